What follows belongs to an exercise in optimizing a design on an open flow for small area and few clock cycles; a production flow would make more cautious choices. At most, simulation tests tie the RTL to the original design; equivalence was not proved. Runs are listed by start time; runs that overlapped did not see each other's results, and the first one shown may already differ from the original design. The series may have gaps, and a smaller design here may also do less where the tests do not look. The RTL of runs 1 and 2 was laid out without a check of its function. Power is estimated from default activity; no workload was simulated.

===== flow/design.v =====
module cpu (
    input clk, 
    input reset,
    output reg [31:0] iaddr,
    input [31:0] idata,
    output reg [31:0] daddr,
    input [31:0] drdata,
    output reg [31:0] dwdata,
    output reg [3:0] dwe
);
    wire [3:0] dwe1;
    wire [5:0] op;
    wire [31:0] rv1, rv2, rvout, r_rv2, wdata,daddr1,dwdata1;
    wire [4:0] rs1, rs2, rd;
    wire we;
    alu32 u1(
        .op(op),
        .rv1(rv1),            
        .rv2(rv2),
        .rvout(rvout),
        .drdata(drdata),      
        .dwdata(dwdata1),     
        .dwe(dwe1),
        .daddr(daddr1),
        .iaddr(iaddr),
        .instr(idata)
    );
    regfile u2(
        .rs1(rs1),
        .rs2(rs2),
        .rd(rd),
        .we(we),
        .wdata(rvout),
        .rv1(rv1),
        .rv2(r_rv2),
        .clk(clk),
        .op(op),
        .instr(idata),
        .daddr(daddr1)
    );
    dummydecoder u3(
        .instr(idata),
        .op(op),
        .rs1(rs1),
        .rs2(rs2),
        .rd(rd),
        .r_rv2(r_rv2),
        .rv2(rv2),
        .we(we)
    );
    always @* begin
        if (reset) begin
            daddr = 0;
            dwdata = 0;
            dwe = 0;
            end
        else begin
        daddr = daddr1;
        dwdata = dwdata1;
        dwe = dwe1;
        end
    end
    always @(posedge clk) begin
        if (reset) begin
            iaddr <= 0;
        end else begin 
            case(op)  
                29 : iaddr <= iaddr + {{12{idata[31]}},idata[19:12],idata[20],idata[30:21],1'b0};  
                30 : iaddr <= (rv1 + {{20{idata[31]}},idata[31:20]}) & 32'hfffffffe;  
                31 : begin if(rv1 == rv2) iaddr <= iaddr + {{20{idata[31]}},idata[7],idata[30:25],idata[11:8],1'b0};  
                     else iaddr <= iaddr + 4; end
                32 : begin if(rv1 != rv2) iaddr <= iaddr + {{20{idata[31]}},idata[7],idata[30:25],idata[11:8],1'b0};  
                     else iaddr <= iaddr + 4; end
                33 : begin if($signed(rv1) < $signed(rv2)) iaddr <= iaddr + {{20{idata[31]}},idata[7],idata[30:25],idata[11:8],1'b0};  
                     else iaddr <= iaddr + 4; end
                34 : begin if($signed(rv1) >= $signed(rv2)) iaddr <= iaddr + {{20{idata[31]}},idata[7],idata[30:25],idata[11:8],1'b0};  
                     else iaddr <= iaddr + 4;  end
                35 : begin if(rv1 < rv2) iaddr <= iaddr + {{20{idata[31]}},idata[7],idata[30:25],idata[11:8],1'b0};  
                     else iaddr <= iaddr + 4; end
                36 : begin if(rv1 >= rv2) iaddr <= iaddr + {{20{idata[31]}},idata[7],idata[30:25],idata[11:8],1'b0}; 
                     else iaddr <= iaddr + 4; end
                default : iaddr <= iaddr + 4;  
            endcase
        end
    end
endmodule
module alu32(
    input [5:0] op,       
    input [31:0] rv1,     
    input [31:0] rv2,     
    output reg [31:0] rvout,   
    input [31:0] drdata,
    output reg [31:0] dwdata,
    output reg [3:0] dwe,
    input [31:0] daddr,
    input [31:0] iaddr,
    input [31:0] instr
);
    always @* begin
        case(op)
            0 : begin dwdata = 0;rvout = rv1 + rv2; dwe = 0; end   
            1 : begin dwdata = 0;rvout = $signed(rv1) < $signed(rv2); dwe = 0; end  
            2 : begin dwdata = 0;rvout = rv1 < rv2; dwe = 0; end  
            3 : begin dwdata = 0;rvout = rv1 ^ rv2; dwe = 0; end  
            4 : begin dwdata = 0;rvout = rv1 | rv2; dwe = 0; end  
            5 : begin dwdata = 0;rvout = rv1 & rv2; dwe = 0; end  
            6 : begin dwdata = 0;rvout = rv1 << rv2[4:0]; dwe = 0; end  
            7 : begin dwdata = 0;rvout = rv1 >> rv2[4:0]; dwe = 0; end  
            8 : begin dwdata = 0;rvout = $signed(rv1) >>> rv2[4:0]; dwe = 0; end  
            9 : begin dwdata = 0;rvout = rv1 + rv2; dwe = 0; end  
            10: begin dwdata = 0;rvout = rv1 - rv2; dwe = 0; end  
            11: begin dwdata = 0;rvout = rv1 << rv2[4:0]; dwe = 0; end  
            12: begin dwdata = 0;rvout = $signed(rv1) < $signed(rv2); dwe = 0; end  
            13: begin dwdata = 0;rvout = rv1 < rv2; dwe = 0; end  
            14: begin dwdata = 0;rvout = rv1 ^ rv2; dwe = 0; end  
            15: begin dwdata = 0;rvout = rv1 >> rv2[4:0]; dwe = 0; end  
            16: begin dwdata = 0;rvout = $signed(rv1) >>> rv2[4:0]; dwe = 0; end  
            17: begin dwdata = 0;rvout = rv1 | rv2; dwe = 0; end  
            18: begin dwdata = 0;rvout = rv1 & rv2; dwe = 0; end  
            19: begin dwdata = 0;dwe = 0;  
                case (daddr[1:0])
                    2'b00 : rvout = {{24{drdata[7]}},drdata[7:0]};
                    2'b01 : rvout = {{24{drdata[15]}},drdata[15:8]};
                    2'b10 : rvout = {{24{drdata[23]}},drdata[23:16]};
                    2'b11 : rvout = {{24{drdata[31]}},drdata[31:24]};
                    default : rvout = {{24{drdata[7]}}, drdata[7:0]};
                endcase
                end
            20: begin dwdata = 0;dwe = 0;  
                case (daddr[1:0])
                    2'b00 : rvout = {{16{drdata[15]}},drdata[15:0]};
                    2'b10 : rvout = {{16{drdata[31]}},drdata[31:16]};
                    default : rvout = {{16{drdata[15]}}, drdata[15:0]};
                endcase
                end
            21: begin dwdata = 0;rvout = drdata; dwe = 0; end  
            22: begin dwdata = 0;dwe = 0;  
                case (daddr[1:0])
                    2'b00 : rvout = {{24{1'b0}},drdata[7:0]};
                    2'b01 : rvout = {{24{1'b0}},drdata[15:8]};
                    2'b10 : rvout = {{24{1'b0}},drdata[23:16]};
                    2'b11 : rvout = {{24{1'b0}},drdata[31:24]};
                    default : rvout = {{24{1'b0}}, drdata[7:0]};
                endcase
                end
            23: begin dwdata = 0;dwe = 0;  
                case(daddr[1:0])
                    2'b00 : rvout = {{16{1'b0}},drdata[15:0]};
                    2'b10 : rvout = {{16{1'b0}},drdata[31:16]};
                    default : rvout = {{16{1'b0}}, drdata[15:0]};
                endcase
                end
            24: begin dwdata = {4{rv2[7:0]}};rvout =0;  
                case(daddr[1:0])
                    2'b00 : dwe = 4'b0001;
                    2'b01 : dwe = 4'b0010;
                    2'b10 : dwe = 4'b0100;
                    2'b11 : dwe = 4'b1000;
                    default : dwe = 4'b0001;
                endcase
                end
            25: begin dwdata = {2{rv2[15:0]}};rvout =0;  
                case(daddr[1:0])
                    2'b00 : dwe = 4'b0011;
                    2'b10 : dwe = 4'b1100;
                    default : dwe = 4'b0011;
                endcase
                end
            26: begin dwdata = rv2; dwe = 4'b1111;rvout =0; end  
            27: begin dwdata = 0;rvout = {instr[31:12],{12{1'b0}}}; dwe = 0; end  
            28: begin dwdata = 0;rvout = iaddr + {instr[31:12],{12{1'b0}}}; dwe = 0; end  
            29: begin dwdata = 0;rvout = iaddr +4; dwe = 0; end  
            30: begin dwdata = 0;rvout = iaddr +4; dwe = 0; end  
            31: begin dwdata = 0;dwe = 0;rvout =0; end   
            32: begin dwdata = 0;dwe = 0;rvout =0; end
            33: begin dwdata = 0;dwe = 0;rvout =0; end
            34: begin dwdata = 0;dwe = 0;rvout =0; end
            35: begin dwdata = 0;dwe = 0;rvout =0; end
            36: begin dwdata = 0;dwe = 0;rvout =0; end
            default : begin dwdata = 0;rvout =0;dwe=0; end
        endcase
    end
endmodule
module regfile(
    input [4:0] rs1,      
    input [4:0] rs2,      
    input [4:0] rd,       
    input we,             
    input [31:0] wdata,   
    output reg [31:0] rv1,    
    output reg [31:0] rv2,    
    input clk,             
    input [5:0] op,
    input [31:0] instr,
    output reg [31:0] daddr
);
        integer i;
    reg [31:0] memory [0:31];
    always @*
        begin
        rv1 = memory[rs1];
        rv2 = memory[rs2];
        case(op)
            19,20,21,22,
            23: daddr = rv1 + {{20{instr[31]}},instr[31:20]};  
            24,25,
            26: daddr = rv1 + {{20{instr[31]}},instr[31:25],instr[11:7]};
            default : daddr = 0;
        endcase 
    end
    always @(posedge clk) begin
        if(we == 1 & rd!=0) begin  
            memory[rd] <= wdata;
        end
        else begin
            memory[0] <= 0;
        end
    end
endmodule
module dummydecoder(
    input [31:0] instr,       
    output reg [5:0] op,      
    output reg [4:0] rs1,     
    output reg [4:0] rs2,     
    output reg [4:0] rd,      
    input  [31:0] r_rv2,      
    output reg [31:0] rv2,    
    output reg we             
);
    always @* begin
        case({instr[14:12], instr[6:0]})
            10'b0000010011 : begin op = 0; rv2 = {{20{instr[31]}},instr[31:20]}; we = 1;end			 
            10'b0100010011 : begin op = 1; rv2 = {{20{instr[31]}},instr[31:20]}; we = 1;end			 
            10'b0110010011 : begin op = 2; rv2 = {{20{instr[31]}},instr[31:20]}; we = 1;end			 
            10'b1000010011 : begin op = 3; rv2 = {{20{instr[31]}},instr[31:20]}; we = 1;end			 
            10'b1100010011 : begin op = 4; rv2 = {{20{instr[31]}},instr[31:20]}; we = 1;end			 
            10'b1110010011 : begin op = 5; rv2 = {{20{instr[31]}},instr[31:20]}; we = 1;end			 
            10'b0010010011 : begin op = 6; rv2 = {{20{instr[31]}},instr[31:20]}; we = 1;end			 
            10'b1010010011 : begin op = instr[30] ? 8 : 7;  rv2 = instr[24:20]; we = 1;end	 
            10'b0000110011 : begin op = instr[30] ? 10 : 9; rv2 = r_rv2; we = 1;end	 
		    10'b0010110011 : begin op = 11; rv2 = r_rv2; we = 1;end			    
		    10'b0100110011 : begin op = 12; rv2 = r_rv2; we = 1;end			    
		    10'b0110110011 : begin op = 13; rv2 = r_rv2; we = 1;end			    
		    10'b1000110011 : begin op = 14; rv2 = r_rv2; we = 1;end			    
            10'b1010110011 : begin op = instr[30] ? 16 : 15; rv2 = r_rv2; we = 1;end	 
		    10'b1100110011 : begin op = 17; rv2 = r_rv2; we = 1;end			    
		    10'b1110110011 : begin op = 18; rv2 = r_rv2; we = 1;end			    
            10'b0000000011 : begin op = 19; rv2 = r_rv2; we = 1;end             
            10'b0010000011 : begin op = 20; rv2 = r_rv2; we = 1;end             
            10'b0100000011 : begin op = 21; rv2 = r_rv2; we = 1;end             
            10'b1000000011 : begin op = 22; rv2 = r_rv2; we = 1;end             
            10'b1010000011 : begin op = 23; rv2 = r_rv2; we = 1;end             
            10'b0000100011 : begin op = 24; rv2 = r_rv2; we = 0;end             
            10'b0010100011 : begin op = 25; rv2 = r_rv2; we = 0;end             
            10'b0100100011 : begin op = 26; rv2 = r_rv2; we = 0;end             
            10'b0001100011 : begin op = 31; rv2 = r_rv2; we = 0;end             
            10'b0011100011 : begin op = 32; rv2 = r_rv2; we = 0;end             
            10'b1001100011 : begin op = 33; rv2 = r_rv2; we = 0;end             
            10'b1011100011 : begin op = 34; rv2 = r_rv2; we = 0;end             
            10'b1101100011 : begin op = 35; rv2 = r_rv2; we = 0;end             
            10'b1111100011 : begin op = 36; rv2 = r_rv2; we = 0;end             
            10'b0001100111 : begin op = 30; rv2 = r_rv2; we = 1;end             
            default : begin case(instr[6:0])      
                7'b1101111 : begin op = 29; rv2 = r_rv2; we = 1;end             
                7'b0110111 : begin op = 27; rv2 = r_rv2; we = 1;end             
                7'b0010111 : begin op = 28; rv2 = r_rv2; we = 1;end             
                default: begin op = 0; rv2 = r_rv2;we = 0; end
            endcase
            end        
    endcase
     rs1 = instr [19:15];
     rs2 = instr [24:20];
     rd  = instr [11:7];
    end    
endmodule

===== flow/run.sh =====
#!/bin/bash
# synth_recipe.tcl (not shown) runs the flow's synth.tcl, then flattens the netlist and writes it again
# the make line also repeats each setting of config.mk as NAME=value (left out here)
make -C /OpenROAD-flow-scripts/flow DESIGN_CONFIG=/design/flow/config.mk WORK_HOME=/design/flow/orfs CLKGATE_MAP_FILE= SYNTH_SCRIPT=/design/flow/synth_recipe.tcl finish

===== flow/config.mk =====
export PLATFORM = sky130hd
export DESIGN_NAME = cpu
export DESIGN_NICKNAME = cpu
export VERILOG_FILES = /design/flow/design.v
export SDC_FILE = /design/flow/constraint.sdc
export NUM_CORES = 4
export LEC_CHECK = 0
export CAP_MARGIN = 20
export CORE_MARGIN = 2
export CORE_UTILIZATION = 40
export SLEW_MARGIN = 20

===== flow/constraint.sdc =====
create_clock -name core_clock -period 15.0 [get_ports {clk}]
set_input_delay 3.0000 -clock core_clock [delete_from_list [all_inputs] [get_ports {clk}]]
set_output_delay 3.0000 -clock core_clock [all_outputs]
set_load 0.01 [all_outputs]

==> results of run 1 <==
-- layout make-up --
class,instances,share of cell area [%]
multi-input combinational,4071,45.3
sequential,1055,41.5
timing repair buffer,343,4.11
clock buffer,128,3.76
tap,2204,3.65
clock inverter,76,1.08
inverter,112,0.560
antenna,3,0.00994
-- through the flow --
| stage | power [mW] | setup slack (ns) | hold WS, ns | utilization [%] |
|---|---|---|---|---|
| floorplan | 4.45 | 4.27 | 0.520 | - |
| global route | 8.20 | 1.97 | 0.629 | 45.1 |
| CTS | 7.93 | 2.30 | 0.630 | 45.1 |
| detailed placement | 5.17 | 2.30 | 0.624 | 42.9 |
| finish | 8.00 | 2.15 | 0.622 | 45.1 |
| global placement | 5.17 | 2.16 | 0.600 | 42.9 |
-- kinds of logic (layout without fill, tap and decap cells) --
family | after synthesis | in the layout | synth area share [%]
DFF | 1055 | 1055 | 46.5
xor gates and xnor gates | 143 | 143 | 1.86
other | 1 | 4 | 0.00556
muxes | 936 | 936 | 19.9
adders and majority gates | 195 | 195 | 3.69
AOI/OAI and AO/OA | 1553 | 1553 | 15.3
and+or+nand+nor | 1243 | 1243 | 8.99
buffers and inverters | 548 | 659 | 3.76
-- where the power goes --
group | leakage [nW] | switching, mW | internal (mW)
clock | 1.78 | 1.21 | 1.59
combinational | 15.3 | 1.32 | 0.637
sequential | 10.2 | 0.0203 | 3.22
-- layer usage --
layer	vias up	share of wire (%)
li1	22700	-
met1	28100	38
met2	4203	43
met3	903	12
met4	4	6.9
met5	-	0.0087
-- path summary, 6_finish.rpt --
path | cells past startpoint | from | slack (ns) | to
setup / recovery | 18 | idata[17] | 2.15 | daddr[25]
setup reg to reg | 17 | u2.memory[31][0] | 7.19 | u2.memory[5][30]
hold / removal | 2 | iaddr[1] | 0.62 | iaddr[1]
hold reg to reg | 2 | iaddr[1] | 0.62 | iaddr[1]
-- flip-flops by register name, indices dropped and copies added (netlist names) --
name	count
u2.memory	1024
iaddr	31
-- placed cells by master (no fill, tap or decap), types with 39 or more instances in the layout --
| cell type | count |
|---|---|
| a21o_1 | 91 |
| a31oi_1 | 65 |
| o22ai_1 | 157 |
| clkbuf_16 | 111 |
| nor2_1 | 269 |
| clkdlybuf4s50_1 | 157 |
| edfxtp_1 | 1024 |
| xor2_1 | 43 |
| nand3_1 | 150 |
| mux4_2 | 324 |
| a211oi_1 | 51 |
| o21bai_1 | 39 |
| a21oi_1 | 386 |
| inv_1 | 108 |
| nor3_1 | 62 |
| and3_1 | 60 |
| nand2_1 | 353 |
| nor4_1 | 53 |
| ha_1 | 188 |
| xnor2_1 | 100 |
| buf_4 | 168 |
| a22oi_1 | 141 |
| a221oi_1 | 51 |
| o21ai_0 | 220 |
| mux2i_1 | 598 |
-- worst max-delay path, delay by kind of cell --
| family | cells | cell delay [ns] |
|---|---|---|
| AND/OR/NAND/NOR | 5 | 2.09 |
| adder cells (fa/ha/maj) | 1 | 0.71 |
| buffers and inverters | 4 | 2.14 |
| AO/OA/AOI/OAI | 8 | 1.87 |
==> flow_summary.yaml, run 1 <==
drt:
  first_iter_violations: 8922
  vias: 55900
  firstDrtPassIters: 8
  wl_per_cell_um: 37.6
  postRouteAntennaNets: 0
  routed_wirelength_um: 301000
  viasPerCell: 6.99
  drc_errors: 0
critical_path:
  critPathLaunchType: "input pin"
  cp_max_fo: 21
  crit_type: "input pin to primary output"
  slowest_stage: "or4b_2"
  cp_common_cell: "a21oi_1"
  crit_path_end_kind: "primary output"
  slowest_delay_ns: 0.98
  required_ns: 12.00
  worstPathCellList: "clkdlybuf4s50_1 > buf_4 > or4b_2 > buf_4 > o22ai_1 > nor4_1 > nand3_1 > ha_1 > a21oi_1 > o21ai_0 > a21boi_0 > o21ai_0 > a21oi_1 > nand2_1 > a21oi_1 > nor2_1 > a31o_2 > clkdlybuf4s50_1"
  arrival_ns: 9.85
run_status:
  status: "finished clean"
synthesis:
  synth-main-ff-cell: "edfxtp_1"
  yosysTopAreaCellShare_pct: 45.6
  synth_cells: 5674
  yosys.cell_types.count: 111
  synth_area_mm2: 0.0675
  ys_async_sr_fraction_pct: 0
  synth_seq_cells: 1055
  synth_largest_area_cell: "edfxtp_1"
  synth.avg_cell_area_um2: 11.9
  synth_edf_count: 1024
  synth_common_cells: "1024 x edfxtp_1, 599 x mux2i_1, 393 x a21oi_1"
  synthTopCellsByArea: "edfxtp_1 46%, mux4_2 11%, mux2i_1 8.9%, ha_1 3.5%, a21oi_1 2.9%"
  ys_seq_area_share_pct: 46.5
  yosysWarnings: 4
  yosysMostFrequentCell: "edfxtp_1"
clock_network:
  clk_latency_ns: 0.76
  clkSlewWorstSetupHoldPaths_ns: 0.05
  cts_inserted_buffers: 110
  cts_root_buf: "clkbuf_16"
  cts_resized: 0
  cts.sinks: 1055
  ctsHoldBuffers: 0
  clockBufferDepth: 3
  cts_tree: "yes"
  htreeDepth: 3
  post_cts_buffers: 0
layout:
  syn_to_final_growth_pct: 11.9
  multi_input_area_mm2: 0.0342
  final_cell_count_no_fill: 7992
  final.fill_count: 15100
  drive_gt1_share_pct: 14.4
  seq_area_mm2: 0.0314
  fin_nets: 5954
  final_cell_area_mm2: 0.0755
placement:
  place_area_mm2: 0.0719
  dp.cells: 7784
  hpwl_um: 200000
  gp_congestion: 1.08
  portBuffers: 164
sta:
  max_freq_ghz: 0.0778
  finalHoldViolCount: 0
  setup_viol: 0
  tightest_slew_ns: 1.22
  rsz0062_at_grt: "false"
  fin_crit_sh_pct: 85.7
  fin_skew_ns: 0.0541
  slew_viol_final: 0
  post-route-min-period_ns: 12.85
  max-slew-margin-rel_pct: 17.7
  tns_ns: 0
global_route:
  met2_usage_pct: 50.6
  grt_pass1_vias: 52800
  top_usage_layer: "met2"
  antenna_found_initial: 9
  track_usage_pct: 33.8
  grt_start_max_net_pins: 121
  met3_usage_pct: 8.55
  grt_use_met1_pct: 44.4
  grt_remaining_overflow: 0
  grt_pass1_wl_um: 415000
power_and_ir_drop:
  irDropWorstVdd_mv: 0.0877
  power_density_mw_per_mm2: 106
  power_leakage_nw: 27.3
floorplan:
  initial_core_util_pct: 40.3
  fp.dieH_um: 415
  rows: 150
  core_mm2: 0.167
  dieArea_mm2: 0.172
  pin_count: 166
  dieWidth_um: 415
min_path:
  min_path_type: "flip-flop to flip-flop"
flow_run:
  max_cap_violations: 0
==> run 2, diff against run 1 <==
==> flow/design.v (replaced) <==
module cpu (
    input         clk,
    input         reset,
    output [31:0] iaddr,
    input  [31:0] idata,
    output [31:0] daddr,
    input  [31:0] drdata,
    output [31:0] dwdata,
    output [3:0]  dwe
);
    reg  [31:2] pc;
    wire [31:0] ins = idata;
    wire [4:0]  opc = ins[6:2];
    wire [2:0]  f3  = ins[14:12];
    wire o_jmp   =  opc[4] &  opc[0];               
    wire o_jal   =  opc[4] &  opc[1];
    wire o_br    =  opc[4] & ~opc[0];
    wire o_ls    = ~opc[4] & ~opc[2];               
    wire o_st    =  o_ls   &  opc[3];
    wire o_u     = ~opc[4] &  opc[2] &  opc[0];     
    wire o_auipc =  o_u    & ~opc[3];
    wire o_alu   = ~opc[4] &  opc[2] & ~opc[0];     
    wire o_op    =  o_alu  &  opc[3];
    wire        s31 = ins[31];
    wire [31:0] imm_i = {{21{s31}}, ins[30:20]};
    wire [31:0] imm_s = {{21{s31}}, ins[30:25], ins[11:7]};
    wire [31:0] imm_u = {ins[31:12], 12'd0};
    wire [31:0] imm_j = {{12{s31}}, ins[19:12], ins[20], ins[30:21], 1'b0};
    wire [31:0] imm = o_u ? imm_u : o_jal ? imm_j : o_st ? imm_s : imm_i;
    wire [31:0] rv1, rv2, wdata;
    wire        we = ~o_st & ~o_br;
    wire [31:1] ws, s1, s2;
    rf_dec dw (.a(ins[11:7]),  .en(we),              .y(ws));
    rf_dec d1 (.a(ins[19:15]), .en(~(o_u | o_jal)), .y(s1));
    rf_dec d2 (.a(ins[24:20]), .en(1'b1),            .y(s2));
    wire        pc_sel = o_auipc | o_jal;    
    wire [31:0] q [1:31];
    genvar i;
    generate
        for (i = 1; i < 32; i = i + 1) begin : r
            reg  [31:0] x;
            wire [31:0] d;
            rf_wr w (.s(ws[i]), .ns(~ws[i]), .w(wdata), .q(x), .d(d));
            always @(posedge clk) x <= d;
            assign q[i] = x;
        end
    endgenerate
    wire [31:0] g1 [0:10];
    wire [31:0] g2 [0:10];
    generate
        for (i = 0; i < 10; i = i + 1) begin : rd
            rf_rd3 a (.sa(s1[3*i+1]), .sb(s1[3*i+2]), .sc(s1[3*i+3]),
                      .qa(q[3*i+1]), .qb(q[3*i+2]), .qc(q[3*i+3]), .y(g1[i]));
            rf_rd3 b (.sa(s2[3*i+1]), .sb(s2[3*i+2]), .sc(s2[3*i+3]),
                      .qa(q[3*i+1]), .qb(q[3*i+2]), .qc(q[3*i+3]), .y(g2[i]));
        end
    endgenerate
    rf_rd2 a10 (.sa(s1[31]), .sb(pc_sel), .qa(q[31]), .qb({pc, 2'b00}), .y(g1[10]));
    rf_rd1 b10 (.sa(s2[31]), .qa(q[31]), .y(g2[10]));
    rf_or11 o1 (.g0(g1[0]), .g1(g1[1]), .g2(g1[2]), .g3(g1[3]), .g4(g1[4]), .g5(g1[5]),
                .g6(g1[6]), .g7(g1[7]), .g8(g1[8]), .g9(g1[9]), .g10(g1[10]), .y(rv1));
    rf_or11 o2 (.g0(g2[0]), .g1(g2[1]), .g2(g2[2]), .g3(g2[3]), .g4(g2[4]), .g5(g2[5]),
                .g6(g2[6]), .g7(g2[7]), .g8(g2[8]), .g9(g2[9]), .g10(g2[10]), .y(rv2));
    wire [31:0] opb = (o_op | o_br) ? rv2 : imm;
    wire        sub = o_br | (o_alu & ~f3[2] & f3[1]) | (o_op & ins[30] & f3 == 3'd0);
    wire [31:0] sum, ares;
    wire        eq, lt_s, lt_u;
    alu32 alu (
        .a(rv1), .b(opb), .sub(sub), .sra(ins[30]), .f3(f3),
        .sum(sum), .res(ares), .eq(eq), .lt_s(lt_s), .lt_u(lt_u)
    );
    wire [15:0] h    = sum[1] ? drdata[31:16] : drdata[15:0];
    wire [7:0]  lo8  = sum[0] ? h[15:8] : h[7:0];
    wire        ext  = ~f3[2] & (f3[0] ? h[15] : lo8[7]);
    wire [31:0] ldat = {f3[1] ? drdata[31:16] : {16{ext}},
                        (f3[1] | f3[0]) ? h[15:8] : {8{ext}},
                        lo8};
    wire [31:2] link = pc + 30'd1;
    wire [31:2] btgt = pc + {{20{s31}}, ins[7], ins[30:25], ins[11:9]};
    wire        cond = f3[2] ? (f3[1] ? lt_u : lt_s) : eq;
    wire        taken = o_br & (cond ^ f3[0]);
    always @(posedge clk) begin
        if (reset)
            pc <= 30'd0;
        else if (o_jmp)
            pc <= sum[31:2];
        else if (taken)
            pc <= btgt;
        else
            pc <= link;
    end
    assign wdata = o_ls  ? ldat :
                   o_jmp ? {link, 2'b00} :
                   o_u ? sum : ares;
    assign iaddr  = {pc, 2'b00};
    assign daddr  = sum;
    assign dwdata = {f3[1] ? rv2[31:24] : f3[0] ? rv2[15:8] : rv2[7:0],
                     f3[1] ? rv2[23:16] : rv2[7:0],
                     (f3[1] | f3[0]) ? rv2[15:8] : rv2[7:0],
                     rv2[7:0]};
    wire st = o_st & ~reset;
    assign dwe = {st & (f3[1] | (sum[1] & (f3[0] | sum[0]))),
                  st & (f3[1] | (sum[1] & (f3[0] | ~sum[0]))),
                  st & (f3[1] | (~sum[1] & (f3[0] | sum[0]))),
                  st & (f3[1] | (~sum[1] & (f3[0] | ~sum[0])))};
endmodule
module alu32(
    input      [31:0] a,
    input      [31:0] b,
    input             sub,      
    input             sra,      
    input      [2:0]  f3,
    output     [31:0] sum,
    output     [31:0] res,      
    output            eq,
    output            lt_s,
    output            lt_u
);
    wire [32:0] s33 = {1'b0, a} + {1'b0, b ^ {32{sub}}} + {32'd0, sub};
    assign sum  = s33[31:0];
    assign lt_u = ~s33[32];
    assign lt_s = (a[31] ^ b[31]) ? a[31] : s33[31];
    wire [31:0] x = a ^ b;
    assign eq = ~|x;
    wire left = ~f3[2];
    wire [31:0] ar;
    genvar i;
    generate for (i = 0; i < 32; i = i + 1) begin : rv
        assign ar[i] = a[31 - i];
    end endgenerate
    wire [31:0] sin  = left ? ar : a;
    wire        fill = sra & a[31] & ~left;
    wire [31:0] sh = $signed({fill, sin}) >>> b[4:0];
    wire [31:0] shr;
    generate for (i = 0; i < 32; i = i + 1) begin : rv2
        assign shr[i] = sh[31 - i];
    end endgenerate
    wire [31:0] shv = left ? shr : sh;
    reg [31:0] r;
    always @* begin
        case (f3)
            3'd0: r = sum;
            3'd1: r = shv;
            3'd2: r = {31'd0, lt_s};
            3'd3: r = {31'd0, lt_u};
            3'd4: r = x;
            3'd5: r = shv;
            3'd6: r = a | b;
            default: r = a & b;
        endcase
    end
    assign res = r;
endmodule
module rf_wr(
    input         s,
    input         ns,
    input  [31:0] w,
    input  [31:0] q,
    output [31:0] d
);
    assign d = ({32{s}} & w) | ({32{ns}} & q);
endmodule
module rf_rd3(
    input         sa, sb, sc,
    input  [31:0] qa, qb, qc,
    output [31:0] y
);
    assign y = ~(({32{sa}} & qa) | ({32{sb}} & qb) | ({32{sc}} & qc));
endmodule
module rf_rd2(
    input         sa, sb,
    input  [31:0] qa, qb,
    output [31:0] y
);
    assign y = ~(({32{sa}} & qa) | ({32{sb}} & qb));
endmodule
module rf_rd1(
    input         sa,
    input  [31:0] qa,
    output [31:0] y
);
    assign y = ~({32{sa}} & qa);
endmodule
module rf_or11(
    input  [31:0] g0, g1, g2, g3, g4, g5, g6, g7, g8, g9, g10,
    output [31:0] y
);
    assign y = ~(g0 & g1 & g2 & g3 & g4 & g5 & g6 & g7 & g8 & g9 & g10);
endmodule
module rf_dec(
    input  [4:0]  a,
    input         en,
    output [31:1] y
);
    genvar i;
    generate for (i = 1; i < 32; i = i + 1) begin : d
        assign y[i] = en & (a == i);
    end endgenerate
endmodule
--- a/flow/config.mk
+++ b/flow/config.mk
@@ -11 +11,2 @@
 export SLEW_MARGIN = 20
+export SYNTH_HIERARCHICAL = 1
==> flow_summary.yaml, run 2 <==
layout:
  finish.utilization_pct: 45.2
  largest_registers: "r.x: 992 flops, pc: 30 flops"
  fin_nets: 5533
  final_common_cell: "dfxtp_1"
  syn_to_final_growth_pct: 11.8
  final.fill_count: 12900
  largest_reg_flops: 992
  drive_gt1_share_pct: 14.0
  layout_common_cells: "1022 x dfxtp_1, 933 x a22o_1, 640 x a222oi_1"
  final_cell_count_no_fill: 7211
  largest-register: "r.x"
synthesis:
  ys_async_sr_fraction_pct: 0
  synth_area_mm2: 0.0541
  synth.avg_cell_area_um2: 10.2
  yosysTopAreaCellShare_pct: 37.8
  synth_simple_gate_area_share_pct: 9.37
  synth_common_cells: "1022 x dfxtp_1, 933 x a22o_1, 640 x a222oi_1"
  synthAdderAreaFrac_pct: 2.97
  synth_seq_cells: 1022
  yosys.cell_types.count: 98
  ys_seq_area_share_pct: 37.8
  synth.mux.area_fraction_pct: 3.34
  synth_cells: 5308
  synth_largest_area_cell: "dfxtp_1"
  yosysMostFrequentCell: "dfxtp_1"
  synth_top_family_by_area: "compound AO/OA/AOI/OAI gates"
  synth_edf_count: 0
  synthXorXnorAreaFrac_pct: 1.86
  yosysWarnings: 8
  synth_compound_area_share_pct: 35.6
  synthTopCellsByArea: "dfxtp_1 38%, a22o_1 15%, a222oi_1 12%, buf_6 6.6%, ha_1 2.9%"
  synth-main-ff-cell: "dfxtp_1"
power_and_ir_drop:
  power_density_mw_per_mm2: 156
  power.net_switching_mw: 3.34
  p_int_mw: 6.06
  power_frac_comb_pct: 27.6
  irDropWorstVdd_mv: 0.129
  power_leakage_nw: 23.7
  seqPwrFrac_pct: 42.1
  p_sw_share_pct: 35.6
  clkPwrFrac_pct: 30.3
floorplan:
  fp.dieH_um: 372
  dieArea_mm2: 0.138
  initial_core_util_pct: 40.4
  rows: 134
  dieWidth_um: 372
  pin_count: 166
  core_mm2: 0.134
clock_network:
  cts_resized: 0
  cts_tree: "yes"
  htreeDepth: 3
  cts_inserted_buffers: 105
  clkSlewWorstSetupHoldPaths_ns: 0.06
  clockBufferDepth: 3
  cts.sinks: 1022
  post_cts_buffers: 0
  clk_latency_ns: 0.75
  cts_root_buf: "clkbuf_16"
  ctsHoldBuffers: 0
sta:
  fin_skew_ns: 0.0739
  post-route-min-period_ns: 14.28
  max-slew-margin-rel_pct: 7.50
  tns_ns: 0
  max_freq_ghz: 0.0700
  setup_viol: 0
  slew_viol_final: 0
  rsz0062_at_grt: "false"
  finalHoldViolCount: 0
  tightest_slew_ns: 1.37
  fin_crit_sh_pct: 95.2
  hold_slack_ns: 0.498
global_route:
  grt_remaining_overflow: 0
  track_usage_pct: 38.0
  grt_start_max_net_pins: 64
  antenna_found_initial: 39
  met3_usage_pct: 13.9
  grt_pass1_vias: 48100
  met2_usage_pct: 51.4
  top_usage_layer: "met1"
  grt_use_met1_pct: 51.9
  grt_pass1_wl_um: 377000
critical_path:
  cp_max_fo: 17
  critPathLaunchType: "input pin"
  worst_r2r_endpoint: "r[3].x[24]"
  rrSetupSlack_ns: 7.61
  crit_path_end_kind: "primary output"
  required_ns: 12.00
  r2r-start: "r[25].x[8]"
  crit_type: "input pin to primary output"
  r2r_cells: 21
  arrival_ns: 11.28
placement:
  hpwl_um: 187000
  portBuffers: 161
  gp_congestion: 1.04
  dp.cells: 6996
min_path:
  whs_path_depth: 1
  hold_end: "r[27].x[13]"
  min_path_type: "flip-flop to flip-flop"
  hp-start: "r[27].x[13]"
drt:
  wl_per_cell_um: 38.2
  viasPerCell: 7.54
  first_iter_violations: 13200
  drc_errors: 0
  vias: 54300
  firstDrtPassIters: 14
  routed_wirelength_um: 276000
  postRouteAntennaNets: 0
flow_run:
  max_cap_violations: 0
run_status:
  status: "finished clean"
[run 2: cell count changes after synthesis, moves of 82 or more]
| cell | change |
|---|---|
| a222oi_1 | +617 |
| o22ai_1 | -150 |
| edfxtp_1 | -1024 |
| buf_6 | +291 |
| o21ai_0 | -106 |
| clkbuf_1 | -108 |
| mux4_2 | -286 |
| a21oi_1 | -211 |
| a22oi_1 | -82 |
| a22o_1 | +910 |
| nand4_1 | +119 |
| mux2i_1 | -544 |
| dfxtp_1 | +991 |
[run 2: power by group through the flow]
| stage | logic [mW] | clock network (mW) | registers, mW |
|---|---|---|---|
| floorplan | 1.41 | 0 | 3.81 |
| global placement | 2.43 | 0 | 3.94 |
| detailed placement | 2.46 | 0 | 3.95 |
| CTS | 2.46 | 2.84 | 3.91 |
| global route | 2.66 | 2.95 | 4.01 |
| finish | 2.59 | 2.85 | 3.95 |
[run 2: critical path, stage by stage]
cell and delay (ns):
clkdlybuf4s50_1 0.46, buf_4 0.21, nand2_1 0.20, or2_2 0.44, nand2_1 0.48, inv_1 0.36
nand4b_1 0.49, nor2_4 0.26, buf_4 0.35, a222oi_1 0.40, nand4_1 0.44, or3_1 0.68
ha_1 0.46, nand4_1 0.18, nor2_1 0.40, nand3_1 0.13, nor3_1 0.32, buf_4 0.19
a21oi_1 0.14, o31ai_1 0.29, nand2_1 0.10, xnor2_1 0.58, clkdlybuf4s50_1 0.67
[run 2: metal layers]
layer	routed length, um	part of all wire [%]	up-vias
met5	207	0.075	-
met4	17300	6.3	30
met3	43100	16	822
met2	108000	39	4774
met1	107000	39	26700
li1	-	-	22000
[run 2: how the worst max path moves through the flow]
stage                      to  startpoint  cells after the start  slack (ns)
floorplan           daddr[24]   idata[24]                     20        4.45
global placement    daddr[29]    idata[4]                     23        1.11
detailed placement  daddr[29]    idata[4]                     23        1.11
CTS                 daddr[29]    idata[4]                     23        1.08
global route        daddr[29]    idata[4]                     23        0.77
finish              daddr[29]    idata[4]                     23        0.72
[run 2: modules after synthesis, one instance, submodules excluded]
module | cells | times used
rf_dec | 46 | 3
rf_rd3 | 41 | 20
rf_rd2 | 38 | 1
alu32 | 979 | 1
rf_rd1 | 35 | 1
rf_wr | 38 | 31
rf_or11 | 128 | 2
cpu | 1864 | 1
[run 2: logic make-up (layout without fill, tap and decap cells)]
kind of cell,Yosys count,in the layout
AO/OA/AOI/OAI,2247,2247
XOR/XNOR,114,114
adder cells (fa/ha/maj),127,127
buffers and inverters,631,737
flip-flops,1022,1022
multiplexers,127,127
other,2,31
AND/OR/NAND/NOR,1038,1038
[run 2: per-stage QoR]
stage          total power, mW  worst slack (ns)  area [um2]
2_1_floorplan             5.23              4.45       54100
3_3_place_gp              6.37              1.11       56500
3_5_place_dp              6.41              1.11       56500
4_1_cts                   9.22              1.08       60300
5_1_grt                   9.63             0.768       60400
6_report                  9.40             0.718       60400
[run 2: cell type report]
class,instances,area [um2],area share (%)
well taps,1768,2210,3.66
clock inverters,42,649,1.07
diodes,19,47.5,0.0787
clock buffers,149,3060,5.07
inverters,117,439,0.727
repair buffers,429,3690,6.11
multi-input cells,3665,29900,49.4
flip-flops and latches,1022,20500,33.9
==> run 3, diff against run 2 <==
==> flow/design.v (replaced) <==
module cpu (
    input         clk,
    input         reset,
    output [31:0] iaddr,
    input  [31:0] idata,
    output [31:0] daddr,
    input  [31:0] drdata,
    output [31:0] dwdata,
    output [3:0]  dwe
);
    reg  [31:2] pc;
    wire [31:0] ins = idata;
    wire [4:0]  opc = ins[6:2];
    wire [2:0]  f3  = ins[14:12];
    wire o_jmp   =  opc[4] &  opc[0];               
    wire o_jal   =  opc[4] &  opc[1];
    wire o_br    =  opc[4] & ~opc[0];
    wire o_ls    = ~opc[4] & ~opc[2];               
    wire o_st    =  o_ls   &  opc[3];
    wire o_ld    =  o_ls   & ~opc[3];
    wire o_u     = ~opc[4] &  opc[2] &  opc[0];     
    wire o_auipc =  o_u    & ~opc[3];
    wire o_alu   = ~opc[4] &  opc[2] & ~opc[0];     
    wire o_op    =  o_alu  &  opc[3];
    wire [31:0] rv1, rv2, wdata;
    wire        we = ~o_st & ~o_br;
    wire [31:1] ws, s1, s2;
    rf_dec dw (.a(ins[11:7]),  .en(we),              .y(ws));
    rf_dec d1 (.a(ins[19:15]), .en(~(o_u | o_jal)), .y(s1));
    rf_dec d2 (.a(ins[24:20]), .en(1'b1),            .y(s2));
    wire        pc_sel = o_auipc | o_jal;    
    wire [31:0] q [1:31];
    genvar i, b;
    generate
        for (i = 1; i < 32; i = i + 1) begin : r
            reg  [31:0] x;
            wire [31:0] d;
            wire        nws = ~ws[i];
            for (b = 0; b < 32; b = b + 1) begin : w
                g_ao22 m (.s(ws[i]), .w(wdata[b]), .ns(nws), .q(x[b]), .d(d[b]));
            end
            always @(posedge clk) x <= d;
            assign q[i] = x;
        end
    endgenerate
    wire [31:0] pcw = {pc, 2'b00};
    generate
        for (b = 0; b < 32; b = b + 1) begin : rb
            wire [10:0] g1, g2;
            for (i = 0; i < 10; i = i + 1) begin : t
                g_aoi222 a (.a1(s1[3*i+1]), .a2(q[3*i+1][b]), .b1(s1[3*i+2]), .b2(q[3*i+2][b]),
                            .c1(s1[3*i+3]), .c2(q[3*i+3][b]), .y(g1[i]));
                g_aoi222 c (.a1(s2[3*i+1]), .a2(q[3*i+1][b]), .b1(s2[3*i+2]), .b2(q[3*i+2][b]),
                            .c1(s2[3*i+3]), .c2(q[3*i+3][b]), .y(g2[i]));
            end
            g_aoi22  a10 (.a1(s1[31]), .a2(q[31][b]), .b1(pc_sel), .b2(pcw[b]), .y(g1[10]));
            g_nand2  c10 (.a(s2[31]), .b(q[31][b]), .y(g2[10]));
            g_nand11 o1 (.g(g1), .y(rv1[b]));
            g_nand11 o2 (.g(g2), .y(rv2[b]));
        end
    endgenerate
    wire        s31 = ins[31];
    wire        sub = o_br | (o_alu & ~f3[2] & f3[1]) | (o_op & ins[30] & f3 == 3'd0);
    wire [31:0] opb;
    dp_opb ob (.ins(ins), .rv2(rv2), .sub(sub), .use_rv2(o_op | o_br), .o_u(o_u), .o_jal(o_jal), .o_st(o_st), .opb(opb));
    wire [31:0] p, g, sum;
    wire        cout, allp;
    alu_add add (.a(rv1), .b(opb), .cin(sub), .p(p), .g(g), .sum(sum), .cout(cout), .allp(allp));
    wire        lt_u = ~cout;
    wire        lt_s = p[31] ? sum[31] : rv1[31];
    wire        eq   = allp;           
    wire [31:0] shn;
    alu_shift shf (.a(rv1), .sh(opb[4:0]), .left(~f3[2]), .fill(ins[30] & rv1[31]), .yn(shn));
    wire [31:2] link, btgt;
    dp_pc pcu (.pc(pc), .ins(ins), .link(link), .btgt(btgt));
    wire        cond = f3[2] ? (f3[1] ? lt_u : lt_s) : eq;
    wire        taken = o_br & (cond ^ f3[0]);
    always @(posedge clk) begin
        if (reset)
            pc <= 30'd0;
        else if (o_jmp)
            pc <= sum[31:2];
        else if (taken)
            pc <= btgt;
        else
            pc <= link;
    end
    wire r_sum = o_u | (o_alu & f3 == 3'd0);
    wire r_sh  = o_alu & f3[1:0] == 2'b01;
    wire r_slt = o_alu & f3[2:1] == 2'b01;
    wire r_x   = o_alu & f3 == 3'd4;
    wire r_or  = o_alu & f3 == 3'd6;
    wire r_and = o_alu & f3 == 3'd7;
    wire lt    = f3[0] ? lt_u : lt_s;
    dp_wb wbm (.sum(sum), .shn(shn), .p(p), .g(g), .drdata(drdata), .link(link), .f3(f3),
               .r_sum(r_sum), .r_sh(r_sh), .r_xo(r_x | r_or), .r_ao(r_and | r_or), .r_ld(o_ld),
               .r_jmp(o_jmp), .slt(r_slt & lt), .wdata(wdata));
    assign iaddr  = {pc, 2'b00};
    assign daddr  = sum;
    assign dwdata = {f3[1] ? rv2[31:24] : f3[0] ? rv2[15:8] : rv2[7:0],
                     f3[1] ? rv2[23:16] : rv2[7:0],
                     (f3[1] | f3[0]) ? rv2[15:8] : rv2[7:0],
                     rv2[7:0]};
    wire st = o_st & ~reset;
    assign dwe = {st & (f3[1] | (sum[1] & (f3[0] | sum[0]))),
                  st & (f3[1] | (sum[1] & (f3[0] | ~sum[0]))),
                  st & (f3[1] | (~sum[1] & (f3[0] | sum[0]))),
                  st & (f3[1] | (~sum[1] & (f3[0] | ~sum[0])))};
endmodule
module alu_add(
    input  [31:0] a,
    input  [31:0] b,        
    input         cin,
    output [31:0] p,        
    output [31:0] g,        
    output [31:0] sum,
    output        cout,
    output        allp      
);
    assign p = a ^ b;
    assign g = a & b;
    wire [8:0]  C;
    wire [7:0]  P;
    wire [31:0] c;
    assign C[0] = cin;
    genvar j;
    generate for (j = 0; j < 8; j = j + 1) begin : blk
        wire [3:0] pp = p[4*j+3:4*j];
        wire [3:0] gg = g[4*j+3:4*j];
        wire G1 = gg[1] | pp[1] & gg[0];
        wire G2 = gg[2] | pp[2] & G1;
        wire G3 = gg[3] | pp[3] & G2;
        wire P1 = pp[1] & pp[0];
        wire P2 = pp[2] & P1;
        assign P[j] = pp[3] & P2;
        assign c[4*j]   = C[j];
        assign c[4*j+1] = gg[0] | pp[0] & C[j];
        assign c[4*j+2] = G1 | P1 & C[j];
        assign c[4*j+3] = G2 | P2 & C[j];
        assign C[j+1]   = G3 | P[j] & C[j];
    end endgenerate
    assign sum  = p ^ c;
    assign cout = C[8];
    assign allp = &P;
endmodule
module alu_shst #(parameter K = 1, parameter Z = 0) (
    input  [31:0] x,
    input         n, r, l,
    input         f,
    output [31:0] y
);
    genvar i;
    generate for (i = 0; i < 32; i = i + 1) begin : s
        wire xr = (i + K < 32) ? x[(i + K) % 32] : f;
        if (i >= K)
            g_aoi222 m (.a1(n), .a2(x[i]), .b1(r), .b2(xr), .c1(l), .c2(x[(i + 32 - K) % 32]), .y(y[i]));
        else if (Z)
            g_aoi221 m (.a1(n), .a2(x[i]), .b1(r), .b2(xr), .c(l), .y(y[i]));
        else
            g_aoi22 m (.a1(n), .a2(x[i]), .b1(r), .b2(xr), .y(y[i]));
    end endgenerate
endmodule
module alu_shift(
    input  [31:0] a,
    input  [4:0]  sh,
    input         left,
    input         fill,       
    output [31:0] yn          
);
    wire [31:0] s1, s2, s4, s8;
    wire right = ~left;
    alu_shst #(.K(1),  .Z(0)) t1  (.x(a),  .n(~sh[0]), .r(sh[0] & right), .l(sh[0] & left), .f(fill),  .y(s1));
    alu_shst #(.K(2),  .Z(1)) t2  (.x(s1), .n(~sh[1]), .r(sh[1] & right), .l(sh[1] & left), .f(~fill), .y(s2));
    alu_shst #(.K(4),  .Z(0)) t4  (.x(s2), .n(~sh[2]), .r(sh[2] & right), .l(sh[2] & left), .f(fill),  .y(s4));
    alu_shst #(.K(8),  .Z(1)) t8  (.x(s4), .n(~sh[3]), .r(sh[3] & right), .l(sh[3] & left), .f(~fill), .y(s8));
    alu_shst #(.K(16), .Z(0)) t16 (.x(s8), .n(~sh[4]), .r(sh[4] & right), .l(sh[4] & left), .f(fill),  .y(yn));
endmodule
module g_ao22(input s, input w, input ns, input q, output d);
    assign d = (s & w) | (ns & q);
endmodule
module g_aoi222(input a1, a2, b1, b2, c1, c2, output y);
    assign y = ~((a1 & a2) | (b1 & b2) | (c1 & c2));
endmodule
module g_aoi221(input a1, a2, b1, b2, c, output y);
    assign y = ~((a1 & a2) | (b1 & b2) | c);
endmodule
module g_aoi22(input a1, a2, b1, b2, output y);
    assign y = ~((a1 & a2) | (b1 & b2));
endmodule
module g_nand2(input a, b, output y);
    assign y = ~(a & b);
endmodule
module g_nand11(input [10:0] g, output y);
    assign y = ~&g;
endmodule
module rf_pre2(input [1:0] a, output [3:0] y);
    assign y = {a[1] & a[0], a[1] & ~a[0], ~a[1] & a[0], ~a[1] & ~a[0]};
endmodule
module rf_pre3(input [2:0] a, input en, output [7:0] y);
    genvar i;
    generate for (i = 0; i < 8; i = i + 1) begin : d
        assign y[i] = en & (a == i);
    end endgenerate
endmodule
module g_and2(input a, b, output y);
    assign y = a & b;
endmodule
module rf_dec(
    input  [4:0]  a,
    input         en,
    output [31:1] y
);
    wire [3:0] lo;
    wire [7:0] hi;
    rf_pre2 pl (.a(a[1:0]), .y(lo));
    rf_pre3 ph (.a(a[4:2]), .en(en), .y(hi));
    genvar i;
    generate for (i = 1; i < 32; i = i + 1) begin : d
        g_and2 m (.a(lo[i % 4]), .b(hi[i / 4]), .y(y[i]));
    end endgenerate
endmodule
module g_a2bb2oi(input a1n, a2n, b1, b2, output y);
    assign y = ~((~a1n & ~a2n) | (b1 & b2));
endmodule
module g_nand2b(input an, b, output y);
    assign y = ~(~an & b);
endmodule
module g_nand4(input a, b, c, d, output y);
    assign y = ~(a & b & c & d);
endmodule
module g_xnor2(input a, b, output y);
    assign y = ~(a ^ b);
endmodule
module dp_opb(
    input  [31:0] ins,
    input  [31:0] rv2,
    input         sub,
    input         use_rv2,
    input         o_u,
    input         o_jal,
    input         o_st,
    output [31:0] opb
);
    wire s31 = ins[31];
    wire r   = use_rv2;
    wire iu  = ~use_rv2 & (o_u | o_jal);               
    wire isx = ~use_rv2 & ~(o_u | o_jal);              
    wire ii  = isx & ~o_st;                            
    wire is  = isx &  o_st;                            
    wire ij  = ~use_rv2 & o_jal;                       
    wire iij = ii | ij;                                
    wire iisj = ~use_rv2 & ~o_u;                       
    wire [31:0] y;
    genvar i;
    generate for (i = 0; i < 32; i = i + 1) begin : b
        if (i == 0)                        
            g_aoi222 m (.a1(r), .a2(rv2[i]), .b1(ii), .b2(ins[20]), .c1(is), .c2(ins[7]), .y(y[i]));
        else if (i < 5)                    
            g_aoi222 m (.a1(r), .a2(rv2[i]), .b1(iij), .b2(ins[20+i]), .c1(is), .c2(ins[7+i]), .y(y[i]));
        else if (i < 11)                   
            g_aoi22  m (.a1(r), .a2(rv2[i]), .b1(iisj), .b2(ins[20+i]), .y(y[i]));
        else if (i == 11)                  
            g_aoi222 m (.a1(r), .a2(rv2[i]), .b1(isx), .b2(s31), .c1(ij), .c2(ins[20]), .y(y[i]));
        else if (i < 20)                   
            g_aoi222 m (.a1(r), .a2(rv2[i]), .b1(isx), .b2(s31), .c1(iu), .c2(ins[i]), .y(y[i]));
        else                               
            g_aoi222 m (.a1(r), .a2(rv2[i]), .b1(iisj), .b2(s31), .c1(~use_rv2 & o_u), .c2(ins[i]), .y(y[i]));
        g_xnor2 x (.a(y[i]), .b(sub), .y(opb[i]));
    end endgenerate
endmodule
module dp_pc(
    input  [31:2] pc,
    input  [31:0] ins,
    output [31:2] link,
    output [31:2] btgt
);
    assign link = pc + 30'd1;
    wire [12:2] off = {ins[31], ins[7], ins[30:25], ins[11:9]};
    wire [13:2] c;
    assign c[2] = 1'b0;
    genvar i;
    generate for (i = 2; i < 13; i = i + 1) begin : lo
        assign btgt[i] = pc[i] ^ off[i] ^ c[i];
        assign c[i+1]  = (pc[i] & off[i]) | (c[i] & (pc[i] ^ off[i]));
    end endgenerate
    wire inc = c[13] & ~ins[31];
    wire dec = ins[31] & ~c[13];
    wire [31:13] ones, zeros;     
    assign ones[13]  = 1'b1;
    assign zeros[13] = 1'b1;
    generate for (i = 13; i < 31; i = i + 1) begin : hi
        assign ones[i+1]  = ones[i] & pc[i];
        assign zeros[i+1] = zeros[i] & ~pc[i];
    end endgenerate
    assign btgt[31:13] = pc[31:13] ^ (({19{inc}} & ones) | ({19{dec}} & zeros));
endmodule
module dp_wb(
    input  [31:0] sum,
    input  [31:0] shn,
    input  [31:0] p,
    input  [31:0] g,
    input  [31:0] drdata,
    input  [31:2] link,
    input  [2:0]  f3,
    input         r_sum, r_sh, r_xo, r_ao, r_ld, r_jmp,
    input         slt,
    output [31:0] wdata
);
    wire [31:0] d  = drdata;
    wire [31:0] lk = {link, 2'b00};
    wire [7:0]  b8  = sum[1] ? (sum[0] ? d[31:24] : d[23:16]) : (sum[0] ? d[15:8] : d[7:0]);
    wire        h15 = sum[1] ? d[31] : d[15];
    wire        ext = ~f3[2] & (f3[0] ? h15 : b8[7]);
    wire        hw  = f3[1] | f3[0];                   
    wire        lw  = r_ld & f3[1];                    
    wire        en  = ~(r_ld & ~f3[1] & ext);          
    wire        lh0 = r_ld & hw & ~sum[1];             
    wire        lh1 = r_ld & hw & sum[1];              
    wire        e8n = ~(r_ld & ~hw & ext);             
    wire [3:0]  bs  = {4{r_ld}} & {sum[1] & sum[0], sum[1] & ~sum[0], ~sum[1] & sum[0], ~sum[1] & ~sum[0]};
    wire        hn  = ~r_sh;
    genvar i;
    generate for (i = 0; i < 32; i = i + 1) begin : b
        wire ya, yb, yc, ye;
        g_aoi222 ma (.a1(r_sum), .a2(sum[i]), .b1(r_xo), .b2(p[i]), .c1(r_ao), .c2(g[i]), .y(ya));
        if (i >= 16) begin
            g_a2bb2oi mb (.a1n(shn[i]), .a2n(hn), .b1(d[i]), .b2(lw), .y(yb));
            g_nand2   mc (.a(lk[i]), .b(r_jmp), .y(yc));
            g_nand4   my (.a(ya), .b(yb), .c(yc), .d(en), .y(wdata[i]));
        end else if (i >= 8) begin
            g_aoi222  mb (.a1(d[i]), .a2(lh0), .b1(d[i+16]), .b2(lh1), .c1(lk[i]), .c2(r_jmp), .y(yb));
            g_nand2b  me (.an(shn[i]), .b(r_sh), .y(ye));
            g_nand4   my (.a(ya), .b(yb), .c(ye), .d(e8n), .y(wdata[i]));
        end else begin
            g_aoi222  mb (.a1(d[i]), .a2(bs[0]), .b1(d[i+8]), .b2(bs[1]), .c1(d[i+16]), .c2(bs[2]), .y(yb));
            if (i >= 2)
                g_aoi22 mc (.a1(d[i+24]), .a2(bs[3]), .b1(lk[i]), .b2(r_jmp), .y(yc));
            else
                g_nand2 mc (.a(d[i+24]), .b(bs[3]), .y(yc));
            if (i == 0)
                assign ye = ~((~shn[i] & r_sh) | slt);
            else
                g_nand2b me (.an(shn[i]), .b(r_sh), .y(ye));
            g_nand4   my (.a(ya), .b(yb), .c(yc), .d(ye), .y(wdata[i]));
        end
    end endgenerate
endmodule
--- a/flow/config.mk
+++ b/flow/config.mk
@@ -9,3 +9,6 @@
 export CORE_MARGIN = 2
-export CORE_UTILIZATION = 40
+export CORE_UTILIZATION = 55
+export CTS_BUF_LIST = sky130_fd_sc_hd__clkbuf_8
+export CTS_CLUSTER_DIAMETER = 80
+export CTS_CLUSTER_SIZE = 16
 export SLEW_MARGIN = 20
==> flow_summary.yaml, run 3 <==
clock_network:
  cts_tree: "yes"
  post_cts_buffers: 0
  cts_root_buf: "clkbuf_8"
  cts.sinks: 1022
  clkSlewWorstSetupHoldPaths_ns: 0.08
  ctsHoldBuffers: 0
  cts_resized: 0
  htreeDepth: 3
  clockBufferDepth: 3
  clk_latency_ns: 0.81
  cts_inserted_buffers: 76
floorplan:
  pin_count: 166
  initial_core_util_pct: 55.3
  dieArea_mm2: 0.0876
  fp.dieH_um: 296
  dieWidth_um: 296
  core_mm2: 0.0847
  rows: 107
critical_path:
  cp_max_fo: 32
  slowest_stage: "clkdlybuf4s50_1"
  crit_path_end_kind: "primary output"
  slowest_delay_ns: 0.90
  worst-path-buf-inv: 3
  crit_type: "input pin to primary output"
  worstPathCellList: "clkdlybuf4s50_1 > and4_2 > and2_1 > buf_4 > a222oi_1 > nand4_1 > or3_1 > a222oi_1 > xnor2_1 > ha_1 > nand4_1 > nor2_1 > o211ai_2 > a41oi_2 > a2111oi_0 > nor3_1 > clkdlybuf4s50_1"
  arrival_ns: 10.77
  required_ns: 12.00
  critPathLaunchType: "input pin"
  crit_family: "simple AND/OR/NAND/NOR gates"
sta:
  max_freq_ghz: 0.0726
  setup_viol: 0
  max-slew-margin-rel_pct: 20.6
  post-route-min-period_ns: 13.77
  hold_slack_ns: 0.501
  tightest_slew_ns: 1.19
  finalHoldViolCount: 0
  fin_crit_sh_pct: 91.8
  slew_viol_final: 0
  fin_skew_ns: 0.0758
  tns_ns: 0
  rsz0062_at_grt: "false"
synthesis:
  yosysWarnings: 7
  yosysTopAreaCellShare_pct: 43.7
  synth_common_cells: "1022 x dfxtp_1, 992 x a22o_1, 843 x a222oi_1"
  synth.avg_cell_area_um2: 11.4
  ys_async_sr_fraction_pct: 0
  ys_seq_area_share_pct: 43.7
  synth_largest_area_cell: "dfxtp_1"
  synth_area_mm2: 0.0469
  yosysMostFrequentCell: "dfxtp_1"
  synthTopCellsByArea: "dfxtp_1 44%, a22o_1 19%, a222oi_1 18%, nand4_1 2.3%, a22oi_2 1.7%"
  synth-main-ff-cell: "dfxtp_1"
  synth_cells: 4128
  yosys.cell_types.count: 88
  synth_seq_cells: 1022
  synth_edf_count: 0
drt:
  routed_wirelength_um: 232000
  first_iter_violations: 14700
  wl_per_cell_um: 40.8
  viasPerCell: 8.68
  drc_errors: 0
  firstDrtPassIters: 19
  vias: 49400
  postRouteAntennaNets: 0
global_route:
  grt_remaining_overflow: 0
  grt_start_max_net_pins: 62
  antenna_found_initial: 24
  track_usage_pct: 50.2
  grt_pass1_vias: 43700
  grt_pass1_wl_um: 320000
layout:
  drive_gt1_share_pct: 10.6
  syn_to_final_growth_pct: 11.8
  final_common_cell: "dfxtp_1"
  largest_registers: "r.x: 992 flops, pc: 30 flops"
  largest-register: "r.x"
  layout_common_cells: "1022 x dfxtp_1, 992 x a22o_1, 843 x a222oi_1"
  finish.utilization_pct: 61.8
  fin_nets: 4644
  largest_reg_flops: 992
  final.fill_count: 7092
power_and_ir_drop:
  power_leakage_nw: 19.4
  irDropWorstVdd_mv: 0.114
  power_density_mw_per_mm2: 130
placement:
  gp_congestion: 1.06
  hpwl_um: 146000
  portBuffers: 161
run_status:
  status: "finished clean"
flow_run:
  max_cap_violations: 0
min_path:
  min_path_type: "flip-flop to flip-flop"
-- run 3: changes by cell type in the layout (fill, tap and decap cells not counted), moves of 88 or more --
cell	change
a222oi_1	+203
ha_1	-88
nor2_1	-103
clkbuf_16	-106
a21oi_1	-154
nand2_1	-207
-- run 3: worst paths after layout --
path | startpoint | to | slack (ns) | cells past startpoint
max | idata[22] | daddr[31] | 1.23 | 17
min | r[3].x[24] | r[3].x[24] | 0.50 | 1
max reg2reg | r[7].x[0] | r[25].x[16] | 6.93 | 15
min reg2reg | r[3].x[24] | r[3].x[24] | 0.50 | 1
-- run 3: kinds of logic (layout without fill, tap and decap cells) --
group | after synthesis | count (layout) | synth area share [%]
AO/OA/AOI/OAI | 2067 | 2067 | 41.3
flip-flops | 1022 | 1022 | 43.7
AND/OR/NAND/NOR | 719 | 719 | 8.96
buffers and inverters | 106 | 503 | 1.08
XOR/XNOR | 96 | 96 | 1.81
multiplexers | 61 | 61 | 1.38
adder cells (fa/ha/maj) | 55 | 55 | 1.76
other | 2 | 25 | 0.0160
-- run 3: routing by layer --
metal	share of wire, %	GRT usage, %
met5	0.14	1.72
met4	8.0	32.7
met3	18	19.1
met2	39	68.4
met1	35	65.7
-- run 3: cell type report --
cell class / instances / area [um2] / share of cell area, %
Timing Repair Buffer: 350 / 3050 / 5.82
Sequential cell: 1022 / 20500 / 39.0
Antenna cell: 13 / 32.5 / 0.0621
Multi-Input combinational cell: 3010 / 26000 / 49.6
Clock buffer: 76 / 1050 / 2.00
Tap cell: 1144 / 1430 / 2.73
Inverter: 63 / 236 / 0.451
Clock inverter: 14 / 149 / 0.284
-- run 3: stage by stage --
step | setup WS (ns) | power, mW | cell area [um2] | std cells
finish | 1.23 | 6.82 | 52400 | 5692
global placement | 1.77 | 5.27 | 51200 | 5588
CTS | 1.76 | 6.68 | 52400 | 5678
global route | 1.50 | 7.00 | 52400 | 5684
detailed placement | 1.77 | 5.30 | 51200 | 5588
floorplan | 4.28 | 4.62 | 46900 | 4138
-- run 3: modules after synthesis (local to each module, per instance), a selection --
module | area (um2) | cells
g_nand2 | 3.75 | 1
rf_pre3 | 96.3 | 8
cpu | 22000 | 1262
g_a2bb2oi | 15.0 | 1
dp_opb | 60.1 | 10
g_nand11 | 23.8 | 4
g_xnor2 | 8.76 | 1
g_ao22 | 8.76 | 1
-- run 3: worst reg2reg max path: cells and delay by family (launching register included) --
family / cells / cell delay [ns]
DFF: 1 / 0.34
AOI/OAI and AO/OA: 9 / 4.04
and+or+nand+nor: 3 / 2.07
buffers and inverters: 2 / 1.19
xor gates and xnor gates: 1 / 0.31
-- run 3: power breakdown --
group          internal, mW  switching [mW]  total (mW)  leakage, nW
combinational         0.732           0.998        1.73         10.4
clock                 0.477           0.957        1.43        0.611
sequential             3.22           0.438        3.65         8.37
Testbench counts for the RTL of run 3, summed over its fixed seeds: cycles 111,036.
==> run 4, diff against run 3 <==
--- a/flow/design.v
+++ b/flow/design.v
@@ -48,3 +48,4 @@
         for (b = 0; b < 32; b = b + 1) begin : rb
-            wire [10:0] g1, g2;
+            wire [11:0] g1;
+            wire [10:0] g2;
             for (i = 0; i < 10; i = i + 1) begin : t
@@ -55,5 +56,6 @@
             end
-            g_aoi22  a10 (.a1(s1[31]), .a2(q[31][b]), .b1(pc_sel), .b2(pcw[b]), .y(g1[10]));
+            g_nand2  a10 (.a(s1[31]), .b(q[31][b]), .y(g1[10]));
+            g_nand2  a11 (.a(pc_sel), .b(pcw[b]), .y(g1[11]));
             g_nand2  c10 (.a(s2[31]), .b(q[31][b]), .y(g2[10]));
-            g_nand11 o1 (.g(g1), .y(rv1[b]));
+            g_nand12 o1 (.g(g1), .y(rv1[b]));
             g_nand11 o2 (.g(g2), .y(rv2[b]));
@@ -77,12 +79,14 @@
     wire        taken = o_br & (cond ^ f3[0]);
-    always @(posedge clk) begin
-        if (reset)
-            pc <= 30'd0;
-        else if (o_jmp)
-            pc <= sum[31:2];
-        else if (taken)
-            pc <= btgt;
-        else
-            pc <= link;
-    end
+    wire        pj = ~reset & o_jmp;
+    wire        pt = ~reset & ~o_jmp & taken;
+    wire        pn = ~reset & ~o_jmp & ~taken;
+    wire [31:2] pc_d;
+    genvar k;
+    generate for (k = 2; k < 32; k = k + 1) begin : pn_
+        wire y;
+        g_aoi222 m (.a1(pj), .a2(sum[k]), .b1(pt), .b2(btgt[k]), .c1(pn), .c2(link[k]), .y(y));
+        g_inv    n (.a(y), .y(pc_d[k]));
+    end endgenerate
+    always @(posedge clk)
+        pc <= pc_d;
     wire r_sum = o_u | (o_alu & f3 == 3'd0);
@@ -119,4 +123,2 @@
 );
-    assign p = a ^ b;
-    assign g = a & b;
     wire [8:0]  C;
@@ -125,19 +127,21 @@
     assign C[0] = cin;
-    genvar j;
-    generate for (j = 0; j < 8; j = j + 1) begin : blk
-        wire [3:0] pp = p[4*j+3:4*j];
-        wire [3:0] gg = g[4*j+3:4*j];
-        wire G1 = gg[1] | pp[1] & gg[0];
-        wire G2 = gg[2] | pp[2] & G1;
-        wire G3 = gg[3] | pp[3] & G2;
-        wire P1 = pp[1] & pp[0];
-        wire P2 = pp[2] & P1;
-        assign P[j] = pp[3] & P2;
-        assign c[4*j]   = C[j];
-        assign c[4*j+1] = gg[0] | pp[0] & C[j];
-        assign c[4*j+2] = G1 | P1 & C[j];
-        assign c[4*j+3] = G2 | P2 & C[j];
-        assign C[j+1]   = G3 | P[j] & C[j];
-    end endgenerate
-    assign sum  = p ^ c;
+    genvar i, j;
+    generate
+        for (i = 0; i < 32; i = i + 1) begin : h
+            g_ha m (.a(a[i]), .b(b[i]), .s(p[i]), .c(g[i]));
+            g_xor2 x (.a(p[i]), .b(c[i]), .y(sum[i]));
+        end
+        for (j = 0; j < 8; j = j + 1) begin : blk
+            wire G1, G2, G3;
+            g_a21o m1 (.a(p[4*j+1]), .b(g[4*j]),   .c(g[4*j+1]), .y(G1));
+            g_a21o m2 (.a(p[4*j+2]), .b(G1),       .c(g[4*j+2]), .y(G2));
+            g_a21o m3 (.a(p[4*j+3]), .b(G2),       .c(g[4*j+3]), .y(G3));
+            g_and4 mp (.a(p[4*j]), .b(p[4*j+1]), .c(p[4*j+2]), .d(p[4*j+3]), .y(P[j]));
+            g_a21o mc (.a(P[j]), .b(C[j]), .c(G3), .y(C[j+1]));
+            assign c[4*j] = C[j];
+            g_a21o c1 (.a(p[4*j]),   .b(C[j]),     .c(g[4*j]),   .y(c[4*j+1]));
+            g_a21o c2 (.a(p[4*j+1]), .b(c[4*j+1]), .c(g[4*j+1]), .y(c[4*j+2]));
+            g_a21o c3 (.a(p[4*j+2]), .b(c[4*j+2]), .c(g[4*j+2]), .y(c[4*j+3]));
+        end
+    endgenerate
     assign cout = C[8];
@@ -195,2 +199,5 @@
 endmodule
+module g_nand12(input [11:0] g, output y);
+    assign y = ~&g;
+endmodule
 module rf_pre2(input [1:0] a, output [3:0] y);
@@ -233,2 +240,18 @@
 endmodule
+module g_ha(input a, b, output s, c);
+    assign s = a ^ b;
+    assign c = a & b;
+endmodule
+module g_a21o(input a, b, c, output y);
+    assign y = (a & b) | c;
+endmodule
+module g_and4(input a, b, c, d, output y);
+    assign y = a & b & c & d;
+endmodule
+module g_xor2(input a, b, output y);
+    assign y = a ^ b;
+endmodule
+module g_inv(input a, output y);
+    assign y = ~a;
+endmodule
 module dp_opb(
==> flow/flow/run.sh (new file) <==
#!/bin/bash
# Layout: the standard flow (standard.sh, with config.mk's settings) with
# two changes:
#  - the input and output ports are buffered with buf_1 cells rather than the
#    resizer's default pick (a delay cell);
#  - the clock tree is built without dummy loads.
# make's full output goes to standard.log here; each ORFS step also keeps its
# own log under orfs/logs/.
set -euo pipefail
bash standard.sh \
  "BUFFER_PORTS_ARGS=-buffer_cell sky130_fd_sc_hd__buf_1" \
  "CTS_ARGS=-sink_clustering_enable -repair_clock_nets -dont_use_dummy_load -buf_list sky130_fd_sc_hd__clkbuf_8 -sink_clustering_size 16 -sink_clustering_max_diameter 80" \
  finish > standard.log 2>&1
==> flow/standard.sh (new file) <==
#!/bin/bash
# synth_recipe.tcl (not shown) runs the flow's synth.tcl, then flattens the netlist and writes it again
# the make line also repeats each setting of config.mk as NAME=value (left out here)
make -C /OpenROAD-flow-scripts/flow DESIGN_CONFIG=/design/flow/config.mk WORK_HOME=/design/flow/orfs CLKGATE_MAP_FILE= SYNTH_SCRIPT=/design/flow/synth_recipe.tcl "${@:-finish}"
--- a/flow/config.mk
+++ b/flow/config.mk
@@ -9,3 +9,3 @@
 export CORE_MARGIN = 2
-export CORE_UTILIZATION = 55
+export CORE_UTILIZATION = 50
 export CTS_BUF_LIST = sky130_fd_sc_hd__clkbuf_8
removed: flow/run.sh
==> flow_summary.yaml, run 4 <==
run_status:
  status: "finished clean"
sta:
  finalHoldViolCount: 0
  fin_crit_sh_pct: 91.8
  max-slew-margin-rel_pct: 7.81
  rsz0062_at_grt: "false"
  max_freq_ghz: 0.0726
  post-route-min-period_ns: 13.78
  fin_skew_ns: 0.0885
  fin_ws_ns: 1.22
  tns_ns: 0
  slew_viol_final: 0
  tightest_slew_ns: 1.38
  hold_slack_ns: 0.503
  setup_viol: 0
clock_network:
  cts_tree: "yes"
  cts_resized: 0
  cts_inserted_buffers: 76
  cts.sinks: 1022
  cts_root_buf: "clkbuf_8"
  ctsHoldBuffers: 0
  clkSlewWorstSetupHoldPaths_ns: 0.08
  post_cts_buffers: 0
  clk_latency_ns: 0.81
  htreeDepth: 3
  clockBufferDepth: 3
floorplan:
  dieWidth_um: 307
  initial_core_util_pct: 50.3
  fp.dieH_um: 307
  dieArea_mm2: 0.0944
  rows: 111
  core_mm2: 0.0914
  pin_count: 166
global_route:
  antenna_found_initial: 17
  grt_start_max_net_pins: 40
  track_usage_pct: 48.2
  grt_pass1_wl_um: 329000
  grt_pass1_vias: 42100
  grt_remaining_overflow: 0
layout:
  final_cell_area_mm2: 0.0509
  largest_reg_flops: 992
  final_common_cell: "dfxtp_1"
  syn_to_final_growth_pct: 10.7
  largest-register: "r.x"
  layout_common_cells: "1022 x dfxtp_1, 992 x a22o_1, 873 x a222oi_1"
  fin_nets: 4621
  drive_gt1_share_pct: 9.90
  largest_registers: "r.x: 992 flops, pc: 30 flops"
  final_cell_count_no_fill: 5709
critical_path:
  worst_r2r_endpoint: "r[29].x[0]"
  setup.worst_path.end: "daddr[31]"
  required_ns: 12.00
  slowest_delay_ns: 0.73
  rrSetupSlack_ns: 6.27
  crit_type: "input pin to primary output"
  r2r_cells: 26
  crit_start: "idata[23]"
  slowest_stage: "a222oi_1"
  r2r-start: "r[22].x[3]"
  cp_max_fo: 20
  crit_path_end_kind: "primary output"
  cp_common_cell: "a21o_1"
  critPathLaunchType: "input pin"
  arrival_ns: 10.78
synthesis:
  yosysWarnings: 7
  yosysTopAreaCellShare_pct: 44.5
  ys_seq_area_share_pct: 44.5
  synth.avg_cell_area_um2: 11.4
  synth_largest_area_cell: "dfxtp_1"
  synth_area_mm2: 0.0460
  synth-main-ff-cell: "dfxtp_1"
  yosys.cell_types.count: 66
  yosysMostFrequentCell: "dfxtp_1"
  ys_async_sr_fraction_pct: 0
  synth_common_cells: "1022 x dfxtp_1, 992 x a22o_1, 873 x a222oi_1"
  synth_seq_cells: 1022
  synth_edf_count: 0
  synthTopCellsByArea: "dfxtp_1 44%, a222oi_1 19%, a22o_1 19%, nand4_1 2.8%, and2_1 1.5%"
  synth_cells: 4049
power_and_ir_drop:
  power_density_mw_per_mm2: 132
  seqPwrFrac_pct: 54.5
  power.net_switching_mw: 2.39
  irDropWorstVdd_mv: 0.0836
  clkPwrFrac_pct: 20.6
  power_frac_comb_pct: 24.9
  p_int_mw: 4.35
  power_leakage_nw: 19.6
  p_sw_share_pct: 35.5
min_path:
  min_path_type: "flip-flop to flip-flop"
drt:
  drc_errors: 0
  routed_wirelength_um: 242000
  first_iter_violations: 14900
  viasPerCell: 8.52
  postRouteAntennaNets: 0
  vias: 48700
  wl_per_cell_um: 42.4
  firstDrtPassIters: 17
placement:
  gp_congestion: 1.04
  post-place-ws_ns: 1.63
  portBuffers: 161
  hpwl_um: 157000
  dp.cells: 5593
  place_area_mm2: 0.0496
flow_run:
  max_cap_violations: 0
run 4: cells by family after synthesis:
group | Yosys count | share of synthesized area (%)
AOI/OAI and AO/OA | 2018 | 41.1
xor gates and xnor gates | 112 | 2.13
adders and majority gates | 47 | 1.44
buffers and inverters | 110 | 1.03
DFF | 1022 | 44.5
muxes | 29 | 0.697
other | 2 | 0.0163
and+or+nand+nor | 709 | 9.11
run 4: area by class of cell:
cell class	instances	area, um2
Fill cell	8176	40500
Multi-Input combinational cell	2927	25100
Sequential cell	1022	20500
Timing Repair Buffer	400	2410
Tap cell	1186	1480
Clock buffer	76	1050
Inverter	81	304
Antenna cell	17	42.5
run 4: Yosys stat by module, one instance, submodules excluded, a selection:
module	copies in the design	cells inside	flops+latches	cell area, um2
dp_pc	1	175	0	1360
g_aoi221	10	1	0	15.0
cpu	1	1163	1022	21300
dp_opb	1	10	0	60.1
g_and2	93	1	0	6.26
g_nand2b	15	1	0	6.26
g_ao22	992	1	0	8.76
run 4: worst max-delay path, delay by kind of cell:
family / cells / cell delay [ns]
xor gates and xnor gates: 2 / 0.50
and+or+nand+nor: 4 / 1.76
adders and majority gates: 1 / 0.29
buffers and inverters: 3 / 1.24
AOI/OAI and AO/OA: 15 / 3.93
run 4: power groups by stage:
stage / Clock (mW) / Sequential (mW) / Combinational (mW)
2_1_floorplan: 0 / 3.58 / 1.05
3_3_place_gp: 0 / 3.69 / 1.56
3_5_place_dp: 0 / 3.69 / 1.58
4_1_cts: 1.38 / 3.64 / 1.59
5_1_grt: 1.47 / 3.72 / 1.73
6_report: 1.39 / 3.67 / 1.68
run 4: stage by stage:
stage / util [%] / power, mW
after floorplan: - / 4.63
after global placement: 54.3 / 5.25
after detailed placement: 54.3 / 5.28
after CTS: 55.4 / 6.61
after global routing: 55.7 / 6.92
final: 55.7 / 6.74
run 4: layer usage:
layer  wire (um)  track usage (%)  vias up  part of all wire, %
met5         201                0        -                0.083
met4       20200             33.8       10                  8.3
met2       95100             65.6     4417                   39
li1            -                -    19500                    -
met1       88500             62.5    24000                   37
met3       37800             18.0      692                   16
run 4: how the worst min path moves through the flow:
stage	startpoint	to	slack, ns	cells after the start
after floorplan	r[10].x[0]	r[10].x[0]	0.46	1
after global placement	r[16].x[28]	r[16].x[28]	0.47	1
after detailed placement	r[8].x[0]	r[8].x[0]	0.48	1
after CTS	r[29].x[29]	r[29].x[29]	0.50	1
after global routing	r[29].x[20]	r[29].x[20]	0.52	1
final	r[29].x[29]	r[29].x[29]	0.50	1
Testbench counts for the RTL of run 4, summed over its fixed seeds: cycles 111,036.

==> re-timing with driven ports <==
The flow's constraints put no driver on any port. The routed layouts listed below were extracted and timed again, unchanged, in two steps. Step 1: set_driving_cell puts a clkbuf_16 on clk and a buf_2 on each other input, an assumption about the parent block. Step 2 moves the port delays by t, midway between the first and last clock arrival at a register: inputs arrive t later, outputs are due t later. That takes back most of the time a late clock gives input paths. a / b / c = no drivers / after step 1 / after step 2; a / b = the first two.
run | t, ns | setup WS [ns] | hold WS [ns] | pins driven straight from the clock port
run 1 | 0.817 | 2.150 / 2.125 / 2.125 | 0.622 / 0.622 / 0.622 | 1
run 2 | 0.800 | 0.718 / 0.676 / 0.676 | 0.498 / 0.498 / 0.498 | 1
run 3 | 0.840 | 1.233 / 1.208 / 1.208 | 0.501 / 0.501 / 0.501 | 1
run 4 | 0.843 | 1.223 / 1.195 / 1.195 | 0.503 / 0.503 / 0.503 | 1
After both steps every run listed still meets setup and hold. The setup slack of run 2, which loses most, moves by -0.042 ns with the drivers and by -0.042 ns with both steps.
